From an optimization exercise on the open Yosys and OpenROAD flow, aimed at small area; shortcuts taken in it are not production practice. At most, simulation tests tie the RTL to the original design; equivalence was not proved. Runs are listed by start time; runs that overlapped did not see each other's results, and the first one shown may already differ from the original design. Some runs may be left out. An edit can pass the tests and still lose a function that they never use. The RTL of run 2 was laid out without a check of its function. No activity file was given, so power comes from the tool's default toggle rates.

`flow/run.sh`:
```
#!/bin/bash
# synth_recipe.tcl (not shown) runs the flow's synth.tcl, then flattens the netlist and writes it again
# the make line also repeats each setting of config.mk as NAME=value (left out here)
make -C /OpenROAD-flow-scripts/flow DESIGN_CONFIG=/design/flow/config.mk WORK_HOME=/design/flow/orfs CLKGATE_MAP_FILE= SYNTH_SCRIPT=/design/flow/synth_recipe.tcl finish
```
`flow/config.mk`:
```
export PLATFORM = sky130hd
export DESIGN_NAME = mips
export DESIGN_NICKNAME = mips
export VERILOG_FILES = /design/flow/design.v
export SDC_FILE = /design/flow/constraint.sdc
export NUM_CORES = 4
export LEC_CHECK = 0
export CAP_MARGIN = 20
export CORE_MARGIN = 2
export CORE_UTILIZATION = 40
export PLACE_DENSITY = 0.6
export SLEW_MARGIN = 20
```
`flow/constraint.sdc`:
```
create_clock -name core_clock -period 11.0 [get_ports {clk}]
set_input_delay 2.2000 -clock core_clock [delete_from_list [all_inputs] [get_ports {clk}]]
set_output_delay 2.2000 -clock core_clock [all_outputs]
set_load 0.01 [all_outputs]
```
`flow/design.v`:
```
module instruction_reg (IR, op , rs , rt , rd , first_16 ,first_26,shamt, funct ,move_data);
input [31:0] IR ;
output reg [5:0]  op , funct ;      
output reg [4:0]  rs , rt , rd , shamt ;    
output reg [15:0]  first_16  ;      
output reg [25:0]  first_26 ;
output reg [15:0]  move_data;
always @ (*) begin
   op = IR[31:26];
   rs = IR[25:21];
   rt = IR[20:16];
   rd = IR[15:11];
   first_16 = IR[15:0];
   first_26 = IR[25:0];
   funct = IR[5:0];
   shamt = IR[10:6];
   move_data = IR[15:0];  
end
endmodule
module ALU_Control (input [5:0] op ,funct,
                    output reg [1:0] MemtoReg, output reg Branch, MemRead,output reg [1:0] RegDst ,output reg MemWrite,  ALUSrc, RegWrite,Jump,Jr,  
                    output reg [1:0] ALUOp, output reg [3:0] ALUControl,output reg move_sel);
always @ (*)
begin
Jr = 0;
move_sel = 0;
RegDst = 0;
RegWrite = 0;
ALUSrc = 0;
MemtoReg = 0;
MemRead = 0;
MemWrite = 0;
Branch = 0;
Jump = 0;
ALUOp = 2'b00;
ALUControl = 4'b0010;
if (op == 0)   
begin
RegDst = 1;
ALUOp = 2'b10 ;   
            if (funct == 32 )
              begin
                ALUControl = 4'b0010 ;  
                RegWrite = 1;
               end
            else if (funct == 34 )
              begin
                ALUControl = 4'b0110 ;  
                RegWrite = 1;
               end
            else if (funct == 36)
              begin
                 ALUControl = 4'b0000 ;  
                 RegWrite = 1;
               end
            else if (funct == 37)
              begin
                ALUControl = 4'b0001 ;  
                RegWrite = 1;
               end
            else if (funct == 42)
              begin
                 ALUControl = 4'b0111 ;  
                 RegWrite = 1;
               end
            else if (funct == 8)
              begin
                 ALUControl = 4'b0011 ;  
                 Jr = 1;
               end
           else if (funct == 0)
              begin
                 ALUControl = 4'b1110 ;  
                 MemtoReg = 2'b11;
                 RegWrite = 1;
               end
end
else if (op == 8)   
begin
RegWrite = 1;
ALUSrc = 1;
ALUControl = 4'b0010 ;
end
else if (op == 13)   
begin
RegWrite = 1;
ALUSrc = 1;
ALUOp = 2'b11 ;
ALUControl = 4'b0001 ;
end
else if (op == 35)   
begin
RegWrite = 1;
ALUSrc = 1;
MemtoReg = 1;
MemRead = 1;
ALUControl = 4'b0010 ;
end
else if (op == 43)   
begin
ALUSrc = 1;
MemWrite = 1;
ALUControl = 4'b0010 ;
end
else if (op == 4)   
begin
Branch = 1;
ALUOp = 2'b01 ;  
ALUControl = 4'b0110 ;
end
else if (op == 2)   
begin
Jump = 1;
end
else if (op == 3)   
begin
RegDst = 2'b10;
RegWrite = 1;
MemtoReg = 2'b10;
Jump = 1;
end
else if (op == 56 || op == 57 || op == 59)   
begin
ALUSrc = 1;
move_sel = 1;
end
end
endmodule
module ALU (data1,data2,control,zero_flag,result,result_2);
input  [31:0] data1,data2;
input  [3:0] control;
output reg [31:0] result;
output [31:0] result_2;
output reg zero_flag;
always @(*)
begin
if(control == 4'b0000)
result = data1 & data2;
else if (control == 4'b0001)
result = data1 | data2;
else if (control == 4'b0010)
result = data1 + data2;
else if (control == 4'b0110)
result = data1 - data2;
else if(control == 4'b0011)
result = data1 + 4 ;
else if (control == 4'b0111)
begin
if(data1 < data2)
result = 1;
else
result = 0;
end
else if (control == 4'b1100)
result = ~(data1 | data2);
else result = 32'h00000000;
if(!(data1-data2))
zero_flag=1;
else zero_flag = 0;
end
assign result_2 = result;
endmodule
module resfile(read1,read2,writereg,writedata,write,data1,data2,data2_mem,clk,rst);
input[4:0]read1,read2,writereg;
input[31:0]writedata;
input write,clk,rst;
reg[31:0]rf[0:31];
output [31:0] data1,data2, data2_mem;
assign data1 = rf[read1];
assign data2 = rf[read2];
assign data2_mem = data2;
always@(posedge clk)
begin
if (rst)
begin
rf[0] <= 0;
rf[29] <= 1200;
end
else if (write)
rf[writereg]<=writedata;
end
endmodule
module sign_extend ( oldwire , newwire);
input [15:0]oldwire ;
output [31:0] newwire ;
assign newwire = {{16{oldwire[15]}}, oldwire};
endmodule
module Sll_Generic (shamt , data2 , result);  
input [4:0] shamt;
input [31:0] data2;
output [31:0] result ;
assign result = data2 << shamt ;
endmodule
module Mux2to1_alu (in1 , in2 , sel , out);
input [31:0]in1, in2 ;
input  sel ;
output reg [31:0] out ;
always @ (*)
case (sel)
0 : out = in1;
1 : out = in2;
endcase
endmodule
module Mux3to1_31bit (in1 , in2 , in3, in4 ,sel , out);
input [31:0]in1, in2,in3,in4 ;
input [1:0] sel ;
output reg [31:0] out ;
always @ (*)
case (sel)
2'b00 : out = in1;
2'b01 : out = in2;
2'b10 : out = in3;
2'b11 : out = in4;
endcase
endmodule
module Mux3to1_5bit (in1 , in2 ,in3, sel , out);
input [4:0]in1, in2, in3 ;
input [1:0] sel ;
output reg [4:0] out ;
always @ (*)
case (sel)
2'b00 : out = in1;
2'b01 : out = in2;
2'b10 : out = in3;
default : out = in1;
endcase
endmodule
module SLL_26(in , out);
input [25:0]in;
output [31:0]out;
assign out = in*4;
endmodule
module SLL_32(in , out);
input [31:0]in;
output [31:0]out;
assign out = in*4;
endmodule
module jumbFullAddress(in  , pc , fullAddress);
input [25:0]in;
input [31:0]pc;
output [31:0]fullAddress;
wire [31:0]sll_out;
SLL_26 sll(in , sll_out);
assign fullAddress = sll_out | (pc & 32'hf0000000);
endmodule
module adder (in1 , in2 , out );
input [31:0] in1,in2 ;
output [31:0] out ;
assign out = in1 + in2 ;
endmodule
module And (in1 , in2 , out );
input  in1,in2 ;
output out ;
assign out = in1 & in2 ;
endmodule
module DMA_registers_data(clk,rst,op_code,move_data,flag,memory,data_bus,Address_bus);
input clk,rst;
input[15:0]move_data;
input[5:0]op_code;
input[1:0]flag;        
input memory;          
output reg[15:0]data_bus,Address_bus;
reg[15:0]data_q,addr_q;
reg valid;
reg[15:0]d,a;
always@(*)
begin
valid=1'b1; d=16'h0000; a=16'h0000;
if(op_code==56)
begin
d=move_data;  
a=1;
end
else if(op_code==57)
begin
if(move_data>8191*4) 
begin
if(flag==0) begin a=7;  d=16'h0080; end  
else if(flag==1) begin a=11; d=16'h0000; end  
else if(flag==2) begin a=10; d=16'h0008; end  
else begin a=12; d=16'h0000; end  
end
else  
begin
if(flag==0) begin d=move_data; a=0; end  
else if(flag==1) begin a=11; d=16'h0000; end  
else if(flag==2) begin a=12; d=16'h0000; end  
else valid=1'b0;
end
end
else if (op_code==59)
begin
if(move_data<=4*8191 && memory) 
begin
if(flag==0) begin a=13; d=move_data; end  
else if(flag==1) begin a=7; d=16'h0001; end  
else if(flag==2) begin a=12; d=16'h0000; end  
else valid=1'b0;
end
else if(move_data>4*8191 && memory) 
begin
if(flag==0) begin a=10; d=16'h0004; end  
else begin a=7; d=16'h0000; end  
end
else if(move_data<=4*8191 && !memory) 
begin
d=move_data;  
a=0;
end
else valid=1'b0;
end
else valid=1'b0;
if(valid) begin data_bus=d; Address_bus=a; end
else begin data_bus=data_q; Address_bus=addr_q; end
end
always@(posedge clk)
begin
if(rst) begin data_q<=0; addr_q<=0; end
else begin data_q<=data_bus; addr_q<=Address_bus; end
end
endmodule
module program_counter (clk, rst, pcin, pcout, pcout4, op_code, move_data, request_to_dma, step, memory);
input  clk, rst;
input [31:0] pcin;
output reg [31:0] pcout;
output [31:0] pcout4;
input [5:0] op_code;
input [15:0] move_data;
output reg request_to_dma;
output reg [1:0] step;    
output reg memory;        
wire io = (move_data > 8191*4);
reg move;
reg [1:0] last;
reg done_req;
assign pcout4 = pcout + 4;
always @(*)
begin
move = 1'b1; last = 2'd0; done_req = 1'b0;
if (op_code == 56) last = 2'd1;
else if (op_code == 57) last = 2'd3;
else if (op_code == 59)
begin
  if (!io && memory) last = 2'd3;           
  else if (io && memory) begin last = 2'd1; done_req = 1'b1; end    
  else if (!io && !memory) begin last = 2'd1; done_req = 1'b1; end  
  else last = 2'd0;
end
else move = 1'b0;
end
always @(posedge clk)
begin
if (rst)
begin
  pcout <= 0;
  step <= 0;
  memory <= 0;
  request_to_dma <= 0;
end
else
begin
  request_to_dma <= 0;
  if (!move)
    pcout <= pcin;
  else if (step != last)
    step <= step + 2'd1;
  else
  begin
    step <= 0;
    pcout <= pcin;
    request_to_dma <= done_req;
    if (op_code == 57) memory <= !io;
    else if (op_code == 59) memory <= 1'b0;
  end
end
end
endmodule
module mips(clk, rst, imem_addr, imem_rdata, dmem_addr, dmem_wdata, dmem_we, dmem_re, dmem_rdata,
            DMA_data, DMA_Address, request_to_dma);
input clk, rst;
output [31:0] imem_addr;
input  [31:0] imem_rdata;
output [31:0] dmem_addr, dmem_wdata;
output dmem_we, dmem_re;
input  [31:0] dmem_rdata;
output request_to_dma;
output wire [15:0] DMA_data, DMA_Address;
wire [31:0] con_pcin;
wire [31:0] con_pc_ins , con_ir , con_pcout4;
wire [5:0]  con_op , con_funct ;      
wire [4:0]  con_rs , con_rt , con_rd ;    
wire [15:0]  con_first_16  ;      
wire [25:0] con_first_26 ;
wire [31:0] con_first_32 ;
wire [1:0]   con_ALUOp;
wire [1:0] con_MemtoReg ,con_RegDst ;
wire  con_Branch, con_MemRead, con_MemWrite,con_ALUSrc, con_RegWrite,con_Jump , con_jr;
wire [3:0] con_ALUControl;
wire [4:0] con_mux1_rf ;
wire [31:0] con_data1 , con_data2, con_writedata ;
wire [31:0] con_data2_mem;
wire con_zero_flag;
wire [31:0] con_result ;
wire [31:0] con_result_2;
wire [31:0] con_mux_alu;
wire [31:0] con_readData;
wire [31:0] con_sll_adder, con_adder_out  ;
wire mux_4_sel ;
wire [31:0] mux_4_out  ;
wire [31:0] con_fulladdress ;
wire [31:0] mux_5_out  ;
wire [4:0] ra = 5'd31 ;
wire [4:0] con_shamt ;
wire [31:0] con_sll_result ;
wire move_selector;
wire [15:0] move_data;
wire [1:0] move_step;
wire move_src_mem;
assign con_ir = imem_rdata;
assign imem_addr = con_pc_ins;
assign con_readData = dmem_rdata;
assign dmem_addr = con_result;
assign dmem_wdata = con_data2_mem;
assign dmem_we = con_MemWrite;
assign dmem_re = con_MemRead;
program_counter pc(clk,rst,con_pcin,con_pc_ins,con_pcout4,con_ir[31:26],move_data,request_to_dma,move_step,move_src_mem);
instruction_reg i_r(con_ir, con_op ,con_rs , con_rt , con_rd, con_first_16 ,con_first_26 ,con_shamt ,con_funct,move_data  );
ALU_Control alu_control (con_op ,con_funct,
                         con_MemtoReg, con_Branch, con_MemRead, con_RegDst ,con_MemWrite,  con_ALUSrc, con_RegWrite,con_Jump,con_jr,
                         con_ALUOp, con_ALUControl,move_selector);
sign_extend sx( con_first_16 , con_first_32);
Mux2to1_alu mux_2(con_data2 , con_first_32 , con_ALUSrc , con_mux_alu);
Mux3to1_5bit mux_1_1(con_rt , con_rd ,ra, con_RegDst , con_mux1_rf);  
resfile rf(con_rs, con_rt,con_mux1_rf, con_writedata, con_RegWrite, con_data1,con_data2,con_data2_mem,clk,rst);
ALU alu (con_data1,con_mux_alu,con_ALUControl, con_zero_flag, con_result,con_result_2);
DMA_registers_data dma_controller(clk,rst,con_ir[31:26],move_data,move_step,move_src_mem,DMA_data,DMA_Address);
SLL_32 sll_32 (con_first_32 , con_sll_adder);
adder add (con_sll_adder , con_pcout4 , con_adder_out );
Mux2to1_alu mux_4 (con_pcout4 ,con_adder_out, mux_4_sel , mux_4_out);
And myand (con_Branch , con_zero_flag , mux_4_sel );
jumbFullAddress j(con_first_26  ,con_pcout4 , con_fulladdress);
Mux2to1_alu mux_5 (mux_4_out ,con_fulladdress,con_Jump ,mux_5_out);  
Sll_Generic sll_generic (con_shamt , con_data2 , con_sll_result);
Mux3to1_31bit mux_3_3 (con_result_2 , con_readData , con_pc_ins ,con_sll_result, con_MemtoReg , con_writedata);
Mux2to1_alu mux_6 (mux_5_out , con_result ,  con_jr , con_pcin);  
endmodule
```
==> results.yml, run 1 <==
status:
  outcome: "finished clean"
floorplanning:
  start_util_pct: 40.3
  i_o_pin_total: 197
  core_area_mm2: 0.154
  std_cell_rows: 144
  die_h_um: 399
  fp.dieArea_mm2: 0.159
  die_w_um: 399
clock_tree:
  cts_inserted_buffers: 113
  cts_sinks: 1092
  clockBufferDepth: 3
  cts.htree.levels: 3
  cts_root_buf: "clkbuf_16"
  cts_tree: "built"
  clock_insertion_delay_worst_skew_ps: 780
  clk_pin_slew_ps: 60
sta:
  report.final.hold_viol_count: 0
  final.setup.tns_ps: 0
  slew_violations: 0
  hold-worst-slack_ps: 459
  final.period_utilization_pct: 98.7
  setup_violations: 0
  grt_setup_unrepaired: "no"
  skew_ps: 72.1
  worst_pin_slew_ps: 1210
  min_period_ps: 10860
  timing.max_slew.rel_slack_pct: 19.2
  timing.fmax_ghz: 0.0921
worst_setup_path:
  path_class: "primary input to output port"
  cp_cell_sequence: "buf_4 -> mux4_2 -> mux4_2 -> mux2i_1 -> buf_4 -> inv_1 -> ha_1 -> fa_1 -> nor2b_1 -> o311a_1 -> o41a_1 -> a2111oi_0 -> buf_4 -> o21ai_0 -> buf_4 -> a31o_2 -> a41o_1 -> a31oi_1 -> xnor2_1 -> o21ai_1 -> clkdlybuf4s50_1"
  critical_path_at_ps: 8660
  cp_num_buf_inv: 6
  critical_path.top_delay_family: "compound AO/OA/AOI/OAI gates"
  timing.critical_path.required_ps: 8800
  path_common_cell: "buf_4"
  crit_path_end_kind: "output port"
  worst_setup_path_start_kind: "primary input"
  critPathSlowestCell: "clkdlybuf4s50_1"
  critical-path-max-stage-delay_ps: 630
  path_max_fanout: 19
final_layout:
  most-common-layout-cells: "992 x edfxtp_1, 422 x mux2i_1, 379 x mux4_2"
  register_area_mm2: 0.0318
  multiInputGateArea_mm2: 0.0287
  drive_above_1_share_pct: 20.1
  n_fill_cell: 13600
  post_layout_nonfiller_instances: 7126
  nets: 5187
  mostFrequentLayoutCell: "edfxtp_1"
  utilization_pct: 46.4
  area.growth.synth_to_final_pct: 15.0
placement:
  io_buffers: 196
  place_congestion: 1.08
  detailed_placement_hpwl_mm: 175
  placed_cells: 6910
global_route:
  first_global_vias: 45600
  grt_first_pass_wirelength_mm: 350
  pin_count_of_the_biggest_net_entering_global_routing: 81
  grtUsageTotal_pct: 31.2
  total_overflow_reported_by_the_global_router: 0
  antenna_found_initial: 8
synth:
  yosys_warnings: 9
  postSynthRegisterBits: 1092
  count_of_distinct_cell_types_in_the_synthesized_netlist: 113
  share_of_synthesized_flip_flops_with_an_asynchronous_set_or_reset_pct: 0
  post-synth-top-area-fraction_pct: 47.8
  syn-mean-instance-area_um2: 13.2
  synth.top_cells.by_area: "edfxtp_1 48%, mux4_2 14%, mux2i_1 6.8%"
  dominantRegCellSynth: "edfxtp_1"
  synth_cell_area_mm2: 0.0623
  synth-edff-count: 992
  ys_seq_area_share_pct: 51.0
  synth.largest_area_cell: "edfxtp_1"
  gate_count_post_synth: 4706
routing:
  first_pass_iters: 8
  route.final.wire_length_mm: 253
  antenna_left: 0
  first_iter_violations: 6771
  drc: 0
  vias_per_cell: 6.66
  wl_per_cell_um: 35.5
  vias: 47500
power_and_ir_drop:
  p_total_uw: 10800
  power_frac_clock_pct: 36.1
  power.density_mw_per_mm2: 150
  switching_power_uw: 3190
  internal-power_uw: 7580
  maximum_vdd_ir_drop_mv: 0.132
  seq_power_share_pct: 42.0
  switching_share_pct: 29.6
  p_leak_uw: 0.0258
  comb_power_share_pct: 22.0
flow_run:
  maxCapViolCount: 0
min_path:
  hold_class: "flip-flop to flip-flop"
-- cell families after synthesis --
logic type,after synthesis,share of synthesized area [%]
AND/OR/NAND/NOR,1123,8.77
adder cells (fa/ha/maj),139,2.83
flip-flops,1092,51.0
XOR/XNOR,108,1.53
multiplexers,843,21.6
buffers and inverters,464,3.79
AO/OA/AOI/OAI,937,10.5
-- state kept, by name, summed over array words and instances (netlist names) --
register / flops
pc.pcout: 32
rf.rf: 1024
pc.memory: 1
pc.request_to_dma: 1
pc.step: 2
dma_controller.data_q: 16
dma_controller.addr_q: 16
-- power by group through the flow --
stage	combinational [uW]	sequential, uW	clock, uW
2_1_floorplan	1260	4600	0
3_3_place_gp	2290	4610	0
3_5_place_dp	2280	4610	0
4_1_cts	2290	4520	3920
5_1_grt	2450	4520	4080
6_report	2370	4520	3890
-- tightest hold or removal path, cell delays in order (launching register included) --
cell and delay [ps]:
dfxtp_1 290, nand2_1 60, a21oi_1 50
-- timing repair --
item | in CTS | in global routing
gates resized for setup | 0 | 1
hold buffers | 0 | 0
setup buffers | 0 | 0
endpoints found under the setup margin | 0 | 1
-- per-stage QoR --
step           cell area (um2)  setup WS, ps
6_report                 71700           143
5_1_grt                  71600          8.44
4_1_cts                  71600           251
3_5_place_dp             67900           276
3_3_place_gp             67900           208
2_1_floorplan            62300           913
-- worst paths after layout --
kind	start	to	slack, ps	cells past startpoint
worst max-delay path	imem_rdata[21]	dmem_addr[30]	140	21
worst min-delay path	dma_controller.data_q[4]	dma_controller.data_q[4]	460	2
worst max register to register	rf.rf[7][0]	rf.rf[10][22]	3890	23
worst min register to register	dma_controller.data_q[4]	dma_controller.data_q[4]	460	2
-- synth_stat cells, drive strengths merged (19+ instances only) --
library cell  number
a211oi            34
a21o              25
a21oi            185
a221oi            34
a22oi            256
a31oi             37
and2              39
and3              38
buf              171
clkbuf           171
dfxtp            100
edfxtp           992
ha               136
inv              117
mux2              27
mux2i            425
mux4             391
nand2            248
nand2b            29
nand3            175
nand4             55
nor2             327
nor2b             45
nor3              62
nor4              26
o211ai            22
o21ai            115
o21bai            19
o221ai            30
o22ai             37
xnor2             82
xor2              26
-- layer usage --
metal	wire (um)	global-route usage [%]	vias up
li1	-	-	19300
met5	68	0	-
met4	14500	16.2	10
met3	27900	6.76	569
met1	97400	42.0	24400
met2	113000	47.5	3169
-- cell type report --
cell class,count,share of cell area (%)
antenna,5,0.0175
clock buffer,152,4.26
clock inverter,58,0.966
inverter,122,0.639
multi-input combinational,3150,40.0
sequential,1092,44.4
tap,2044,3.57
timing repair buffer,503,6.16
==> run 2, diff against run 1 <==
==> flow/design.v (replaced) <==
module mips(clk, rst, imem_addr, imem_rdata, dmem_addr, dmem_wdata, dmem_we, dmem_re, dmem_rdata,
            DMA_data, DMA_Address, request_to_dma);
input clk, rst;
output [31:0] imem_addr;
input  [31:0] imem_rdata;
output [31:0] dmem_addr, dmem_wdata;
output dmem_we, dmem_re;
input  [31:0] dmem_rdata;
output reg request_to_dma;
output [15:0] DMA_data, DMA_Address;
wire [31:0] ir = imem_rdata;
wire [5:0] op = ir[31:26];
wire [4:0] rs = ir[25:21];
wire [4:0] rt = ir[20:16];
wire [4:0] rd = ir[15:11];
wire [4:0] shamt = ir[10:6];
wire [5:0] funct = ir[5:0];
wire [15:0] imm = ir[15:0];
wire [31:0] simm = {{16{imm[15]}}, imm};
wire rtype = (op == 6'd0);
wire f_add = rtype & (funct == 6'd32);
wire f_sub = rtype & (funct == 6'd34);
wire f_and = rtype & (funct == 6'd36);
wire f_or  = rtype & (funct == 6'd37);
wire f_slt = rtype & (funct == 6'd42);
wire f_jr  = rtype & (funct == 6'd8);
wire f_sll = rtype & (funct == 6'd0);
wire i_addi = (op == 6'd8);
wire i_ori  = (op == 6'd13);
wire i_lw   = (op == 6'd35);
wire i_sw   = (op == 6'd43);
wire i_beq  = (op == 6'd4);
wire i_j    = (op == 6'd2);
wire i_jal  = (op == 6'd3);
wire i_m56  = (op == 6'd56);
wire i_m57  = (op == 6'd57);
wire i_m59  = (op == 6'd59);
wire move   = i_m56 | i_m57 | i_m59;
wire alusrc = i_addi | i_ori | i_lw | i_sw | move;
wire do_sub = f_sub | f_slt | i_beq;
wire regwrite = f_add | f_sub | f_and | f_or | f_slt | f_sll | i_addi | i_ori | i_lw | i_jal;
reg  [31:0] q [0:31];
wire [31:0] wd;
wire [4:0] wsel = i_jal ? 5'd31 : (rtype ? rd : rt);
wire we_g = regwrite & ~rst;
reg [31:0] a, rtv;
integer k;
always @(*) begin
  a = 32'd0; rtv = 32'd0;
  for (k = 0; k < 32; k = k + 1) begin
    a   = a   | ({32{rs == k}} & q[k]);
    rtv = rtv | ({32{rt == k}} & q[k]);
  end
end
genvar gi;
generate
  for (gi = 0; gi < 32; gi = gi + 1) begin : rf
    reg [31:0] qn;
    wire we_i = (we_g & (wsel == gi)) | ((gi == 0 || gi == 29) ? rst : 1'b0);
    wire [31:0] wd_i = (gi == 0) ? (wd & {32{~rst}}) :
                       (gi == 29) ? ((wd & {32{~rst}}) | ({32{rst}} & 32'd1200)) : wd;
    always @(posedge clk)
      qn <= ~(({32{we_i}} & wd_i) | ({32{~we_i}} & ~qn));
    always @(*) q[gi] = ~qn;
  end
endgenerate
wire [31:0] b = alusrc ? simm : (f_jr ? 32'd4 : rtv);
wire [32:0] sum = {1'b0, a} + {1'b0, b ^ {32{do_sub}}} + {32'd0, do_sub};
wire zero = (sum[31:0] == 32'd0);
wire ltu = ~sum[32];
wire [31:0] shl = rtv << shamt;
reg [31:0] pc;
assign wd = ({32{f_add | f_sub | i_addi}} & sum[31:0])
          | ({32{f_and}} & (a & b))
          | ({32{f_or | i_ori}} & (a | b))
          | {31'd0, f_slt & ltu}
          | ({32{f_sll}} & shl)
          | ({32{i_lw}} & dmem_rdata)
          | ({32{i_jal}} & pc);
assign dmem_addr = sum[31:0];
assign dmem_wdata = rtv;
assign dmem_we = i_sw;
assign dmem_re = i_lw;
wire [31:0] pc4 = {pc[31:2] + 30'd1, pc[1:0]};
wire [31:0] pcbr = {pc4[31:2] + simm[29:0], pc[1:0]};
wire [31:0] pcnext = f_jr ? sum[31:0] :
                     (i_j | i_jal) ? {pc4[31:28], ir[25:0], 2'b00} :
                     (i_beq & zero) ? pcbr : pc4;
reg [1:0] step;
reg mem_src;
wire io = (imm > 16'd32764);
reg [1:0] last;
reg done_req;
always @(*) begin
  last = 2'd0; done_req = 1'b0;
  if (i_m56) last = 2'd1;
  else if (i_m57) last = 2'd3;
  else if (i_m59) begin
    if (!io && mem_src) last = 2'd3;
    else if (io && mem_src) begin last = 2'd1; done_req = 1'b1; end
    else if (!io && !mem_src) begin last = 2'd1; done_req = 1'b1; end
  end
end
always @(posedge clk) begin
  if (rst) begin
    pc <= 32'd0;
    step <= 2'd0;
    mem_src <= 1'b0;
    request_to_dma <= 1'b0;
  end else begin
    request_to_dma <= 1'b0;
    if (!move)
      pc <= pcnext;
    else if (step != last)
      step <= step + 2'd1;
    else begin
      step <= 2'd0;
      pc <= pcnext;
      request_to_dma <= done_req;
      if (i_m57) mem_src <= !io;
      else if (i_m59) mem_src <= 1'b0;
    end
  end
end
assign imem_addr = pc;
reg [15:0] dq;
reg [3:0] aq;
reg valid;
reg [15:0] dn;
reg [3:0] an;
always @(*) begin
  valid = 1'b1; dn = 16'd0; an = 4'd0;
  if (i_m56) begin an = 4'd1; dn = imm; end
  else if (i_m57) begin
    if (io) begin
      case (step)
        2'd0: begin an = 4'd7;  dn = 16'h0080; end
        2'd1: begin an = 4'd11; dn = 16'h0000; end
        2'd2: begin an = 4'd10; dn = 16'h0008; end
        default: begin an = 4'd12; dn = 16'h0000; end
      endcase
    end else begin
      case (step)
        2'd0: begin an = 4'd0;  dn = imm; end
        2'd1: begin an = 4'd11; dn = 16'h0000; end
        2'd2: begin an = 4'd12; dn = 16'h0000; end
        default: valid = 1'b0;
      endcase
    end
  end else if (i_m59) begin
    if (!io && mem_src) begin
      case (step)
        2'd0: begin an = 4'd13; dn = imm; end
        2'd1: begin an = 4'd7;  dn = 16'h0001; end
        2'd2: begin an = 4'd12; dn = 16'h0000; end
        default: valid = 1'b0;
      endcase
    end else if (io && mem_src) begin
      if (step == 2'd0) begin an = 4'd10; dn = 16'h0004; end
      else begin an = 4'd7; dn = 16'h0000; end
    end else if (!io && !mem_src) begin
      an = 4'd0; dn = imm;
    end else valid = 1'b0;
  end else valid = 1'b0;
end
wire [15:0] dbus = valid ? dn : dq;
wire [3:0] abus = valid ? an : aq;
always @(posedge clk) begin
  if (rst) begin dq <= 16'd0; aq <= 4'd0; end
  else begin dq <= dbus; aq <= abus; end
end
assign DMA_data = dbus;
assign DMA_Address = {12'd0, abus};
endmodule
==> results.yml, run 2 <==
placement:
  place_congestion: 1.05
  io_buffers: 184
  dp_worst_setup_slack_ps: -280
  detailed_placement_hpwl_mm: 196
synth:
  share_of_synthesized_flip_flops_with_an_asynchronous_set_or_reset_pct: 0
  ys_seq_area_share_pct: 60.0
  synth.largest_area_cell: "edfxtp_1"
  synth.top_cells.by_area: "edfxtp_1 58%, o22ai_1 11%, nor2_1 2.9%"
  yosys_warnings: 2
  synth_common_cells: "1024 x edfxtp_1, 945 x o22ai_1, 408 x nor2_1, 244 x clkbuf_1, 214 x nand2_1"
  gate_count_post_synth: 4581
  count_of_distinct_cell_types_in_the_synthesized_netlist: 102
  post-synth-top-count-cell: "edfxtp_1"
  syn-mean-instance-area_um2: 11.6
  post-synth-top-area-fraction_pct: 57.9
  synth_cell_area_mm2: 0.0531
  dominantRegCellSynth: "edfxtp_1"
  synth-edff-count: 1024
  postSynthRegisterBits: 1080
global_route:
  grt_first_pass_wirelength_mm: 406
  first_global_vias: 47600
  total_overflow_reported_by_the_global_router: 0
  grtUsageTotal_pct: 43.6
  antenna_found_initial: 12
  pin_count_of_the_biggest_net_entering_global_routing: 57
sta:
  worst_pin_slew_ps: 1240
  hold-worst-slack_ps: 459
  min_period_ps: 10850
  setup_ws_ps: 146
  slew_violations: 0
  timing.fmax_ghz: 0.0921
  timing.max_slew.rel_slack_pct: 16.5
  report.final.hold_viol_count: 0
  skew_ps: 84.7
  grt_setup_unrepaired: "no"
  setup_violations: 0
  final.period_utilization_pct: 98.7
final_layout:
  drive_above_1_share_pct: 17.7
  nets: 5163
  area.growth.synth_to_final_pct: 21.3
  n_fill_cell: 11700
  multiInputGateArea_mm2: 0.0203
  register_area_mm2: 0.0319
  mostFrequentLayoutCell: "edfxtp_1"
  most-common-layout-cells: "1024 x edfxtp_1, 945 x o22ai_1, 446 x buf_4"
min_path:
  hold_class: "flip-flop to flip-flop"
  whs_path_depth: 2
  whs_endpoint: "aq[1]"
  worst_hold_startpoint: "aq[1]"
worst_setup_path:
  r2r_end: "pc[28]"
  regToRegSetupSlack_ps: 3400
  timing.reg2reg.worst_path_depth: 23
  critPathSlowestCell: "clkdlybuf4s50_1"
  path_max_fanout: 8
  timing.critical_path.from: "imem_rdata[21]"
  path_common_cell: "buf_4"
  crit_path_end_kind: "output port"
  critical-path-max-stage-delay_ps: 550
  critical_path.top_delay_family: "simple AND/OR/NAND/NOR gates"
  timing.critical_path.required_ps: 8800
  cp_num_buf_inv: 6
  worst_setup_path_start_kind: "primary input"
  path_class: "primary input to output port"
  critical_path_at_ps: 8650
  cp_cell_sequence: "clkdlybuf4s50_1 -> and2b_1 -> and2_1 -> nand2_2 -> buf_4 -> o22ai_1 -> nor4_1 -> nand3_2 -> fa_1 -> a21o_1 -> a2111oi_1 -> buf_4 -> o21ai_1 -> and4_1 -> o211a_1 -> a2111oi_1 -> buf_4 -> o2111ai_1 -> a31oi_2 -> xor2_2 -> inv_1 -> clkdlybuf4s50_1"
clock_tree:
  post_cts_hold_buffer_count: 0
  clk_pin_slew_ps: 60
  clockBufferDepth: 3
  cts_sinks: 1080
  cts.htree.levels: 3
  cts_inserted_buffers: 115
  cts_setup_buffers: 0
  clock_insertion_delay_worst_skew_ps: 790
  cts_root_buf: "clkbuf_16"
  cts_tree: "built"
power_and_ir_drop:
  seq_power_share_pct: 40.1
  power_frac_clock_pct: 37.9
  switching_power_uw: 3380
  power.density_mw_per_mm2: 176
  maximum_vdd_ir_drop_mv: 0.134
  internal-power_uw: 7940
  p_leak_uw: 0.0248
  switching_share_pct: 29.9
  comb_power_share_pct: 22.1
routing:
  drc: 0
  first_iter_violations: 10300
  vias_per_cell: 7.53
  first_pass_iters: 12
  vias: 51900
  antenna_left: 0
  route.final.wire_length_mm: 306
  wl_per_cell_um: 44.5
floorplanning:
  die_w_um: 369
  die_h_um: 369
  std_cell_rows: 133
  start_util_pct: 40.4
  core_area_mm2: 0.132
  fp.dieArea_mm2: 0.136
  i_o_pin_total: 197
status:
  outcome: "finished clean"
flow_run:
  maxCapViolCount: 0
run 2: cell count changes in the layout (fill, tap and decap cells not counted), sizes merged, moves of 32 or more:
cell    delta
o22ai    +908
mux4     -374
mux2i    -339
a22oi    -249
buf      +149
nor4     +124
nor2      +81
nand3     -66
ha        -65
a21oi     -50
dfxtp     -44
nand2     -33
edfxtp    +32
run 2: layout make-up:
| class | count | share of cell area, % |
|---|---|---|
| antenna | 10 | 0.0388 |
| clock buffer | 133 | 4.60 |
| clock inverter | 83 | 1.81 |
| inverter | 99 | 0.576 |
| multi-input combinational | 3077 | 31.5 |
| sequential | 1080 | 49.4 |
| tap | 1755 | 3.41 |
| timing repair buffer | 651 | 8.65 |
run 2: cell families (layout without fill, tap and decap cells):
kind of cell	Yosys count	count (layout)	synth area share [%]
compound gates	1533	1533	18.9
xor+xnor	101	101	1.66
fa+ha+maj	73	73	1.75
buf+inv	435	966	3.41
flops	1080	1080	60.0
mux	112	112	2.53
other cells	1	22	0.00706
simple gates	1246	1246	11.8
run 2: worst max-delay path by stage:
stage	end	cells after the start
final	dmem_addr[30]	22
after global routing	dmem_addr[30]	25
after CTS	dmem_addr[30]	25
after detailed placement	dmem_addr[30]	22
after global placement	dmem_addr[30]	22
after floorplan	flip-flop	23
run 2: worst min-delay path, stage by stage (launching register included):
cell and delay (ps):
dfxtp_1 290, nand2_1 60, a21oi_1 60
run 2: stage by stage:
stage | utilization [%] | instance area (um2) | TNS, ps | std cells | power [uW]
after floorplan | - | 53200 | 0 | 4592 | 5710
after global placement | 45.7 | 60100 | -279 | 6661 | 6990
after detailed placement | 45.7 | 60100 | -398 | 6661 | 6980
after CTS | 48.8 | 64300 | 0 | 6877 | 11200
after global routing | 49.0 | 64400 | 0 | 6879 | 11500
final | 49.0 | 64500 | 0 | 6888 | 11300
run 2: routing by layer:
layer	track usage, %	part of all wire (%)	vias to the layer above
li1	-	-	19400
met3	17.4	16	1619
met2	62.4	41	5655
met4	28.6	8.7	14
met1	54.2	34	25200
met5	0.499	0.073	-
run 2: power by group through the flow:
stage / clock [uW] / combinational [uW] / sequential (uW)
detailed placement: 0 / 2360 / 4620
CTS: 4280 / 2370 / 4530
floorplan: 0 / 1090 / 4610
global route: 4440 / 2560 / 4530
global placement: 0 / 2360 / 4620
finish: 4290 / 2500 / 4540
run 2: repair_timing:
item                                    in CTS  in global routing
endpoints found under the setup margin       2                 14
resized for setup                            5                 37
pin swaps                                    0                  2
==> run 3, diff against run 2 <==
--- a/flow/design.v
+++ b/flow/design.v
@@ -1,2 +1,8 @@
+module rf_rdpair(input s0n, input q0n, input s1n, input q1n, output y);
+assign y = ~((s0n | q0n) & (s1n | q1n));
+endmodule
+module rf_hold(input we, input wen, input d, input q, output y);
+assign y = (we & d) | (wen & q);
+endmodule
 module mips(clk, rst, imem_addr, imem_rdata, dmem_addr, dmem_wdata, dmem_we, dmem_re, dmem_rdata,
             DMA_data, DMA_Address, request_to_dma);
@@ -40,27 +46,37 @@
 wire do_sub = f_sub | f_slt | i_beq;
 wire regwrite = f_add | f_sub | f_and | f_or | f_slt | f_sll | i_addi | i_ori | i_lw | i_jal;
-reg  [31:0] q [0:31];
 wire [31:0] wd;
 wire [4:0] wsel = i_jal ? 5'd31 : (rtype ? rd : rt);
 wire we_g = regwrite & ~rst;
-reg [31:0] a, rtv;
-integer k;
-always @(*) begin
-  a = 32'd0; rtv = 32'd0;
-  for (k = 0; k < 32; k = k + 1) begin
-    a   = a   | ({32{rs == k}} & q[k]);
-    rtv = rtv | ({32{rt == k}} & q[k]);
+wire [31:0] wdn = ~(wd & {32{~rst}});       
+wire [31:0] wdn29 = wdn & ~({32{rst}} & 32'd1200);
+wire [31:0] sa_n, st_n;
+wire [31:0] qn [0:31];
+reg  [31:0] a, rtv;
+genvar gi, gj;
+generate
+  for (gi = 0; gi < 32; gi = gi + 1) begin : dec
+    assign sa_n[gi] = ~(rs == gi);
+    assign st_n[gi] = ~(rt == gi);
   end
-end
-genvar gi;
-generate
+  for (gi = 0; gi < 32; gi = gi + 1) begin : rdb
+    wire [15:0] ta, tt;
+    for (gj = 0; gj < 16; gj = gj + 1) begin : pr
+      rf_rdpair pa(sa_n[2*gj], qn[2*gj][gi], sa_n[2*gj+1], qn[2*gj+1][gi], ta[gj]);
+      rf_rdpair pt(st_n[2*gj], qn[2*gj][gi], st_n[2*gj+1], qn[2*gj+1][gi], tt[gj]);
+    end
+    always @(*) begin a[gi] = |ta; rtv[gi] = |tt; end
+  end
   for (gi = 0; gi < 32; gi = gi + 1) begin : rf
-    reg [31:0] qn;
+    reg [31:0] r;
     wire we_i = (we_g & (wsel == gi)) | ((gi == 0 || gi == 29) ? rst : 1'b0);
-    wire [31:0] wd_i = (gi == 0) ? (wd & {32{~rst}}) :
-                       (gi == 29) ? ((wd & {32{~rst}}) | ({32{rst}} & 32'd1200)) : wd;
-    always @(posedge clk)
-      qn <= ~(({32{we_i}} & wd_i) | ({32{~we_i}} & ~qn));
-    always @(*) q[gi] = ~qn;
+    wire wen_i = ~we_i;
+    wire [31:0] d_i = (gi == 29) ? wdn29 : wdn;
+    wire [31:0] nx;
+    for (gj = 0; gj < 32; gj = gj + 1) begin : hb
+      rf_hold h(we_i, wen_i, d_i[gj], r[gj], nx[gj]);
+    end
+    always @(posedge clk) r <= nx;
+    assign qn[gi] = r;
   end
 endgenerate
--- a/flow/config.mk
+++ b/flow/config.mk
@@ -11,2 +11,3 @@
 export PLACE_DENSITY = 0.6
 export SLEW_MARGIN = 20
+export SYNTH_HIERARCHICAL = 1
==> results.yml, run 3 <==
status:
  outcome: "complete, but fails checks"
  failed_layout_checks: "negative setup slack"
final_layout:
  max_flop_register: "rf.r"
  most-common-layout-cells: "1080 x dfxtp_1, 1038 x a22o_1, 1037 x o22ai_1"
  mostFrequentLayoutCell: "dfxtp_1"
  drive_above_1_share_pct: 14.6
  finalInstanceArea_mm2: 0.0622
  nets: 6063
  utilization_pct: 50.3
  largest_register_ffs: 1024
  area.growth.synth_to_final_pct: 24.8
  top_regs: "rf.r x1024, pc x32, dq x16"
  n_fill_cell: 11700
worst_setup_path:
  critical_path_at_ps: 8930
  path_class: "primary input to output port"
  path_max_fanout: 13
  crit_path_end_kind: "output port"
  worst_setup_path_start_kind: "primary input"
  timing.critical_path.required_ps: 8800
power_and_ir_drop:
  maximum_vdd_ir_drop_mv: 0.167
  comb_power_share_pct: 25.4
  power_frac_clock_pct: 36.5
  power.density_mw_per_mm2: 184
  p_leak_uw: 0.0250
  seq_power_share_pct: 38.1
  internal-power_uw: 7730
  switching_share_pct: 32.3
  p_total_uw: 11400
  switching_power_uw: 3690
routing:
  vias: 55600
  antenna_left: 0
  first_iter_violations: 9833
  first_pass_iters: 8
  route.final.wire_length_mm: 273
  drc: 0
  vias_per_cell: 7.25
  wl_per_cell_um: 35.6
floorplanning:
  die_h_um: 357
  die_w_um: 357
  fp.dieArea_mm2: 0.127
  start_util_pct: 40.3
  std_cell_rows: 129
  i_o_pin_total: 197
  core_area_mm2: 0.124
sta:
  worst_pin_slew_ps: 1360
  timing.fmax_ghz: 0.0899
  report.final.hold_viol_count: 0
  setup_ws_ps: -129
  timing.max_slew.rel_slack_pct: 8.80
  min_period_ps: 11130
  setup_violations: 2
  skew_ps: 31.6
  final.setup.tns_ps: -202
  slew_violations: 0
  final.period_utilization_pct: 101
  grt_setup_unrepaired: "no"
flow_run:
  maxCapViolCount: 0
synth:
  yosys_warnings: 7
  synth.top_cells.by_area: "dfxtp_1 43%, a22o_1 18%, o22ai_1 13%"
  share_of_synthesized_flip_flops_with_an_asynchronous_set_or_reset_pct: 0
  synth_common_cells: "1080 x dfxtp_1, 1038 x a22o_1, 1037 x o22ai_1, 271 x nor4_1, 222 x nand2_1"
  synth-edff-count: 0
  dominantRegCellSynth: "dfxtp_1"
  synth_cell_area_mm2: 0.0498
  post-synth-top-area-fraction_pct: 43.4
  synth.largest_area_cell: "dfxtp_1"
  post-synth-top-count-cell: "dfxtp_1"
  postSynthRegisterBits: 1080
  syn-mean-instance-area_um2: 9.63
  count_of_distinct_cell_types_in_the_synthesized_netlist: 79
  ys_seq_area_share_pct: 43.4
  gate_count_post_synth: 5171
global_route:
  grtUsageTotal_pct: 40.8
  grt_busiest_layer: "met2"
  total_overflow_reported_by_the_global_router: 0
  pin_count_of_the_biggest_net_entering_global_routing: 54
  first_global_vias: 50500
  grt_first_pass_wirelength_mm: 380
  gr-usage-met3_pct: 14.0
  grt.met1_usage_pct: 52.2
  use_met2_pct: 57.6
  antenna_found_initial: 21
placement:
  io_buffers: 184
  placed_cell_area_mm2: 0.0581
  place_congestion: 1.09
  detailed_placement_hpwl_mm: 184
clock_tree:
  clk_pin_slew_ps: 60
  post_cts_hold_buffer_count: 0
  cts_setup_buffers: 0
  clockBufferDepth: 3
  cts_inserted_buffers: 114
  cts_tree: "built"
  cts.htree.levels: 3
  cts_root_buf: "clkbuf_16"
  cts_sinks: 1080
  clock_insertion_delay_worst_skew_ps: 780
min_path:
  hold_class: "flip-flop to flip-flop"
## run 3: layout make-up
class                   count  area (um2)  area share (%)
repair buffers            770        6650            10.7
inverters                  77         289           0.465
diodes                      8        20.0          0.0322
flip-flops and latches   1080       21600            34.8
clock buffers             155        3240            5.21
clock inverters            56         728            1.17
well taps                1637        2050            3.30
multi-input cells        3881       27600            44.3
## run 3: per-layer routing
| layer | wire length, um | vias up |
|---|---|---|
| met5 | 191 | - |
| met4 | 22500 | 20 |
| met3 | 37900 | 902 |
| met2 | 110000 | 4470 |
| met1 | 103000 | 27000 |
| li1 | - | 23200 |
## run 3: worst paths after layout
kind                   from       endpoint  slack, ps  cells after the start
min            rf[20].r[20]   rf[20].r[20]        500                      1
max          imem_rdata[17]  dmem_addr[30]       -130                     16
max reg2reg      rf[1].r[5]         pc[19]       4310                     22
min reg2reg    rf[20].r[20]   rf[20].r[20]        500                      1
## run 3: per-stage QoR
step,setup WS [ps],cells,hold WS [ps]
final,-129,7664,497
after global routing,14.7,7659,509
after CTS,89.6,7655,498
after detailed placement,-67.5,7444,476
after global placement,6.98,7444,475
after floorplan,2280,5182,459
## run 3: Yosys stat by module, one instance, submodules excluded
module | area [um2] | flip-flops and latches
rf_hold | 8.76 | 0
mips | 34400 | 1080
rf_rdpair | 6.26 | 0
## run 3: logic make-up (layout without fill, tap and decap cells)
| logic type | Yosys count | count (layout) | share of synthesized area [%] |
|---|---|---|---|
| AOI/OAI and AO/OA | 2594 | 2594 | 38.3 |
| xor gates and xnor gates | 104 | 104 | 1.83 |
| adders and majority gates | 73 | 73 | 1.86 |
| buffers and inverters | 221 | 1058 | 1.80 |
| DFF | 1080 | 1080 | 43.4 |
| muxes | 83 | 83 | 2.13 |
| other | 1 | 20 | 0.00753 |
| and+or+nand+nor | 1015 | 1015 | 10.6 |
## run 3: power by group through the flow
stage / clock network [uW] / logic [uW] / registers, uW
2_1_floorplan: 0 / 1230 / 4370
3_3_place_gp: 0 / 2750 / 4420
3_5_place_dp: 0 / 2750 / 4420
4_1_cts: 4160 / 2760 / 4340
5_1_grt: 4330 / 2950 / 4380
6_report: 4160 / 2900 / 4350
## run 3: timing repair
item                       in CTS  in global routing
pin swaps                       0                  0
cloned                          0                  0
setup endpoints to repair       1                  8
gates resized for setup         1                 18
## run 3: worst max-delay path, stage by stage
cell and delay (ps):
clkdlybuf4s50_1 610, nor2b_2 380, nand2_1 610, buf_4 330, o22ai_1 110, nor4_1 950, nand4_1 750, a21oi_1 570
xnor2_1 140, ha_1 360, and2_1 190, a221o_1 360, a221o_1 330, a41o_1 230, xor2_1 190, clkdlybuf4s50_1 580
==> run 4, diff against run 3 <==
==> flow/config.mk (replaced) <==
export PLATFORM = sky130hd
export DESIGN_NAME = mips
export DESIGN_NICKNAME = mips
export VERILOG_FILES = /design/flow/design.v
export SDC_FILE = /design/flow/constraint.sdc
export NUM_CORES = 4
export LEC_CHECK = 0
export CAP_MARGIN = 0
export CORE_MARGIN = 2
export CORE_UTILIZATION = 55
export CTS_BUF_LIST = sky130_fd_sc_hd__clkbuf_4
export PLACE_DENSITY = 0.7
export SETUP_SLACK_MARGIN = 0.4
export SLEW_MARGIN = 0
export SYNTH_HIERARCHICAL = 1
==> results.yml, run 4 <==
status:
  outcome: "complete, but fails checks"
  failed_layout_checks: "max-capacitance violations, max-slew violations"
floorplanning:
  die_w_um: 305
  i_o_pin_total: 197
  fp.dieArea_mm2: 0.0930
  die_h_um: 305
  start_util_pct: 55.4
  core_area_mm2: 0.0899
  std_cell_rows: 110
power_and_ir_drop:
  p_leak_uw: 0.0251
  switching_power_uw: 3680
  comb_power_share_pct: 26.6
  power.density_mw_per_mm2: 176
  seq_power_share_pct: 40.1
  power_frac_clock_pct: 33.3
  maximum_vdd_ir_drop_mv: 0.128
  internal-power_uw: 7170
  switching_share_pct: 33.9
final_layout:
  largest_register_ffs: 1024
  n_fill_cell: 7387
  most-common-layout-cells: "1080 x dfxtp_1, 1038 x a22o_1, 1036 x o22ai_1"
  finalInstanceArea_mm2: 0.0615
  mostFrequentLayoutCell: "dfxtp_1"
  top_regs: "rf.r x1024, pc x32, dq x16"
  nets: 6189
  drive_above_1_share_pct: 18.2
  max_flop_register: "rf.r"
  area.growth.synth_to_final_pct: 23.5
global_route:
  antenna_found_initial: 40
  grtUsageTotal_pct: 54.6
  total_overflow_reported_by_the_global_router: 0
  pin_count_of_the_biggest_net_entering_global_routing: 56
  first_global_vias: 52200
  grt_first_pass_wirelength_mm: 374
routing:
  wl_per_cell_um: 36.0
  vias: 58500
  route.final.wire_length_mm: 268
  first_pass_iters: 8
  drc: 0
  vias_per_cell: 7.86
  first_iter_violations: 11900
  antenna_left: 0
worst_setup_path:
  crit_path_end_kind: "output port"
  timing.critical_path.required_ps: 8800
  path_max_fanout: 13
  critical-path-max-stage-delay_ps: 820
  path_class: "primary input to output port"
  worst_setup_path_start_kind: "primary input"
  critical_path.top_delay_family: "simple AND/OR/NAND/NOR gates"
  cp_num_buf_inv: 3
  regToRegSetupSlack_ps: 4130
  cp_cell_sequence: "clkdlybuf4s50_1 -> and3_1 -> nand2_1 -> buf_4 -> o22ai_1 -> nor4_1 -> nand4_1 -> ha_1 -> a21oi_1 -> o21bai_1 -> and2_1 -> o21a_1 -> o21ai_0 -> nand2b_1 -> a21o_1 -> o2111a_1 -> or3_1 -> clkdlybuf4s50_1"
  critPathSlowestCell: "clkdlybuf4s50_1"
  path_common_cell: "clkdlybuf4s50_1"
  path_depth: 18
  timing.reg2reg.worst_path_depth: 23
  critical_path_at_ps: 8640
sta:
  final.period_utilization_pct: 98.6
  timing.fmax_ghz: 0.0922
  worst_pin_slew_ps: 1540
  report.final.hold_viol_count: 0
  setup_violations: 0
  hold-worst-slack_ps: 499
  grt_setup_unrepaired: "yes"
  min_period_ps: 10840
  skew_ps: 124
  slew_violations: 2
  setup_ws_ps: 159
  timing.max_slew.rel_slack_pct: -3.50
  final.setup.tns_ps: 0
synth:
  dominantRegCellSynth: "dfxtp_1"
  post-synth-top-area-fraction_pct: 43.4
  synth-edff-count: 0
  synthAdderAreaFrac_pct: 1.86
  yosys_warnings: 7
  share_of_synthesized_flip_flops_with_an_asynchronous_set_or_reset_pct: 0
  synth_compound_area_share_pct: 38.3
  synth.top_cells.by_area: "dfxtp_1 43%, a22o_1 18%, o22ai_1 13%"
  synth_cell_area_mm2: 0.0498
  synth.largest_area_cell: "dfxtp_1"
  yosys.area_share.simple_pct: 10.6
  mux_contribution_to_synthesized_area_pct: 2.13
  ys_seq_area_share_pct: 43.4
  post-synth-top-count-cell: "dfxtp_1"
  synth_top_family_by_area: "compound AO/OA/AOI/OAI gates"
  synth_common_cells: "1080 x dfxtp_1, 1038 x a22o_1, 1037 x o22ai_1, 271 x nor4_1, 222 x nand2_1"
  yosys.area_share.xor_xnor_pct: 1.83
  count_of_distinct_cell_types_in_the_synthesized_netlist: 79
  syn-mean-instance-area_um2: 9.63
  postSynthRegisterBits: 1080
  gate_count_post_synth: 5171
min_path:
  whs_path_depth: 1
  hold_class: "flip-flop to flip-flop"
placement:
  io_buffers: 184
  place_congestion: 1.15
  detailed_placement_hpwl_mm: 176
  placed_cell_area_mm2: 0.0573
  dp_worst_setup_slack_ps: -41.4
clock_tree:
  cts_sinks: 1080
  cts_tree: "built"
  clockBufferDepth: 4
  clk_pin_slew_ps: 70
  post_cts_hold_buffer_count: 0
  cts_root_buf: "clkbuf_4"
  cts.htree.levels: 5
  clock_insertion_delay_worst_skew_ps: 1300
  cts_inserted_buffers: 298
flow_run:
  maxCapViolCount: 1
==> run 4: cell counts after synthesis <==
Identical to the previous run, type by type.
==> run 4: power by group through the flow <==
stage	registers (uW)	clock network, uW	logic [uW]
after global placement	4420	0	2660
after global routing	4370	3790	2910
final	4350	3610	2890
after CTS	4340	3570	2680
after detailed placement	4420	0	2660
after floorplan	4370	0	1230
==> run 4: metrics by stage <==
| step | std cells | utilization (%) | power, uW |
|---|---|---|---|
| after global placement | 6915 | 63.7 | 7080 |
| after CTS | 7405 | 67.8 | 10600 |
| after global routing | 7425 | 68.4 | 11100 |
| final | 7443 | 68.4 | 10800 |
| after floorplan | 5182 | - | 5600 |
| after detailed placement | 6918 | 63.8 | 7090 |
==> run 4: kinds of logic (layout without fill, tap and decap cells) <==
kind of cell               after synthesis  in the layout
buffers and inverters                  221           1276
and+or+nand+nor                       1015           1015
xor gates and xnor gates               104            104
adders and majority gates               73             73
muxes                                   83             83
DFF                                   1080           1080
AOI/OAI and AO/OA                     2594           2594
other                                    1             42
==> run 4: worst paths after layout <==
path / start / endpoint
setup reg to reg: rf[4].r[0] / pc[19]
hold reg to reg: rf[23].r[8] / rf[23].r[8]
hold / removal: rf[23].r[8] / rf[23].r[8]
setup / recovery: imem_rdata[24] / dmem_addr[31]
==> run 4: routing by layer <==
| layer | up-vias | track usage [%] | part of all wire [%] |
|---|---|---|---|
| met1 | 27300 | 65.5 | 34 |
| met2 | 5927 | 74.2 | 39 |
| li1 | 23600 | - | - |
| met4 | 36 | 42.7 | 10 |
| met3 | 1529 | 25.9 | 17 |
| met5 | - | 2.95 | 0.24 |
==> run 4: layout make-up <==
type	instances	area (um2)	area share (%)
multi-input cells	3881	28100	45.8
flip-flops and latches	1080	21600	35.2
repair buffers	712	6380	10.4
clock buffers	406	3050	4.96
well taps	1176	1470	2.39
clock inverters	81	474	0.771
inverters	77	289	0.470
diodes	30	75.1	0.122
==> run 4: what timing repair did <==
action                     in CTS  in global routing
gates resized for setup        21                 70
setup buffers                   0                  8
setup endpoints to repair      18                 18
pin swaps                       0                 12
==> run 4: modules after synthesis (local to each module, per instance) <==
| module | cells inside | cell area [um2] | times used |
|---|---|---|---|
| mips | 3123 | 34400 | 1 |
| rf_rdpair | 1 | 6.26 | 1024 |
| rf_hold | 1 | 8.76 | 1024 |
==> run 5, diff against run 4 <==
--- a/flow/design.v
+++ b/flow/design.v
@@ -4,4 +4,7 @@
 module rf_hold(input we, input wen, input d, input q, output y);
 assign y = (we & d) | (wen & q);
+endmodule
+module fa_cell(input a, input b, input ci, output s, output co);
+assign {co, s} = a + b + ci;
 endmodule
 module mips(clk, rst, imem_addr, imem_rdata, dmem_addr, dmem_wdata, dmem_we, dmem_re, dmem_rdata,
@@ -99,5 +102,16 @@
 assign dmem_re = i_lw;
 wire [31:0] pc4 = {pc[31:2] + 30'd1, pc[1:0]};
-wire [31:0] pcbr = {pc4[31:2] + simm[29:0], pc[1:0]};
+wire [16:0] brlo;
+wire [16:0] brc;
+assign brc[0] = 1'b0;
+genvar bi;
+generate for (bi = 0; bi < 16; bi = bi + 1) begin : brfa
+  fa_cell f(pc4[bi+2], imm[bi], brc[bi], brlo[bi], brc[bi+1]);
+end endgenerate
+assign brlo[16] = brc[16];
+wire [13:0] brhi_inc = pc4[31:18] + 14'd1;
+wire [13:0] brhi_dec = pc4[31:18] - 14'd1;
+wire [13:0] brhi = (imm[15] == brlo[16]) ? pc4[31:18] : (brlo[16] ? brhi_inc : brhi_dec);
+wire [31:0] pcbr = {brhi, brlo[15:0], pc[1:0]};
 wire [31:0] pcnext = f_jr ? sum[31:0] :
                      (i_j | i_jal) ? {pc4[31:28], ir[25:0], 2'b00} :
==> flow/config.mk (replaced) <==
export PLATFORM = sky130hd
export DESIGN_NAME = mips
export DESIGN_NICKNAME = mips
export VERILOG_FILES = /design/flow/design.v
export SDC_FILE = /design/flow/constraint.sdc
export NUM_CORES = 4
export LEC_CHECK = 0
export CAP_MARGIN = 40
export CORE_MARGIN = 2
export CORE_UTILIZATION = 45
export CTS_CLUSTER_DIAMETER = 100
export CTS_CLUSTER_SIZE = 30
export GPL_TIMING_DRIVEN = 0
export PLACE_DENSITY = 0.6
export SETUP_SLACK_MARGIN = 0.3
export SLEW_MARGIN = 40
export SYNTH_HIERARCHICAL = 1
==> results.yml, run 5 <==
sta:
  slew_violations: 0
  report.final.hold_viol_count: 0
  setup_violations: 0
  min_period_ps: 10880
  timing.fmax_ghz: 0.0919
  skew_ps: 41.6
  grt_setup_unrepaired: "yes"
  worst_pin_slew_ps: 1040
  final.period_utilization_pct: 98.9
  timing.max_slew.rel_slack_pct: 30.4
synth:
  yosys_warnings: 7
  syn-mean-instance-area_um2: 9.60
  share_of_synthesized_flip_flops_with_an_asynchronous_set_or_reset_pct: 0
  synth.top_cells.by_area: "dfxtp_1 43%, a22o_1 18%, o22ai_1 13%"
  gate_count_post_synth: 5202
  postSynthRegisterBits: 1080
  count_of_distinct_cell_types_in_the_synthesized_netlist: 85
  synth_common_cells: "1080 x dfxtp_1, 1038 x a22o_1, 1037 x o22ai_1, 271 x nor4_1, 251 x nand2_1"
  synth.largest_area_cell: "dfxtp_1"
  dominantRegCellSynth: "dfxtp_1"
  synth_cell_area_mm2: 0.0499
  post-synth-top-count-cell: "dfxtp_1"
  synth-edff-count: 0
  post-synth-top-area-fraction_pct: 43.3
  ys_seq_area_share_pct: 43.3
power_and_ir_drop:
  switching_share_pct: 37.0
  power.density_mw_per_mm2: 158
  seq_power_share_pct: 45.0
  power_frac_clock_pct: 22.6
  switching_power_uw: 3560
  p_leak_uw: 0.0235
  internal-power_uw: 6070
  comb_power_share_pct: 32.3
  maximum_vdd_ir_drop_mv: 0.119
routing:
  route.final.wire_length_mm: 287
  vias: 56000
  drc: 0
  antenna_left: 0
  vias_per_cell: 7.80
  first_iter_violations: 9782
  wl_per_cell_um: 40.0
  first_pass_iters: 9
min_path:
  hold_class: "flip-flop to flip-flop"
clock_tree:
  cts_tree: "built"
  cts_inserted_buffers: 45
  cts_sinks: 1080
  cts_root_buf: "clkbuf_16"
  clk_pin_slew_ps: 90
  clockBufferDepth: 3
  clock_insertion_delay_worst_skew_ps: 720
  cts.htree.levels: 2
worst_setup_path:
  worst_setup_path_start_kind: "primary input"
  cp_cell_sequence: "clkdlybuf4s50_1 -> and2_1 -> clkbuf_4 -> nand2_4 -> o22ai_1 -> nor4_2 -> nand4_1 -> ha_1 -> nand2_1 -> nor2_1 -> and4_1 -> nand3_1 -> mux2i_4 -> nor4_1 -> nor2_1 -> clkdlybuf4s50_1"
  critical_path_at_ps: 8680
  crit_path_end_kind: "output port"
  path_max_fanout: 16
  timing.critical_path.required_ps: 8800
  critPathSlowestCell: "nor4_2"
  critical-path-max-stage-delay_ps: 770
  path_class: "primary input to output port"
global_route:
  pin_count_of_the_biggest_net_entering_global_routing: 34
  antenna_found_initial: 22
  grtUsageTotal_pct: 47.3
  total_overflow_reported_by_the_global_router: 0
  grt_first_pass_wirelength_mm: 386
  first_global_vias: 49000
floorplanning:
  i_o_pin_total: 197
  die_w_um: 337
  core_area_mm2: 0.110
  die_h_um: 337
  std_cell_rows: 122
  fp.dieArea_mm2: 0.114
  start_util_pct: 45.3
placement:
  detailed_placement_hpwl_mm: 175
  io_buffers: 177
  placed_cell_area_mm2: 0.0565
  place_congestion: 1.08
flow_run:
  maxCapViolCount: 0
final_layout:
  n_fill_cell: 9921
  mostFrequentLayoutCell: "dfxtp_1"
  area.growth.synth_to_final_pct: 21.8
  most-common-layout-cells: "1080 x dfxtp_1, 1038 x a22o_1, 1037 x o22ai_1"
  top_regs: "rf.r x1024, pc x32, dq x16"
  max_flop_register: "rf.r"
  utilization_pct: 55.1
  nets: 5807
  finalInstanceArea_mm2: 0.0608
  largest_register_ffs: 1024
  drive_above_1_share_pct: 14.7
status:
  outcome: "finished clean"
run 5: cell types whose count changed after synthesis, sizes merged, moves of 17 or more:
cell    delta
a211oi    -19
nor3b     +17
o21ai     +27
a21o      -30
nand2     +29
ha        -17
nand3     +25
and2      +22
run 5: worst paths after layout:
kind / from / end / slack (ps) / cells after the start
min reg2reg: rf[13].r[17] / rf[13].r[17] / 510 / 1
min: rf[13].r[17] / rf[13].r[17] / 510 / 1
max: imem_rdata[25] / dmem_addr[17] / 120 / 16
max reg2reg: pc[2] / pc[31] / 1560 / 29
run 5: layout make-up:
cell class,count,area [um2],share of cell area (%)
Multi-Input combinational cell,3946,31300,51.5
Sequential cell,1080,21600,35.5
Timing Repair Buffer,381,3630,5.97
Tap cell,1488,1860,3.06
Clock buffer,46,1150,1.89
Buffer,140,667,1.10
Inverter,75,372,0.611
Clock inverter,8,151,0.249
Antenna cell,12,30.0,0.0494
run 5: kinds of logic (layout without fill, tap and decap cells):
family / Yosys count / count (layout) / synth area share [%]
muxes: 97 / 97 / 2.27
DFF: 1080 / 1080 / 43.3
buffers and inverters: 215 / 650 / 1.78
other: 1 / 25 / 0.00751
and+or+nand+nor: 1094 / 1121 / 11.5
adders and majority gates: 72 / 72 / 2.07
xor gates and xnor gates: 89 / 89 / 1.56
AOI/OAI and AO/OA: 2554 / 2554 / 37.5
run 5: what timing repair did:
item,4_1_cts,5_1_grt
pin swaps,64,39
endpoints found under the setup margin,39,28
hold buffers,0,0
cloned,16,11
setup buffers,92,29
gates resized for setup,184,91
run 5: stage by stage:
stage                     worst slack [ps]  cells  total power [uW]  TNS [ps]  hold slack, ps
after global routing                   185   7166              9800         0             523
after CTS                              301   7123              9320         0             510
after detailed placement             -2040   6961              7020    -52810             478
final                                  122   7176              9630         0             508
after global placement               -5430   6879              6890  -2730840             475
after floorplan                        322   5214              5660         0             456
run 5: metal layers:
layer	part of all wire (%)	vias to the layer above	GRT usage, %
met3	16	1172	17.9
met1	36	27000	60.5
met5	0.10	-	0.681
met4	8.7	24	31.4
li1	-	22700	-
met2	39	5119	65.9
run 5: Yosys stat by module, one instance, submodules excluded:
module     times used  flops+latches  cell area (um2)  cells inside
fa_cell            16              0             20.0             1
rf_hold          1024              0             8.76             1
rf_rdpair        1024              0             6.26             1
mips                1           1080            34300          3138
run 5: power groups by stage:
stage,clock (uW),combinational (uW),sequential [uW]
after floorplan,0,1290,4370
final,2180,3110,4340
after global placement,0,2480,4410
after global routing,2290,3140,4370
after CTS,2160,2840,4330
after detailed placement,0,2610,4410
run 5: critical path, delay by kind of cell:
kind	cells	cell delay, ps
AO/OA/AOI/OAI	1	150
adder cells (fa/ha/maj)	1	570
buffers and inverters	3	1850
multiplexers	1	330
AND/OR/NAND/NOR	10	3550
==> run 6, diff against run 5 <==
==> flow/flow/run.sh (new file) <==
#!/bin/bash
set -euo pipefail
export BUFFER_PORTS_ARGS="-buffer_cell sky130_fd_sc_hd__buf_1"
export CTS_ARGS="-sink_clustering_enable -repair_clock_nets -dont_use_dummy_load -sink_clustering_size 20 -sink_clustering_max_diameter 100"
bash standard.sh > standard_flow.log 2>&1
==> flow/standard.sh (new file) <==
#!/bin/bash
# synth_recipe.tcl (not shown) runs the flow's synth.tcl, then flattens the netlist and writes it again
# the make line also repeats each setting of config.mk as NAME=value (left out here)
make -C /OpenROAD-flow-scripts/flow DESIGN_CONFIG=/design/flow/config.mk WORK_HOME=/design/flow/orfs CLKGATE_MAP_FILE= SYNTH_SCRIPT=/design/flow/synth_recipe.tcl "${@:-finish}"
--- a/flow/config.mk
+++ b/flow/config.mk
@@ -8,10 +8,8 @@
 export CAP_MARGIN = 40
 export CORE_MARGIN = 2
-export CORE_UTILIZATION = 45
-export CTS_CLUSTER_DIAMETER = 100
-export CTS_CLUSTER_SIZE = 30
+export CORE_UTILIZATION = 40
 export GPL_TIMING_DRIVEN = 0
 export PLACE_DENSITY = 0.6
-export SETUP_SLACK_MARGIN = 0.3
+export SETUP_SLACK_MARGIN = 0.6
 export SLEW_MARGIN = 40
 export SYNTH_HIERARCHICAL = 1
removed: flow/run.sh
==> results.yml, run 6 <==
placement:
  detailed_placement_hpwl_mm: 177
  place_congestion: 1.09
  io_buffers: 177
synth:
  post-synth-top-count-cell: "dfxtp_1"
  count_of_distinct_cell_types_in_the_synthesized_netlist: 85
  dominantRegCellSynth: "dfxtp_1"
  ys_seq_area_share_pct: 43.3
  post-synth-top-area-fraction_pct: 43.3
  postSynthRegisterBits: 1080
  synth_cell_area_mm2: 0.0499
  synth_common_cells: "1080 x dfxtp_1, 1038 x a22o_1, 1037 x o22ai_1, 271 x nor4_1, 251 x nand2_1"
  gate_count_post_synth: 5202
  share_of_synthesized_flip_flops_with_an_asynchronous_set_or_reset_pct: 0
  syn-mean-instance-area_um2: 9.60
  yosys_warnings: 7
  synth-edff-count: 0
  synth.largest_area_cell: "dfxtp_1"
  synth.top_cells.by_area: "dfxtp_1 43%, a22o_1 18%, o22ai_1 13%"
floorplanning:
  fp.dieArea_mm2: 0.128
  i_o_pin_total: 197
  die_h_um: 357
  std_cell_rows: 129
  die_w_um: 357
  start_util_pct: 40.3
  core_area_mm2: 0.124
routing:
  first_pass_iters: 10
  first_iter_violations: 9824
  vias: 55500
  wl_per_cell_um: 38.7
  drc: 0
  vias_per_cell: 7.64
  antenna_left: 0
  route.final.wire_length_mm: 281
sta:
  final.setup.tns_ps: 0
  slew_violations: 0
  setup_violations: 0
  skew_ps: 64.0
  hold-worst-slack_ps: 502
  grt_setup_unrepaired: "yes"
  min_period_ps: 10580
  report.final.hold_viol_count: 0
  final.period_utilization_pct: 96.2
  timing.fmax_ghz: 0.0945
  timing.max_slew.rel_slack_pct: 26.2
  worst_pin_slew_ps: 1100
final_layout:
  top_regs: "rf.r x1024, pc x32, dq x16"
  drive_above_1_share_pct: 13.6
  n_fill_cell: 11400
  largest_register_ffs: 1024
  area.growth.synth_to_final_pct: 19.0
  nets: 5761
  max_flop_register: "rf.r"
  mostFrequentLayoutCell: "dfxtp_1"
  most-common-layout-cells: "1080 x dfxtp_1, 1038 x a22o_1, 1037 x o22ai_1"
clock_tree:
  cts.htree.levels: 3
  clock_insertion_delay_worst_skew_ps: 690
  cts_tree: "built"
  clk_pin_slew_ps: 80
  cts_inserted_buffers: 66
  post_cts_hold_buffer_count: 0
  cts_root_buf: "clkbuf_16"
  clockBufferDepth: 3
  cts_sinks: 1080
global_route:
  pin_count_of_the_biggest_net_entering_global_routing: 34
  first_global_vias: 48800
  total_overflow_reported_by_the_global_router: 0
  antenna_found_initial: 28
  grtUsageTotal_pct: 41.2
  grt_first_pass_wirelength_mm: 381
worst_setup_path:
  worst_setup_path_start_kind: "primary input"
  timing.critical_path.required_ps: 8800
  path_class: "primary input to output port"
  critical-path-max-stage-delay_ps: 890
  critical_path_at_ps: 8380
  crit_path_end_kind: "output port"
  path_max_fanout: 17
  regToRegSetupSlack_ps: 1750
  critPathSlowestCell: "nor4_2"
  path_common_cell: "a21o_1"
  cp_cell_sequence: "buf_1 -> nor2b_1 -> clkbuf_2 -> nand2_2 -> buf_16 -> o22ai_1 -> nor4_2 -> nand4_1 -> ha_1 -> a21o_1 -> a21o_1 -> a21o_1 -> or3_1 -> o221a_2 -> a311o_1 -> inv_1 -> buf_1"
power_and_ir_drop:
  switching_power_uw: 3450
  switching_share_pct: 36.1
  maximum_vdd_ir_drop_mv: 0.116
  p_leak_uw: 0.0231
  internal-power_uw: 6100
  power.density_mw_per_mm2: 161
  comb_power_share_pct: 28.7
  seq_power_share_pct: 45.4
  power_frac_clock_pct: 25.9
status:
  outcome: "finished clean"
min_path:
  hold_class: "flip-flop to flip-flop"
flow_run:
  maxCapViolCount: 0
==> run 6: area by class of cell <==
cell class	count	area (um2)	area share [%]
multi-input cells	3933	30900	52.0
flip-flops and latches	1080	21600	36.4
repair buffers	327	2160	3.64
well taps	1637	2050	3.45
clock buffers	66	1650	2.78
plain buffers	140	659	1.11
inverters	75	373	0.627
diodes	4	10.0	0.0168
==> run 6: critical path: cells and delay by family <==
family	cells	cell delay, ps
and+or+nand+nor	5	2510
AOI/OAI and AO/OA	6	1520
adders and majority gates	1	580
buffers and inverters	5	1530
==> run 6: what timing repair did <==
item,4_1_cts,5_1_grt
gates cloned,4,10
hold endpoints to repair,0,0
pin swaps,25,31
gates resized for setup,105,57
buffers inserted,34,35
endpoints found under the setup margin,30,25
==> run 6: kinds of logic after synthesis <==
kind of cell | Yosys count | share of synthesized area (%)
AOI/OAI and AO/OA | 2554 | 37.5
xor gates and xnor gates | 89 | 1.56
adders and majority gates | 72 | 2.07
buffers and inverters | 215 | 1.78
DFF | 1080 | 43.3
muxes | 97 | 2.27
other | 1 | 0.00751
and+or+nand+nor | 1094 | 11.5
==> run 6: path summary, 6_finish.rpt <==
kind                   from       endpoint  depth (start not counted)
min reg2reg           dq[7]          dq[7]                          2
min                   dq[7]          dq[7]                          2
max          imem_rdata[25]  dmem_addr[25]                         17
max reg2reg           pc[2]         pc[31]                         29
==> run 6: layer usage <==
metal  global-route usage (%)  part of all wire, %  vias to the layer above
li1                         -                    -                    22500
met2                     54.8                   38                     4858
met1                     54.0                   37                    27000
met4                     24.5                  7.6                       28
met3                     18.7                   17                     1070
met5                    0.593                 0.10                        -
==> run 6: per-module statistics from Yosys, one instance, submodules excluded <==
module / times used / area, um2 / flops+latches
rf_rdpair: 1024 / 6.26 / 0
fa_cell: 16 / 20.0 / 0
rf_hold: 1024 / 8.76 / 0
mips: 1 / 34300 / 1080
==> run 6: stage by stage <==
stage	power (uW)	worst slack, ps	cell area [um2]	util [%]	std cells
after floorplan	5660	615	50000	-	5214
after global placement	6650	-4540	52700	42.6	7028
after detailed placement	6780	-931	55900	45.2	7108
after CTS	9250	600	58500	47.3	7212
after global routing	9700	468	59400	48.0	7261
final	9550	423	59500	48.0	7262
==> run 6: power by group through the flow <==
stage	Combinational (uW)	Sequential [uW]	Clock, uW
floorplan	1290	4370	0
global placement	2250	4400	0
detailed placement	2370	4410	0
CTS	2470	4320	2450
global route	2770	4360	2570
finish	2740	4330	2470
==> run 7, diff against run 6 <==
--- a/flow/config.mk
+++ b/flow/config.mk
@@ -8,8 +8,8 @@
 export CAP_MARGIN = 40
 export CORE_MARGIN = 2
-export CORE_UTILIZATION = 40
+export CORE_UTILIZATION = 45
 export GPL_TIMING_DRIVEN = 0
 export PLACE_DENSITY = 0.6
-export SETUP_SLACK_MARGIN = 0.6
+export SETUP_SLACK_MARGIN = 0.5
 export SLEW_MARGIN = 40
 export SYNTH_HIERARCHICAL = 1
==> results.yml, run 7 <==
synth:
  synthAdderAreaFrac_pct: 2.07
  gate_count_post_synth: 5202
  yosys.area_share.xor_xnor_pct: 1.56
  ys_seq_area_share_pct: 43.3
  synth_compound_area_share_pct: 37.5
  synth_common_cells: "1080 x dfxtp_1, 1038 x a22o_1, 1037 x o22ai_1, 271 x nor4_1, 251 x nand2_1"
  synth_top_family_by_area: "compound AO/OA/AOI/OAI gates"
  synth-edff-count: 0
  postSynthRegisterBits: 1080
  syn-mean-instance-area_um2: 9.60
  yosys_warnings: 7
  count_of_distinct_cell_types_in_the_synthesized_netlist: 85
  post-synth-top-count-cell: "dfxtp_1"
  synth.largest_area_cell: "dfxtp_1"
  post-synth-top-area-fraction_pct: 43.3
  synth_cell_area_mm2: 0.0499
  synth.top_cells.by_area: "dfxtp_1 43%, a22o_1 18%, o22ai_1 13%"
  share_of_synthesized_flip_flops_with_an_asynchronous_set_or_reset_pct: 0
  mux_contribution_to_synthesized_area_pct: 2.27
  yosys.area_share.simple_pct: 11.5
  dominantRegCellSynth: "dfxtp_1"
clock_tree:
  post_cts_hold_buffer_count: 0
  cts_root_buf: "clkbuf_16"
  cts_sinks: 1080
  clockBufferDepth: 3
  clk_pin_slew_ps: 80
  cts_inserted_buffers: 60
  cts_tree: "built"
  cts.htree.levels: 2
  clock_insertion_delay_worst_skew_ps: 720
routing:
  met3_length_mm: 43.0
  first_pass_iters: 8
  vias_per_cell: 7.74
  topRoutingLayerUsed: "met5"
  wl_met2_mm: 112
  vias: 55300
  wl_per_cell_um: 39.5
  detail_route.wirelength.met1_mm: 105
  first_iter_violations: 9807
  antenna_left: 0
  drc: 0
  route.final.wire_length_mm: 282
worst_setup_path:
  regToRegSetupSlack_ps: 1620
  critical_path_at_ps: 8560
  path_max_fanout: 32
  timing.critical_path.required_ps: 8800
  path_class: "primary input to output port"
  worst_setup_path_start_kind: "primary input"
  crit_path_end_kind: "output port"
global_route:
  pin_count_of_the_biggest_net_entering_global_routing: 34
  first_global_vias: 48500
  grt_first_pass_wirelength_mm: 383
  grtUsageTotal_pct: 46.9
  total_overflow_reported_by_the_global_router: 0
  antenna_found_initial: 33
sta:
  worst_pin_slew_ps: 1180
  report.final.hold_viol_count: 0
  setup_ws_ps: 245
  timing.max_slew.rel_slack_pct: 20.6
  timing.fmax_ghz: 0.0930
  final.period_utilization_pct: 97.8
  grt_setup_unrepaired: "yes"
  hold-worst-slack_ps: 501
  slew_violations: 0
  min_period_ps: 10760
  skew_ps: 24.6
  setup_violations: 0
final_layout:
  max_flop_register: "rf.r"
  area.growth.synth_to_final_pct: 18.1
  largest_register_ffs: 1024
  nets: 5776
  mostFrequentLayoutCell: "dfxtp_1"
  utilization_pct: 53.5
  most-common-layout-cells: "1080 x dfxtp_1, 1038 x a22o_1, 1037 x o22ai_1"
  drive_above_1_share_pct: 13.0
  top_regs: "rf.r x1024, pc x32, dq x16"
floorplanning:
  fp.dieArea_mm2: 0.114
  start_util_pct: 45.3
  std_cell_rows: 122
  core_area_mm2: 0.110
  die_w_um: 337
  die_h_um: 337
  i_o_pin_total: 197
power_and_ir_drop:
  p_leak_uw: 0.0230
  maximum_vdd_ir_drop_mv: 0.129
  power.density_mw_per_mm2: 160
  p_total_uw: 9470
placement:
  io_buffers: 177
  detailed_placement_hpwl_mm: 176
  dp_worst_setup_slack_ps: -1160
  place_congestion: 1.04
status:
  outcome: "finished clean"
flow_run:
  maxCapViolCount: 0
min_path:
  hold_class: "flip-flop to flip-flop"
==> run 7: metrics by stage <==
step           std cells   TNS, ps  cell area [um2]
3_3_place_gp        6879  -2155760            52500
3_5_place_dp        6965     -7190            55500
2_1_floorplan       5214         0            50000
5_1_grt             7126         0            59000
6_report            7138         0            59000
4_1_cts             7089         0            58100
==> run 7: timing repair <==
action,4_1_cts,5_1_grt
gates resized for setup,88,61
pin swaps,44,31
setup endpoints to repair,28,29
buffers inserted,50,31
gates cloned,14,4
==> run 7: worst paths after layout <==
kind             startpoint             to  cells past startpoint
min                   dq[7]          dq[7]                      2
min reg2reg           dq[7]          dq[7]                      2
max          imem_rdata[18]  dmem_addr[29]                     20
max reg2reg           pc[2]         pc[30]                     30
==> run 7: final cells by class <==
type	instances	area, um2
Inverter	75	377
Multi-Input combinational cell	3937	30600
Antenna cell	14	35.0
Tap cell	1488	1860
Fill cell	10000	51400
Timing Repair Buffer	344	2310
Sequential cell	1080	21600
Buffer	140	658
Clock buffer	60	1500
==> run 7: critical path: stages <==
cell        delay (ps)
buf_1              320
clkinvlp_4         260
and3_2             440
nand2_8            360
o22ai_1            130
nor4_1            1010
and4_1             480
nor3_1              80
a21oi_1            440
xnor2_1            140
ha_1               430
a21oi_1            320
o21a_1             220
o31ai_4            120
or3_1              400
o221ai_2           260
mux2i_4            480
nor2_4             160
inv_1               90
buf_1              150
==> run 7: cell families (layout without fill, tap and decap cells) <==
| group | Yosys count | in the layout |
|---|---|---|
| flops | 1080 | 1080 |
| mux | 97 | 97 |
| fa+ha+maj | 72 | 72 |
| xor+xnor | 89 | 89 |
| simple gates | 1094 | 1112 |
| compound gates | 2554 | 2554 |
| buf+inv | 215 | 619 |
| other cells | 1 | 27 |
==> run 7: metal layers <==
| layer | track usage [%] | up-vias |
|---|---|---|
| met3 | 18.4 | 1037 |
| met2 | 64.6 | 4703 |
| li1 | - | 22600 |
| met4 | 30.4 | 30 |
| met1 | 60.5 | 26900 |
| met5 | 0 | - |
==> run 7: modules after synthesis, one instance, submodules excluded <==
module / copies in the design / cell area (um2) / cells
mips: 1 / 34300 / 3138
fa_cell: 16 / 20.0 / 1
rf_hold: 1024 / 8.76 / 1
rf_rdpair: 1024 / 6.26 / 1
==> run 7: report_power, final <==
part | internal, uW | switching, uW
Sequential | 4140 | 191
Combinational | 887 | 1920
Clock | 965 | 1360
==> run 8, diff against run 7 <==
--- a/flow/design.v
+++ b/flow/design.v
@@ -4,4 +4,24 @@
 module rf_hold(input we, input wen, input d, input q, output y);
 assign y = (we & d) | (wen & q);
+endmodule
+module rf_nor2(input a, input b, output y);
+assign y = ~(a | b);
+endmodule
+module rf_nand4(input [3:0] a, output y);
+assign y = ~&a;
+endmodule
+module rf_or2(input a, input b, output y);
+assign y = a | b;
+endmodule
+module rf_or16(input [15:0] t, output y);
+wire [7:0] n;
+wire [1:0] m;
+genvar i;
+generate for (i = 0; i < 8; i = i + 1) begin : p
+  rf_nor2 g(t[2*i], t[2*i+1], n[i]);
+end endgenerate
+rf_nand4 g0(n[3:0], m[0]);
+rf_nand4 g1(n[7:4], m[1]);
+rf_or2 g2(m[0], m[1], y);
 endmodule
 module fa_cell(input a, input b, input ci, output s, output co);
@@ -69,5 +89,8 @@
       rf_rdpair pt(st_n[2*gj], qn[2*gj][gi], st_n[2*gj+1], qn[2*gj+1][gi], tt[gj]);
     end
-    always @(*) begin a[gi] = |ta; rtv[gi] = |tt; end
+    wire ya, yt;
+    rf_or16 oa(ta, ya);
+    rf_or16 ot(tt, yt);
+    always @(*) begin a[gi] = ya; rtv[gi] = yt; end
   end
   for (gi = 0; gi < 32; gi = gi + 1) begin : rf
==> results.yml, run 8 <==
status:
  outcome: "finished clean"
sta:
  timing.fmax_ghz: 0.0947
  setup_violations: 0
  min_period_ps: 10560
  worst_pin_slew_ps: 1050
  grt_setup_unrepaired: "yes"
  skew_ps: 118
  hold-worst-slack_ps: 502
  slew_violations: 0
  report.final.hold_viol_count: 0
  timing.max_slew.rel_slack_pct: 29.8
  final.period_utilization_pct: 96.0
worst_setup_path:
  regToRegSetupSlack_ps: 1610
  timing.reg2reg.worst_path_depth: 30
  path_class: "primary input to output port"
  r2r-start: "pc[2]"
  worst_setup_path_start_kind: "primary input"
  crit_path_end_kind: "output port"
  critical_path_at_ps: 8360
  r2r_end: "pc[30]"
  path_max_fanout: 21
  timing.critical_path.required_ps: 8800
clock_tree:
  clk_pin_slew_ps: 70
  cts_tree: "built"
  cts_inserted_buffers: 61
  cts_sinks: 1080
  clock_insertion_delay_worst_skew_ps: 770
  post_cts_hold_buffer_count: 0
  cts_root_buf: "clkbuf_16"
  cts.htree.levels: 2
  clockBufferDepth: 3
floorplanning:
  fp.dieArea_mm2: 0.116
  die_w_um: 341
  core_area_mm2: 0.113
  start_util_pct: 45.4
  std_cell_rows: 123
  i_o_pin_total: 197
  die_h_um: 341
final_layout:
  n_fill_cell: 10600
  max_flop_register: "rf.r"
  utilization_pct: 52.0
  largest_register_ffs: 1024
  register_area_mm2: 0.0216
  drive_above_1_share_pct: 9.60
  nets: 6018
  area.growth.synth_to_final_pct: 14.4
  most-common-layout-cells: "1080 x dfxtp_1, 1038 x a22o_1, 1032 x o22ai_1"
  mostFrequentLayoutCell: "dfxtp_1"
  top_regs: "rf.r x1024, pc x32, dq x16"
  post_layout_nonfiller_instances: 7389
  multiInputGateArea_mm2: 0.0299
  finalInstanceArea_mm2: 0.0586
synth:
  post-synth-top-count-cell: "dfxtp_1"
  synth.largest_area_cell: "dfxtp_1"
  gate_count_post_synth: 5519
  ys_seq_area_share_pct: 42.2
  yosys_warnings: 7
  synth_cell_area_mm2: 0.0512
  synth-edff-count: 0
  dominantRegCellSynth: "dfxtp_1"
  count_of_distinct_cell_types_in_the_synthesized_netlist: 90
  share_of_synthesized_flip_flops_with_an_asynchronous_set_or_reset_pct: 0
  syn-mean-instance-area_um2: 9.27
  synth_common_cells: "1080 x dfxtp_1, 1038 x a22o_1, 1034 x o22ai_1, 652 x nor2_1, 200 x nand2_1"
  postSynthRegisterBits: 1080
  synth.top_cells.by_area: "dfxtp_1 42%, a22o_1 18%, o22ai_1 13%"
  post-synth-top-area-fraction_pct: 42.2
min_path:
  whs_endpoint: "rf[1].r[17]"
  worst_hold_startpoint: "rf[1].r[17]"
  hold_class: "flip-flop to flip-flop"
  whs_path_depth: 1
power_and_ir_drop:
  maximum_vdd_ir_drop_mv: 0.140
  p_leak_uw: 0.0228
  p_total_uw: 9410
  power.density_mw_per_mm2: 161
routing:
  vias_per_cell: 7.42
  route.final.wire_length_mm: 271
  first_iter_violations: 8594
  vias: 54800
  drc: 0
  first_pass_iters: 9
  wl_per_cell_um: 36.7
  antenna_left: 0
placement:
  place_congestion: 1.12
  io_buffers: 178
  placed_cells: 7260
  detailed_placement_hpwl_mm: 182
  placed_cell_area_mm2: 0.0558
global_route:
  first_global_vias: 48700
  grt_first_pass_wirelength_mm: 372
  antenna_found_initial: 28
  grtUsageTotal_pct: 44.0
  pin_count_of_the_biggest_net_entering_global_routing: 34
  total_overflow_reported_by_the_global_router: 0
flow_run:
  maxCapViolCount: 0
[run 8: cell types whose count changed after synthesis, moves of 18 or more]
cell      previous run  this run
a211o_1              5        23
a221oi_1            11        44
and2_1              37        18
buf_4               14        48
nand2_1            251       200
nand3_1             65        37
nand4_1             89       142
nor2_1             173       652
nor2b_1             17        38
nor4_1             271        13
or2_1                0        64
or2_2                5        35
[run 8: worst max-delay path, stage by stage]
cell and delay, ps:
clkbuf_4 260, nand2b_2 270, nor2_4 70, buf_12 150, nand2_8 140, buf_16 190, o22ai_1 130, nor2_4 260
nand4_1 450, or2_4 460, or3_1 390, o21ai_1 250, xnor2_1 120, ha_1 390, and2_1 140, clkbuf_1 240
nand3_1 150, or3_1 470, or2_2 390, o221ai_4 320, and3_1 270, or3_1 160, and2_2 250, buf_1 170
[run 8: area by class of cell]
type / instances / area share, %
Multi-Input combinational cell: 4215 / 51.1
Tap cell: 1500 / 3.20
Sequential cell: 1080 / 36.9
Buffer: 171 / 1.49
Antenna cell: 13 / 0.0555
Timing Repair Buffer: 278 / 4.04
Clock buffer: 61 / 2.61
Inverter: 71 / 0.575
[run 8: metrics by stage]
stage               TNS, ps  setup slack (ps)
floorplan                 0               515
global placement    -169840             -1560
detailed placement   -11120              -719
CTS                       0               480
global route              0               464
finish                    0               437
[run 8: modules after synthesis (local to each module, per instance), a selection]
module	flops+latches	cell area [um2]	times used
fa_cell	0	20.0	16
mips	1080	32400	1
rf_hold	0	8.76	1024
rf_nand4	0	6.26	128
rf_nor2	0	3.75	512
rf_or2	0	6.26	64
rf_rdpair	0	6.26	1024
[run 8: power by group]
part           internal, uW  total [uW]  switching, uW
registers              4160        4350            196
logic                   871        2710           1840
clock network           979        2340           1360
[run 8: logic make-up after synthesis]
group / Yosys count / synth area share (%)
AOI/OAI and AO/OA: 2582 / 37.1
and+or+nand+nor: 1356 / 12.5
DFF: 1080 / 42.2
buffers and inverters: 242 / 2.18
muxes: 98 / 2.40
xor gates and xnor gates: 86 / 1.47
adders and majority gates: 74 / 2.07
other: 1 / 0.00733
[run 8: worst max-delay path by stage]
stage / startpoint / to / slack (ps) / cells after the start
CTS: imem_rdata[16] / dmem_addr[31] / 480 / 22
floorplan: imem_rdata[0] / pc[31] / 510 / 29
global route: imem_rdata[18] / dmem_addr[30] / 460 / 23
detailed placement: imem_rdata[17] / dmem_addr[21] / -720 / 21
global placement: imem_rdata[20] / dmem_addr[29] / -1560 / 20
finish: imem_rdata[18] / dmem_addr[29] / 440 / 24
[run 8: per-layer routing]
| metal | vias up | wire length (um) | global-route usage, % |
|---|---|---|---|
| met5 | - | 296 | 0.980 |
| met4 | 26 | 22700 | 30.0 |
| met3 | 912 | 37300 | 15.1 |
| met2 | 4136 | 109000 | 62.0 |
| met1 | 26700 | 102000 | 56.2 |
| li1 | 23000 | - | - |
[run 8: timing repair]
action / in CTS / in global routing
endpoints found under the setup margin: 39 / 37
gates cloned: 1 / 5
setup buffers: 7 / 38
pin swaps: 9 / 22
gates resized for setup: 102 / 57
==> run 9, diff against run 8 <==
==> flow/flow/run.sh (replaced) <==
#!/bin/bash
set -euo pipefail
export BUFFER_PORTS_ARGS="-buffer_cell sky130_fd_sc_hd__buf_1"
export CTS_ARGS="-sink_clustering_enable -repair_clock_nets -dont_use_dummy_load -sink_clustering_size 24 -sink_clustering_max_diameter 100"
bash standard.sh > standard_flow.log 2>&1
--- a/flow/config.mk
+++ b/flow/config.mk
@@ -11,5 +11,5 @@
 export GPL_TIMING_DRIVEN = 0
 export PLACE_DENSITY = 0.6
-export SETUP_SLACK_MARGIN = 0.5
+export SETUP_SLACK_MARGIN = 0.4
 export SLEW_MARGIN = 40
 export SYNTH_HIERARCHICAL = 1
==> results.yml, run 9 <==
clock_tree:
  clk_pin_slew_ps: 100
  clock_insertion_delay_worst_skew_ps: 760
  post_cts_hold_buffer_count: 0
  cts_inserted_buffers: 52
  cts.htree.levels: 2
  clockBufferDepth: 3
  cts_sinks: 1080
  cts_root_buf: "clkbuf_16"
  cts_tree: "built"
placement:
  placed_cell_area_mm2: 0.0553
  place_congestion: 1.10
  detailed_placement_hpwl_mm: 174
  io_buffers: 178
  dp_worst_setup_slack_ps: -449
sta:
  slew_violations: 0
  grt_setup_unrepaired: "yes"
  report.final.hold_viol_count: 0
  hold-worst-slack_ps: 504
  min_period_ps: 10700
  timing.max_slew.rel_slack_pct: 33.7
  skew_ps: 132
  worst_pin_slew_ps: 991
  final.setup.tns_ps: 0
  timing.fmax_ghz: 0.0935
  final.period_utilization_pct: 97.2
  setup_violations: 0
  setup_ws_ps: 304
final_layout:
  nets: 5968
  utilization_pct: 51.2
  largest_register_ffs: 1024
  max_flop_register: "rf.r"
  finalInstanceArea_mm2: 0.0577
  area.growth.synth_to_final_pct: 12.6
  top_regs: "rf.r x1024, pc x32, dq x16"
  drive_above_1_share_pct: 8.63
  most-common-layout-cells: "1080 x dfxtp_1, 1038 x a22o_1, 1033 x o22ai_1"
  mostFrequentLayoutCell: "dfxtp_1"
floorplanning:
  fp.dieArea_mm2: 0.116
  die_h_um: 341
  i_o_pin_total: 197
  std_cell_rows: 123
  die_w_um: 341
  core_area_mm2: 0.113
  start_util_pct: 45.4
worst_setup_path:
  timing.critical_path.required_ps: 8800
  critical-path-max-stage-delay_ps: 510
  cp_cell_sequence: "clkbuf_2 -> inv_1 -> nand2_1 -> nor2_4 -> nand2_4 -> buf_12 -> o22ai_1 -> nor2_1 -> nand4_1 -> or2_1 -> and3_1 -> a21oi_1 -> xnor2_1 -> ha_1 -> a21oi_1 -> o21a_1 -> nor2_1 -> nor4_4 -> o221ai_4 -> and3_1 -> or3_1 -> and2_1 -> buf_1"
  path_class: "primary input to output port"
  worst_setup_path_start_kind: "primary input"
  r2r-start: "pc[2]"
  path_max_fanout: 31
  critical_path_at_ps: 8500
  critPathSlowestCell: "or2_1"
  crit_path_end_kind: "output port"
  timing.critical_path.from: "imem_rdata[19]"
global_route:
  pin_count_of_the_biggest_net_entering_global_routing: 34
  gr-usage-met3_pct: 13.7
  grt_busiest_layer: "met2"
  grt.met1_usage_pct: 56.1
  total_overflow_reported_by_the_global_router: 0
  use_met2_pct: 61.4
  antenna_found_initial: 21
  grtUsageTotal_pct: 43.4
  grt_first_pass_wirelength_mm: 369
  first_global_vias: 49000
routing:
  drc: 0
  antenna_left: 0
  wl_per_cell_um: 36.7
  route.final.wire_length_mm: 269
  vias: 54700
  vias_per_cell: 7.45
  first_pass_iters: 9
  first_iter_violations: 8864
synth:
  count_of_distinct_cell_types_in_the_synthesized_netlist: 90
  ys_seq_area_share_pct: 42.2
  synth_common_cells: "1080 x dfxtp_1, 1038 x a22o_1, 1034 x o22ai_1, 652 x nor2_1, 200 x nand2_1"
  postSynthRegisterBits: 1080
  yosys_warnings: 7
  synth-edff-count: 0
  post-synth-top-area-fraction_pct: 42.2
  syn-mean-instance-area_um2: 9.27
  share_of_synthesized_flip_flops_with_an_asynchronous_set_or_reset_pct: 0
  post-synth-top-count-cell: "dfxtp_1"
  synth.largest_area_cell: "dfxtp_1"
  synth_cell_area_mm2: 0.0512
  gate_count_post_synth: 5519
  synth.top_cells.by_area: "dfxtp_1 42%, a22o_1 18%, o22ai_1 13%"
  dominantRegCellSynth: "dfxtp_1"
min_path:
  hold_class: "flip-flop to flip-flop"
  worst_hold_startpoint: "rf[9].r[19]"
flow_run:
  maxCapViolCount: 0
power_and_ir_drop:
  power.density_mw_per_mm2: 159
  p_leak_uw: 0.0224
  maximum_vdd_ir_drop_mv: 0.108
status:
  outcome: "finished clean"
==> run 9: cell types whose count changed in the layout (fill, tap and decap cells not counted), sizes merged <==
cell,delta
buf,-43
clkbuf,-7
diode,-3
clkinvlp,-2
clkinv,+1
inv,+1
==> run 9: cells by family (layout without fill, tap and decap cells) <==
kind of cell               after synthesis  count (layout)  synth area share [%]
adders and majority gates               74              74                  2.07
other                                    1              23               0.00733
AOI/OAI and AO/OA                     2582            2582                  37.1
and+or+nand+nor                       1356            1362                  12.5
xor gates and xnor gates                86              86                  1.47
muxes                                   98              98                  2.40
DFF                                   1080            1080                  42.2
buffers and inverters                  242             531                  2.18
==> run 9: report_power, final <==
group,internal [uW],switching (uW)
sequential,4160,196
clock,844,1330
combinational,836,1820
==> run 9: per-module statistics from Yosys, one instance, submodules excluded, a selection <==
module	cell area (um2)	times used
mips	32400	1
fa_cell	20.0	16
rf_hold	8.76	1024
rf_nand4	6.26	128
rf_rdpair	6.26	1024
rf_nor2	3.75	512
==> run 9: cell type report <==
cell class | count | area [um2]
Inverter | 71 | 339
Clock buffer | 52 | 1300
Buffer | 171 | 878
Tap cell | 1500 | 1880
Antenna cell | 10 | 25.0
Fill cell | 10600 | 55000
Sequential cell | 1080 | 21600
Multi-Input combinational cell | 4215 | 30000
Timing Repair Buffer | 237 | 1600
==> run 9: metal layers <==
layer	routed length [um]	part of all wire, %
met5	113	0.042
met4	23200	8.6
met3	36800	14
met2	108000	40
met1	101000	37
==> run 9: path summary, 6_finish.rpt <==
| kind | endpoint | slack, ps | depth (start not counted) |
|---|---|---|---|
| min | rf[9].r[19] | 500 | 1 |
| min reg2reg | rf[9].r[19] | 500 | 1 |
| max | dmem_addr[29] | 300 | 23 |
| max reg2reg | pc[30] | 1610 | 30 |
==> run 9: what timing repair did <==
item / 4_1_cts / 5_1_grt
cloned: 0 / 6
pin swaps: 5 / 22
buffers inserted: 10 / 14
resized for setup: 76 / 63
setup endpoints to repair: 22 / 22
==> run 9: worst max-delay path: cells and delay by family <==
family | cells | cell delay [ps]
and+or+nand+nor | 12 | 3610
AOI/OAI and AO/OA | 5 | 1240
buffers and inverters | 4 | 830
adders and majority gates | 1 | 390
xor gates and xnor gates | 1 | 120
==> run 9: stage by stage <==
stage,cells,total power [uW]
after floorplan,5531,5720
after CTS,7303,8970
after detailed placement,7241,6830
final,7336,9190
after global placement,7209,6750
after global routing,7328,9380

==> what the ideal ports hide <==
How much do the figures lean on ideal ports? The routed layouts below were timed once more, with nothing changed but the port constraints.
Step 1 sets driving cells, clkbuf_16 on the clock port and buf_2 on the other inputs (assumed; they add their load-dependent delay and slew).
Step 2 also shifts input and output timing later by t, the mid clock arrival at the registers, as if the neighbouring blocks saw the same clock.
Three values: ideal, step 1, step 2; two values: the first two.
| run | t, ns | setup slack, ns | worst register clock-pin slew, ns | worst slew at a driven data input, ns |
|---|---|---|---|---|
| run 1 | 0.822 | 0.143 / 0.093 / 0.093 | 0.08 / 0.08 | 0.13 |
| run 2 | 0.834 | 0.146 / 0.125 / 0.125 | 0.07 / 0.07 | 0.13 |
| run 3 | 0.849 | -0.129 / -0.170 / -0.170 | 0.07 / 0.07 | 0.15 |
| run 4 | 1.314 | 0.159 / 0.115 / 0.115 | 0.09 / 0.09 | 0.13 |
| run 5 | 0.772 | 0.122 / 0.044 / -0.096 | 0.12 / 0.12 | 0.15 |
| run 6 | 0.733 | 0.423 / 0.394 / 0.094 | 0.09 / 0.09 | 0.23 |
| run 7 | 0.780 | 0.245 / 0.036 / 0.036 | 0.10 / 0.10 | 0.22 |
| run 8 | 0.799 | 0.437 / 0.412 / 0.040 | 0.10 / 0.10 | 0.14 |
| run 9 | 0.775 | 0.304 / 0.173 / -0.002 | 0.11 / 0.11 | 0.12 |
With both steps, setup timing fails in run 5 and run 9, where it was met with ideal ports. For run 8, which loses most, drivers alone change the setup slack by -0.025 ns; drivers and shift together by -0.397 ns.
